What follows belongs to an exercise in optimizing a design on an open flow for small area; a production flow would make more cautious choices. At most, simulation tests tie the RTL to the original design; equivalence was not proved. Order is by start time. A run may have started before the one above it ended, and the first run may already hold edits. Some runs may be left out. An edit can pass the tests and still lose a function that they never use. Only the layout flow was run in run 8; the RTL was not checked for function there. No driver is modelled on the clock port, so clocking that relies on it looks cheaper here than on a real chip. No activity file was given, so power comes from the tool's default toggle rates.

**flow/config.mk**
```make
export PLATFORM = sky130hd
export DESIGN_NAME = TOP_UPdown
export DESIGN_NICKNAME = TOP_UPdown
export VERILOG_FILES = /design/flow/design.v
export SDC_FILE = /design/flow/constraint.sdc
export NUM_CORES = 4
export LEC_CHECK = 0
export CAP_MARGIN = 20
export CORE_MARGIN = 2
export CORE_UTILIZATION = 40
export SLEW_MARGIN = 20
```
**flow/constraint.sdc**
```tcl
create_clock -name core_clock -period 10.0 [get_ports {i_clk}]
set_input_delay 2.0000 -clock core_clock [delete_from_list [all_inputs] [get_ports {i_clk}]]
set_output_delay 2.0000 -clock core_clock [all_outputs]
set_load 0.01 [all_outputs]
```
**flow/design.v**
```verilog
`timescale 1ns / 1ps
module ButtonController(
    input i_clk,
    input i_reset,
    input i_button,
    output o_button
    );
    parameter   PUSHED = 1'b1,
                RELEASED = 1'b0,
                TRUE = 1'b1,
                FALSE = 1'b0;
    parameter   DEBOUNCE = 500_000;  
    reg r_prevState;
    reg r_button;
    reg [31:0] r_counter;
    assign  o_button = r_button;
    always @(posedge i_clk or posedge i_reset) begin  
        if(i_reset) begin
            r_button <= FALSE;
            r_prevState <= RELEASED;
            r_counter <= 0;
        end
        else begin
            if((i_button == PUSHED) && (r_prevState == RELEASED) && (r_counter < DEBOUNCE)) begin
                r_counter <= r_counter +1;
                r_button <= FALSE;
            end
            else if((i_button == PUSHED) && (r_prevState == RELEASED) && (r_counter == DEBOUNCE)) begin
                r_counter <= 0;
                r_prevState <= PUSHED;
                r_button <= FALSE;
            end
            else if((i_button == RELEASED) && (r_prevState == PUSHED) && (r_counter < DEBOUNCE)) begin
                r_counter <= r_counter +1;
                r_button <= FALSE;
            end
            else if((i_button == RELEASED) && (r_prevState == PUSHED) && (r_counter == DEBOUNCE)) begin
                r_counter <= 0;
                r_prevState <= RELEASED;
                r_button <= TRUE;
            end
            else begin
                r_counter <= 0;
                r_button <= FALSE;
            end
        end
    end
endmodule
`timescale 1ns / 1ps
module clock_divider(
    input i_clk,
    input i_reset,
    output o_clk,
    output o_tick
    );
    reg r_clk;
    reg [6:0] r_counter;
    assign o_clk = r_clk;
    assign o_tick = (r_counter == 50 -1) && !r_clk;
    always @(posedge i_clk or posedge i_reset) begin
        if(i_reset) begin
            r_clk <= 0;
            r_counter <=0;
        end
        else begin
            if(r_counter == 50 -1) begin
                r_counter <=0;
                r_clk <= ~r_clk;
            end
            else begin
                r_counter <= r_counter +1;
            end
        end
    end
endmodule
`timescale 1ns / 1ps
module counter(
    input i_clk,
    input i_en,
    input i_reset,
    output [9:0] o_counter
    );
    reg [9:0] r_counter;
    assign o_counter = r_counter;
    always @(posedge i_clk or posedge i_reset) begin
        if(i_reset) begin
            r_counter <= 0;
        end
        else if(i_en) begin
            if(r_counter == 999) begin
                r_counter <= 0;
            end
            else begin
                r_counter <= r_counter +1;
            end
        end
    end
endmodule
`timescale 1ns / 1ps
module Comparator(
    input [9:0] i_counter,
    output o_light_1, o_light_2, o_light_3, o_light_4
    );
    assign o_light_1 = (i_counter < 300) ? 1'b1 : 1'b0;
    assign o_light_2 = (i_counter < 600) ? 1'b1 : 1'b0;
    assign o_light_3 = (i_counter < 800) ? 1'b1 : 1'b0;
    assign o_light_4 = (i_counter < 999) ? 1'b1 : 1'b0;
endmodule
`timescale 1ns / 1ps
module FSM_LED_UpDown(
    input i_clk,
    input i_reset,
    input  [2:0] i_button,
    output [2:0] o_lightState
    );
    parameter
        S_LS_000 = 3'b000,
        S_LS_001 = 3'b001,
        S_LS_010 = 3'b010,
        S_LS_011 = 3'b011,
        S_LS_100 = 3'b100;
    reg [2:0] curState, nextState;
    reg [2:0] r_lightState ; 
    assign o_lightState = r_lightState;
    always @(posedge i_clk or posedge i_reset) begin
        if(i_reset) curState <= S_LS_000;
        else        curState <= nextState;
    end
    always @(curState or i_button) begin
        case(curState)
            S_LS_000 : begin 
                if      (i_button[0]) nextState <= S_LS_000;
                else if (i_button[1]) nextState <= S_LS_001;
                else if (i_button[2]) nextState <= S_LS_000;
                else nextState <= S_LS_000;
            end
            S_LS_001 : begin
                if      (i_button[0]) nextState <= S_LS_000;
                else if (i_button[1]) nextState <= S_LS_010;
                else if (i_button[2]) nextState <= S_LS_000;
                else nextState <= S_LS_001;
            end
            S_LS_010 : begin
                if      (i_button[0]) nextState <= S_LS_000;
                else if (i_button[1]) nextState <= S_LS_011;
                else if (i_button[2]) nextState <= S_LS_001;
                else nextState <= S_LS_010;
            end
            S_LS_011 : begin
                if      (i_button[0]) nextState <= S_LS_000;
                else if (i_button[1]) nextState <= S_LS_100;
                else if (i_button[2]) nextState <= S_LS_010;
                else nextState <= S_LS_011;
            end
            S_LS_100 : begin
                if      (i_button[0]) nextState <= S_LS_000;
                else if (i_button[1]) nextState <= S_LS_100;
                else if (i_button[2]) nextState <= S_LS_011;
                else nextState <= S_LS_100;
            end
            default : nextState <= S_LS_000;
        endcase
    end
    always @(curState) begin
        case (curState)
            S_LS_000 : r_lightState <= 3'b000;
            S_LS_001 : r_lightState <= 3'b001;
            S_LS_010 : r_lightState <= 3'b010;
            S_LS_011 : r_lightState <= 3'b011;
            S_LS_100 : r_lightState <= 3'b100;
            default  : r_lightState <= 3'b000;
        endcase
    end
endmodule
`timescale 1ns / 1ps
module Mux(
    input [4:0] i_x,
    input [2:0] i_select,
    output o_y 
    );
    reg r_y;
    assign o_y = r_y;
    always @(*) begin
        case (i_select)
            3'b000 : r_y <= 1'b0;
            3'b001 : r_y <= i_x[0];
            3'b010 : r_y <= i_x[1];
            3'b011 : r_y <= i_x[2];
            3'b100 : r_y <= i_x[3];
            default : r_y <= 1'b0;
        endcase
    end
endmodule
`timescale 1ns / 1ps
module TOP_UPdown(
    input i_clk,
    input i_reset,
    input [2:0] i_button,
    output o_LED_UP_down
    );
    wire [2:0] w_button;
    wire w_clk;
    wire w_tick;
    wire [9:0] w_counter;
    wire [4:0] w_light;
    wire [2:0] w_lightState;
    clock_divider clock_divide (
    .i_clk(i_clk),
    .i_reset(i_reset),
    .o_clk(w_clk),
    .o_tick(w_tick)
    );
    counter counter(
    .i_clk(i_clk),
    .i_en(w_tick),
    .i_reset(i_reset),
    .o_counter(w_counter)
    );
    Comparator Compare(
    .i_counter(w_counter),
    .o_light_1(w_light[0]),
    .o_light_2(w_light[1]),
    .o_light_3(w_light[2]),
    .o_light_4(w_light[3])
    );
    assign w_light[4] = 1'b0;
    ButtonController ButtonController0 (
    .i_clk(i_clk),
    .i_reset(i_reset),
    .i_button(i_button[0]),
    .o_button(w_button[0])
    );
    ButtonController ButtonController1 (
    .i_clk(i_clk),
    .i_reset(i_reset),
    .i_button(i_button[1]),
    .o_button(w_button[1])
    );
    ButtonController ButtonController2 (
    .i_clk(i_clk),
    .i_reset(i_reset),
    .i_button(i_button[2]),
    .o_button(w_button[2])
    );
    FSM_LED_UpDown FSM_LED_UpDown0(
    .i_clk(i_clk),
    .i_reset(i_reset),
    .i_button(w_button),
    .o_lightState(w_lightState)
    );
    Mux Mux(
    .i_x(w_light),
    .i_select(w_lightState),
    .o_y(o_LED_UP_down) 
    );
endmodule
```
**flow/run.sh**
```bash
#!/bin/bash
# synth_recipe.tcl (not shown) runs the flow's synth.tcl, then flattens the netlist and writes it again
# the make line also repeats each setting of config.mk as NAME=value (left out here)
make -C /OpenROAD-flow-scripts/flow DESIGN_CONFIG=/design/flow/config.mk WORK_HOME=/design/flow/orfs CLKGATE_MAP_FILE= SYNTH_SCRIPT=/design/flow/synth_recipe.tcl finish
```
==> metrics.md, run 1 <==
| Metric | Value |
|---|---|
| Syn Inst Count | 532 |
| Hold Path Depth | 1 |
| Worst-Margin Slew | 0.801 ns |
| Count leader, synth | dfrtp_1 |
| DRC errors left | 0 |
| Area of the mapped netlist | 5600 sq um |
| Drt via density | 5.28 |
| Row cnt | 43 |
| # IOs | 6 |
| Nets@finish | 590 |
| Worst hold-check path type | register to register |
| Hold buffer count at cts | 0 |
| Worst Skew | 0.00512 ns |
| Vias | 4050 |
| CP max FO | 7 |
| Number of synthesized flops with an enable pin | 0 |
| Syn avg cell area | 10.5 sq um |
| Max-cap violations | 0 |
| Crit path time final | 4.05 ns |
| Critical path endpoint category | primary output |
| Area leader, netlist | dfrtp_1 |
| Largest net degree at the start of global routing | 66 |
| CP Class | register to primary output |
| Initial antenna violation count | 0 |
| Post-route ant nets | 0 |
| Yosys warns | 5 |
| Startpoint types | register |
| Detail Placement HPWL | 6.68 mm |
| Die area | 15000 sq um |
| Core area | 13800 sq um |
| Port Buf Inserts | 5 |
| Largest cells by area after synthesis | dfrtp_1, nor3_1, xnor2_1 |
| DRT Wirelength | 10.2 mm |
| Power after layout | 1.10 mW |
| Sequential share of the synthesized area | 55.0% |
| Clk root buf | clkbuf_16 |
| Post-synth top cells | dfrtp_1, nor3_1, nand2_1 |
| Period Utilization, post-route | 40.5% |
| Clock edge transition at the registers on the reported setup and hold paths | 0.05 ns |
| Yosys top cell area share | 55.0% |
| Post-synth ARST share | 100% |
| Aggregate global routing overflow | 0 |
| P per Cell Area | 169 nW/um^2 |
| Highest clock rate | 247 MHz |
| Deepest clock path buffer count | 2 |
| CTS tree | done |
| Final setup vio count | 0 |
| CTS Sinks | 123 |
| Top_reg_cell synth | dfrtp_1 |
| WP data arrival | 2.05 ns |
| DR pass1 iterations | 4 |
| Worst path required time | 8.00 ns |
| #FFs+latches synth | 123 |
| Vias in the first global route | 3970 |
| Cts bufs inserted | 17 |
| Worst relative slew slack | 46.6% |
| # H-tree levels | 4 |
| Share of layout cells above drive strength 1 | 7.16% |
| Min Hold Slack | 0.468 ns |
| RSZ-0062 raised after global routing | false |
| Layout Area Growth over Synthesis | 16.5% |
| Worst VDD drop | 0.000117 V |
| Die width | 122 microns |
| Chip height | 122 microns |
| Final GP Congestion | 0.773 |
| Hold Violations, Final | 0 |
| Fin Setup TNS | 0 ns |
| Cts repair resizes | 0 |
| Slew Limit Fails | 0 |
| GRT Total Usage | 15.4% |
| FF-to-FF setup slack | 7.78 ns |
| Worst Reg2Reg Path Length in Cells | 5 |
| Static Leak | 2.62 nW |
| WL/cell | 13.4 microns |
| Post-CTS Repair Setup Buffers | 0 |
| DRT iter0 DRCs | 308 |
| First-pass GRT wire length | 18.0 mm |
| Initial Util | 40.7% |
| ANT cells | 0 |
| Clock latency on the worst-skew pair | 0.41 ns |
| Status | timing/DRC/antenna clean |
| Post-synth cell types | 46 |
==> final timing paths <==
path                                                    to                             from
hold reg to reg                FSM_LED_UpDown0.curState[1]       ButtonController0.r_button
hold / removal                 FSM_LED_UpDown0.curState[1]       ButtonController0.r_button
min in group asynchronous        clock_divide.r_counter[0]                          i_reset
setup / recovery                             o_LED_UP_down             counter.r_counter[2]
setup reg to reg            ButtonController0.r_counter[1]  ButtonController0.r_counter[14]
max in group asynchronous  ButtonController1.r_counter[12]                          i_reset
==> registers in the layout, summed over array words and instances (netlist names) <==
signal,flops
ButtonController0.r_counter,32
ButtonController1.r_counter,32
ButtonController2.r_counter,32
counter.r_counter,10
clock_divide.r_counter,7
FSM_LED_UpDown0.curState,3
ButtonController0.r_button,1
ButtonController0.r_prevState,1
ButtonController1.r_button,1
ButtonController1.r_prevState,1
ButtonController2.r_button,1
ButtonController2.r_prevState,1
clock_divide.r_clk,1
==> power by group <==
part           internal, mW  leakage (nW)  switching, mW  total (mW)
logic               0.00315         0.735         0.0127      0.0158
clock network         0.373         0.278          0.205       0.579
registers             0.507          1.61        0.00245       0.509
==> worst max-delay path: stages, from the launching register on <==
cell and delay (ns):
dfrtp_1 0.46, a21o_1 0.21, a211oi_1 0.25, o31ai_1 0.09
nand4_1 0.10, clkdlybuf4s50_1 0.53
==> metrics by stage <==
stage | util, % | instance area [sq um] | std cells | setup slack (ns)
2_1_floorplan | - | 5740 | 570 | 4.73
3_3_place_gp | 43.3 | 5970 | 737 | 6.15
3_5_place_dp | 43.3 | 5970 | 737 | 6.10
4_1_cts | 47.4 | 6530 | 767 | 5.93
5_1_grt | 47.4 | 6530 | 767 | 5.83
6_report | 47.4 | 6530 | 767 | 5.95
==> area by class of cell <==
class,count,area [sq um]
inverter,19,73.8
fill,1303,7250
timing repair buffer,9,80.1
clock inverter,9,97.6
multi-input combinational,406,2510
tap,180,225
clock buffer,21,460
sequential,123,3080
==> logic make-up after synthesis <==
family	Yosys count	share of synthesized area, %
AO/OA/AOI/OAI	65	7.75
XOR/XNOR	48	7.51
adder cells (fa/ha/maj)	9	2.01
buffers and inverters	41	2.77
flip-flops	123	55.0
multiplexers	3	0.603
other	1	0.0670
AND/OR/NAND/NOR	242	24.3
==> per-layer routing <==
| metal | routed length, microns | global-route usage [%] | vias up | share of wire [%] |
|---|---|---|---|---|
| li1 | - | - | 2000 | - |
| met1 | 4870 | 19.2 | 1983 | 47 |
| met2 | 4870 | 24.5 | 47 | 48 |
| met4 | 227 | 7.40 | 0 | 2.2 |
| met5 | 0 | 0 | - | 0 |
| met3 | 281 | 4.37 | 20 | 2.7 |
==> cells in the final DEF, fill, tap and decap left out, drive strengths merged, types with 3 or more instances in the layout <==
cell	netlist	layout
nor4bb	4	4
ha	9	9
xor2	24	24
nor4	13	13
o31ai	10	10
xnor2	24	24
and4	8	8
inv	19	19
and2	3	3
nand4	27	27
or4	12	12
o21ai	13	13
clkbuf	20	21
a211oi	15	15
and3	3	3
clkdlybuf4s50	0	5
nand3	29	29
clkinv	0	6
nand2b	7	7
dfrtp	123	123
nor3b	5	5
a31oi	3	3
conb	1	39
or3	13	13
buf	2	4
nor3	52	52
nand2	31	31
mux2	3	3
a21o	4	4
nor2	23	23
a21oi	11	11
==> run 2: changes to the inputs <==
==> flow/design.v (replaced) <==
`timescale 1ns / 1ps
module ButtonController(
    input  i_clk,
    input  i_reset,
    input  i_button,
    output o_click       
    );
    localparam [18:0] TERM = 19'b1011100111001011110;
    reg        r_level;
    reg [18:0] r_cnt;
    wire w_differ = i_button ^ r_level;
    wire w_term   = (r_cnt == TERM);
    wire w_step   = w_differ & ~w_term;
    wire w_fb     = r_cnt[18] ^ r_cnt[5];
    assign o_click = w_term & r_level & ~i_button;
    always @(posedge i_clk or posedge i_reset) begin
        if (i_reset) begin
            r_level <= 1'b0;
            r_cnt   <= 19'd0;
        end else begin
            if (w_term) r_level <= i_button;
            r_cnt <= w_step ? {~r_cnt[17:0], w_fb} : 19'd0;
        end
    end
endmodule
`timescale 1ns / 1ps
module clock_divider(
    input  i_clk,
    input  i_reset,
    output o_tick
    );
    reg [6:0] r_ph;
    assign o_tick    = ((r_ph & 7'd91) == 7'd10);
    wire   w_wrap    = ((r_ph & 7'd47) == 7'd42);
    wire   w_fb      = r_ph[6] ^ r_ph[0];
    always @(posedge i_clk or posedge i_reset) begin
        if (i_reset) r_ph <= 7'd0;
        else         r_ph <= w_wrap ? 7'd0 : {~r_ph[5:0], w_fb};
    end
endmodule
`timescale 1ns / 1ps
module counter(
    input i_clk,
    input i_en,
    input i_reset,
    output [9:0] o_counter
    );
    reg [9:0] r_counter;
    assign o_counter = r_counter;
    wire w_last = &{r_counter[9:5], r_counter[2:0]};
    always @(posedge i_clk or posedge i_reset) begin
        if (i_reset)
            r_counter <= 10'd0;
        else if (i_en)
            r_counter <= w_last ? 10'd0 : r_counter + 10'd1;
    end
endmodule
`timescale 1ns / 1ps
module Comparator(
    input [9:0] i_counter,
    output o_light_1, o_light_2, o_light_3, o_light_4
    );
    assign o_light_1 = (i_counter < 300);
    assign o_light_2 = (i_counter < 600);
    assign o_light_3 = (i_counter < 800);
    assign o_light_4 = (i_counter < 999);
endmodule
`timescale 1ns / 1ps
module FSM_LED_UpDown(
    input i_clk,
    input i_reset,
    input  [2:0] i_click,        
    output [2:0] o_lightState
    );
    localparam [1:0] A_NONE = 2'd0, A_ZERO = 2'd1, A_UP = 2'd2, A_DOWN = 2'd3;
    reg [1:0] r_act;
    reg [2:0] r_state;
    assign o_lightState = r_state;
    always @(posedge i_clk or posedge i_reset) begin
        if (i_reset) begin
            r_act   <= A_NONE;
            r_state <= 3'd0;
        end else begin
            if      (i_click[0]) r_act <= A_ZERO;
            else if (i_click[1]) r_act <= A_UP;
            else if (i_click[2]) r_act <= A_DOWN;
            else                 r_act <= A_NONE;
            case (r_act)
                A_ZERO: r_state <= 3'd0;
                A_UP:   if (r_state != 3'd4) r_state <= r_state + 3'd1;
                A_DOWN: if (r_state != 3'd0) r_state <= r_state - 3'd1;
                default: ;
            endcase
        end
    end
endmodule
`timescale 1ns / 1ps
module Mux(
    input [4:0] i_x,
    input [2:0] i_select,
    output o_y
    );
    reg r_y;
    assign o_y = r_y;
    always @(*) begin
        case (i_select)
            3'b001 : r_y = i_x[0];
            3'b010 : r_y = i_x[1];
            3'b011 : r_y = i_x[2];
            3'b100 : r_y = i_x[3];
            default : r_y = 1'b0;
        endcase
    end
endmodule
`timescale 1ns / 1ps
module TOP_UPdown(
    input i_clk,
    input i_reset,
    input [2:0] i_button,
    output o_LED_UP_down
    );
    wire [2:0] w_click;
    wire w_tick;
    wire [9:0] w_counter;
    wire [4:0] w_light;
    wire [2:0] w_lightState;
    clock_divider clock_divide (
    .i_clk(i_clk),
    .i_reset(i_reset),
    .o_tick(w_tick)
    );
    counter counter(
    .i_clk(i_clk),
    .i_en(w_tick),
    .i_reset(i_reset),
    .o_counter(w_counter)
    );
    Comparator Compare(
    .i_counter(w_counter),
    .o_light_1(w_light[0]),
    .o_light_2(w_light[1]),
    .o_light_3(w_light[2]),
    .o_light_4(w_light[3])
    );
    assign w_light[4] = 1'b0;
    ButtonController ButtonController0 (
    .i_clk(i_clk),
    .i_reset(i_reset),
    .i_button(i_button[0]),
    .o_click(w_click[0])
    );
    ButtonController ButtonController1 (
    .i_clk(i_clk),
    .i_reset(i_reset),
    .i_button(i_button[1]),
    .o_click(w_click[1])
    );
    ButtonController ButtonController2 (
    .i_clk(i_clk),
    .i_reset(i_reset),
    .i_button(i_button[2]),
    .o_click(w_click[2])
    );
    FSM_LED_UpDown FSM_LED_UpDown0(
    .i_clk(i_clk),
    .i_reset(i_reset),
    .i_click(w_click),
    .o_lightState(w_lightState)
    );
    Mux Mux(
    .i_x(w_light),
    .i_select(w_lightState),
    .o_y(o_LED_UP_down)
    );
endmodule
==> run 2 against run 1 <==
Still clean. Clock power fell by 57%. Power down 41%. Fmax down 2.3%. Critical path type unchanged. Largest cell class unchanged.
==> metrics.md, run 2 <==
| Metric | Value |
|---|---|
| Status | timing/DRC/antenna clean |
| Chip height | 95.9 microns |
| Post-synth top cells | dfrtp_1, nor2_1, o21ai_0 |
| Detail Placement HPWL | 3.92 mm |
| Port Buf Inserts | 5 |
| Multi-input logic area | 1270 sq um |
| Share of layout cells above drive strength 1 | 9.58% |
| Worst relative slew slack | 42.0% |
| Highest clock rate | 241 MHz |
| Clock edge transition at the registers on the reported setup and hold paths | 0.08 ns |
| Aggregate global routing overflow | 0 |
| Number of synthesized flops with an enable pin | 0 |
| Core area | 8220 sq um |
| Registers with the most flip-flops | ButtonController0.r_cnt x19, ButtonController1.r_cnt x19, ButtonController2.r_cnt x19 |
| Sequential share of power | 56.1% |
| Drt via density | 5.22 |
| Power share of the combinational group | 5.8% |
| DRT Wirelength | 5.76 mm |
| Cts repair resizes | 0 |
| Clk root buf | clkbuf_8 |
| Area leader, netlist | dfrtp_1 |
| Setup WS post-layout | 5.85 ns |
| Final GP Congestion | 0.793 |
| Sequential share of the synthesized area | 60.7% |
| Deepest clock path buffer count | 2 |
| Post-synth ARST share | 100% |
| Placed cell areas | 3540 sq um |
| Worst VDD drop | 0.0000656 V |
| Switching pwr | 0.160 mW |
| WL/cell | 13.8 microns |
| Post-Layout Inst Area | 3760 sq um |
| Hold buffer count at cts | 0 |
| Hold Violations, Final | 0 |
| DRC errors left | 0 |
| ANT cells | 0 |
| GRT Total Usage | 14.3% |
| Hold Crit Start | clock_divide.r_ph[5] |
| Clock latency on the worst-skew pair | 0.35 ns |
| Post-route ant nets | 0 |
| Largest cells by area after synthesis | dfrtp_1, nor2_1, ha_1 |
| Yosys top cell area share | 60.7% |
| Startpoint types | register |
| Switching share of power | 24.4% |
| CP max FO | 6 |
| Count leader, synth | dfrtp_1 |
| Most frequent cells in the layout | dfrtp_1, nor2_1, o21ai_0, nand2_1 |
| Initial antenna violation count | 0 |
| Vias in the first global route | 2157 |
| Crit path time final | 4.15 ns |
| CTS tree | done |
| CP Class | register to primary output |
| Layout Area Growth over Synthesis | 11.4% |
| Worst path required time | 8.00 ns |
| Worst-Margin Slew | 0.863 ns |
| Reg2reg start | ButtonController1.r_cnt[5] |
| Largest net degree at the start of global routing | 62 |
| # H-tree levels | 3 |
| Cts bufs inserted | 9 |
| Initial Util | 41.1% |
| Period Utilization, post-route | 41.5% |
| Post-CTS Repair Setup Buffers | 0 |
| Vias | 2181 |
| Max-cap violations | 0 |
| WP data arrival | 2.15 ns |
| Commonest non-fill, non-tap cell in the layout | dfrtp_1 |
| Area taken by flip-flops and latches | 2050 sq um |
| RSZ-0062 raised after global routing | false |
| #FFs+latches synth | 82 |
| Die width | 95.9 microns |
| Syn Inst Count | 297 |
| Design internal power | 0.494 mW |
| CTS Sinks | 82 |
| Final setup vio count | 0 |
| Die area | 9200 sq um |
| Worst hold-check path type | register to register |
| # IOs | 6 |
| Fin Setup TNS | 0 ns |
| Slew Limit Fails | 0 |
| Syn avg cell area | 11.4 sq um |
| Post-synth cell types | 51 |
| Setup WS pre-CTS | 6.17 ns |
| Nets@finish | 320 |
| P per Cell Area | 174 nW/um^2 |
| First-pass GRT wire length | 10.0 mm |
| Row cnt | 33 |
| Static Leak | 1.68 nW |
| Worst Skew | 0.0114 ns |
| DRT iter0 DRCs | 73 |
| DR pass1 iterations | 4 |
| Top_reg_cell synth | dfrtp_1 |
| Critical path endpoint category | primary output |
| Yosys warns | 5 |
| Fill cells | 747 |
| Power share of the clock group | 38.1% |
| Area of the mapped netlist | 3380 sq um |
| Critical path launch point | FSM_LED_UpDown0.r_state[0] |
## run 2: cell families (layout without fill, tap and decap cells)
group | Yosys count | after routing | synth area share (%)
buf+inv | 17 | 33 | 1.93
mux | 5 | 5 | 1.78
simple gates | 134 | 134 | 22.0
compound gates | 43 | 43 | 8.63
xor+xnor | 9 | 9 | 2.33
flops | 82 | 82 | 60.7
fa+ha+maj | 7 | 7 | 2.59
## run 2: area by class of cell
| class | instances | area share (%) |
|---|---|---|
| Clock inverter | 6 | 1.89 |
| Clock buffer | 10 | 3.66 |
| Inverter | 11 | 1.13 |
| Tap cell | 105 | 3.49 |
| Timing Repair Buffer | 6 | 1.53 |
| Multi-Input combinational cell | 198 | 33.8 |
| Sequential cell | 82 | 54.5 |
## run 2: metal layers
layer  track usage, %  routed length [microns]  vias to the layer above
met4             8.10                      137                        0
met5                0                        0                        -
met1             19.4                     2910                     1083
met3             2.82                      124                       13
li1                 -                        -                     1061
met2             21.3                     2600                       24
## run 2: worst max-delay path: stages, from the launching register on
cell	delay, ns
dfrtp_1	0.44
inv_1	0.20
ha_1	0.28
nand2_1	0.10
o21ai_0	0.09
o2bb2ai_1	0.13
clkdlybuf4s50_1	0.55
## run 2: power by group through the flow
stage                     Combinational, mW  Clock (mW)  Sequential [mW]
final                                0.0377       0.249            0.367
after detailed placement             0.0378           0            0.374
after global placement               0.0363           0            0.373
after floorplan                      0.0289           0            0.369
after CTS                            0.0382       0.257            0.367
after global routing                 0.0435       0.272            0.370
## run 2: path summary, 6_finish.rpt
check	slack, ns	endpoint	depth (start not counted)
setup reg to reg	8.18	ButtonController1.r_cnt[0]	4
max in group asynchronous	7.02	clock_divide.r_ph[2]	3
hold / removal	0.40	clock_divide.r_ph[6]	1
setup / recovery	5.85	o_LED_UP_down	6
hold reg to reg	0.40	clock_divide.r_ph[6]	1
min in group asynchronous	1.92	ButtonController1.r_cnt[4]	2
## run 2: through the flow
step	utilization, %	hold WS (ns)	cells	power (mW)
2_1_floorplan	-	0.394	297	0.398
3_3_place_gp	43.1	0.401	402	0.410
3_5_place_dp	43.1	0.404	402	0.411
4_1_cts	45.7	0.403	418	0.663
5_1_grt	45.8	0.425	418	0.685
6_report	45.8	0.402	418	0.654
==> run 3: changes to the inputs <==
==> flow/design.v (replaced) <==
`timescale 1ns / 1ps
module ButtonController(
    input  i_clk,
    input  i_reset,
    input  i_button,
    output o_click       
    );
    localparam [18:0] TERM = 19'b1011100111001011110;
    reg        r_level;
    reg [18:0] r_cnt;
    wire w_differ = i_button ^ r_level;
    wire w_term   = (r_cnt == TERM);
    wire w_step   = w_differ & ~w_term;
    wire w_fb     = r_cnt[18] ^ r_cnt[5];
    assign o_click = w_term & r_level & ~i_button;
    always @(posedge i_clk or posedge i_reset) begin
        if (i_reset) begin
            r_level <= 1'b0;
            r_cnt   <= 19'd0;
        end else begin
            if (w_term) r_level <= i_button;
            r_cnt <= w_step ? {~r_cnt[17:0], w_fb} : 19'd0;
        end
    end
endmodule
`timescale 1ns / 1ps
module clock_divider(
    input  i_clk,
    input  i_reset,
    output [2:0] o_zone
    );
    localparam [14:0] SEG_START = 15'b010100110101010;
    reg [14:0] r_seg;
    reg [2:0]  r_zone;
    assign o_zone = r_zone;
    wire w_end30000 = ((r_seg & 15'b111011111111111) == 15'b101010100111010);
    wire w_end20000 = ((r_seg & 15'b101111111110111) == 15'b101111000100000);
    wire w_end19900 = ((r_seg & 15'b111111101100111) == 15'b110011101000010);
    wire w_end100   = ((r_seg & 15'b010001000000010) == 15'b000001000000000);
    wire w_z01 = ~r_zone[1];                
    wire w_z2  =  r_zone[1] & ~r_zone[2];   
    wire w_z3  =  r_zone[2] &  r_zone[0];   
    wire w_z4  =  r_zone[2] & ~r_zone[0];   
    wire w_end = (w_z01 & w_end30000) | (w_z2 & w_end20000) |
                 (w_z3 & w_end19900) | (w_z4 & w_end100);
    wire w_fb = r_seg[14] ^ r_seg[0];
    always @(posedge i_clk or posedge i_reset) begin
        if (i_reset) begin
            r_seg  <= 15'd0;
            r_zone <= 3'b000;
        end else begin
            r_seg <= w_end ? SEG_START : {~r_seg[13:0], w_fb};
            if (w_end) r_zone <= {r_zone[1] & r_zone[0], r_zone[0], ~r_zone[2]};
        end
    end
endmodule
`timescale 1ns / 1ps
`timescale 1ns / 1ps
module Comparator(
    input [2:0] i_zone,
    output o_light_1, o_light_2, o_light_3, o_light_4
    );
    assign o_light_1 = ~i_zone[1] & ~i_zone[0];    
    assign o_light_2 = ~i_zone[1];                 
    assign o_light_3 = ~i_zone[2];                 
    assign o_light_4 = ~(i_zone[2] & ~i_zone[0]);  
endmodule
`timescale 1ns / 1ps
module FSM_LED_UpDown(
    input i_clk,
    input i_reset,
    input  [2:0] i_click,        
    output [2:0] o_lightState    
    );
    reg       r_act0, r_act1;
    reg [2:0] r_s;
    assign o_lightState = r_s;
    wire w_none = ~r_act1 & ~r_act0;
    wire w_up   = ~r_act1 &  r_act0;
    wire w_down =  r_act1 & ~r_act0;
    always @(posedge i_clk or posedge i_reset) begin
        if (i_reset) begin
            r_act0 <= 1'b0;
            r_act1 <= 1'b0;
            r_s    <= 3'b000;
        end else begin
            r_act0 <= i_click[0] | i_click[1];
            r_act1 <= i_click[0] | (~i_click[1] & i_click[2]);
            r_s[0] <= (w_none & r_s[0]) | (w_up & ~r_s[2])           | (w_down & r_s[1]);
            r_s[1] <= (w_none & r_s[1]) | (w_up & (r_s[1] | r_s[0])) | (w_down & r_s[2]);
            r_s[2] <= (w_none & r_s[2]) | (w_up & r_s[1])            | (w_down & r_s[2] & ~r_s[0]);
        end
    end
endmodule
`timescale 1ns / 1ps
module Mux(
    input [4:0] i_x,
    input [2:0] i_select,
    output o_y
    );
    wire s1 = ~i_select[1] &  i_select[0];    
    wire s2 = ~i_select[2] &  i_select[1];    
    wire s3 =  i_select[2] &  i_select[0];    
    wire s4 =  i_select[2] & ~i_select[0];    
    assign o_y = (s1 & i_x[0]) | (s2 & i_x[1]) | (s3 & i_x[2]) | (s4 & i_x[3]);
endmodule
`timescale 1ns / 1ps
module TOP_UPdown(
    input i_clk,
    input i_reset,
    input [2:0] i_button,
    output o_LED_UP_down
    );
    wire [2:0] w_click;
    wire [2:0] w_zone;
    wire [4:0] w_light;
    wire [2:0] w_lightState;
    clock_divider clock_divide (
    .i_clk(i_clk),
    .i_reset(i_reset),
    .o_zone(w_zone)
    );
    Comparator Compare(
    .i_zone(w_zone),
    .o_light_1(w_light[0]),
    .o_light_2(w_light[1]),
    .o_light_3(w_light[2]),
    .o_light_4(w_light[3])
    );
    assign w_light[4] = 1'b0;
    ButtonController ButtonController0 (
    .i_clk(i_clk),
    .i_reset(i_reset),
    .i_button(i_button[0]),
    .o_click(w_click[0])
    );
    ButtonController ButtonController1 (
    .i_clk(i_clk),
    .i_reset(i_reset),
    .i_button(i_button[1]),
    .o_click(w_click[1])
    );
    ButtonController ButtonController2 (
    .i_clk(i_clk),
    .i_reset(i_reset),
    .i_button(i_button[2]),
    .o_click(w_click[2])
    );
    FSM_LED_UpDown FSM_LED_UpDown0(
    .i_clk(i_clk),
    .i_reset(i_reset),
    .i_click(w_click),
    .o_lightState(w_lightState)
    );
    Mux Mux(
    .i_x(w_light),
    .i_select(w_lightState),
    .o_y(o_LED_UP_down)
    );
endmodule
--- a/flow/config.mk
+++ b/flow/config.mk
@@ -8,4 +8,5 @@
 export CAP_MARGIN = 20
 export CORE_MARGIN = 2
 export CORE_UTILIZATION = 40
+export CTS_BUF_LIST = sky130_fd_sc_hd__clkbuf_4 sky130_fd_sc_hd__clkbuf_8
 export SLEW_MARGIN = 20
==> run 3 against run 2 <==
Still clean on timing, DRC and antenna. Die area decreased by 11%. Utilization is 0.48 points higher. Clock power decreased by 5%. Via count down 22%. Global-route usage decreased by 1.2 points. Clock-buffer cell count up 2. Sequential share of layout area rose by 7.3 points. Worst setup slack better by 0.32 ns. Clock skew is 0.0028 ns lower. Synthesized cell count down 19%. Synthesized area shrank 12%. Register-to-register slack improved by 0.03 ns. Critical path type unchanged.
==> metrics.md, run 3 <==
| Metric | Value |
|---|---|
| RSZ-0062 raised after global routing | false |
| Cts repair resizes | 0 |
| Worst hold-check path type | register to register |
| Cts bufs inserted | 9 |
| Deepest clock path buffer count | 2 |
| Row cnt | 31 |
| Hold Crit Start | ButtonController2.r_cnt[11] |
| Post-route ant nets | 0 |
| Highest clock rate | 261 MHz |
| Registers with the most flip-flops | ButtonController0.r_cnt x19, ButtonController1.r_cnt x19, ButtonController2.r_cnt x19 |
| Static Leak | 1.50 nW |
| Largest net degree at the start of global routing | 84 |
| GRT Total Usage | 13.1% |
| Worst relative slew slack | 53.7% |
| Syn Inst Count | 240 |
| Slew Limit Fails | 0 |
| P per Cell Area | 198 nW/um^2 |
| ANT cells | 0 |
| Worst VDD drop | 0.0000643 V |
| Initial antenna violation count | 0 |
| Chip height | 90.4 microns |
| Commonest non-fill, non-tap cell in the layout | dfrtp_1 |
| Max incr delay on CP | 0.58 ns |
| Nets@finish | 259 |
| Number of synthesized flops with an enable pin | 0 |
| Worst path required time | 8.00 ns |
| Period Utilization, post-route | 38.3% |
| Post-CTS Repair Setup Buffers | 0 |
| Status | timing/DRC/antenna clean |
| Critical path launch point | clock_divide.r_zone[0] |
| Syn avg cell area | 12.4 sq um |
| Post-synth top cells | dfrtp_1, nor2_1, nand2_1 |
| Crit path time final | 3.83 ns |
| Clk root buf | clkbuf_8 |
| Most frequent cells in the layout | dfrtp_1, nor2_1, nand2_1, clkbuf_8, xnor2_1 |
| Yosys top cell area share | 69.5% |
| Top_reg_cell synth | dfrtp_1 |
| Sequential share of the synthesized area | 69.5% |
| Clock edge transition at the registers on the reported setup and hold paths | 0.07 ns |
| Final setup vio count | 0 |
| Max-cap violations | 0 |
| Area of the mapped netlist | 2990 sq um |
| Die width | 90.4 microns |
| Layout Area Growth over Synthesis | 12.4% |
| Yosys warns | 3 |
| Critical path buffer and inverter count | 1 |
| Worst Skew | 0.00864 ns |
| Detail Placement HPWL | 2.98 mm |
| Share of layout cells above drive strength 1 | 11.6% |
| Post-synth ARST share | 100% |
| Critical path's slowest cell | clkdlybuf4s50_1 |
| WP data arrival | 1.83 ns |
| Hold Violations, Final | 0 |
| Initial Util | 41.2% |
| Post-synth cell types | 33 |
| Fill cells | 690 |
| DRT Wirelength | 4.59 mm |
| CTS tree | done |
| CP Class | register to primary output |
| Core area | 7250 sq um |
| Largest cells by area after synthesis | dfrtp_1, nor2_1, xnor2_1 |
| Critical path endpoint category | primary output |
| First-pass GRT wire length | 8.29 mm |
| Crit-path leading delay family | buffers and inverters |
| #FFs+latches synth | 83 |
| # IOs | 6 |
| Final GP Congestion | 0.746 |
| Hold buffer count at cts | 0 |
| DRT iter0 DRCs | 50 |
| Drt via density | 4.74 |
| CP max FO | 6 |
| Reg2reg start | clock_divide.r_seg[6] |
| Worst-Margin Slew | 0.689 ns |
| Fin Setup TNS | 0 ns |
| WL/cell | 12.8 microns |
| Port Buf Inserts | 5 |
| CP Cell Sequence | nor3b_1 -> a21oi_1 -> o21ai_0 -> clkdlybuf4s50_1 |
| CTS Sinks | 83 |
| Aggregate global routing overflow | 0 |
| Die area | 8170 sq um |
| Min Hold Slack | 0.415 ns |
| Area leader, netlist | dfrtp_1 |
| Startpoint types | register |
| DRC errors left | 0 |
| Vias | 1696 |
| Clock latency on the worst-skew pair | 0.35 ns |
| Count leader, synth | dfrtp_1 |
| DR pass1 iterations | 5 |
| Fin util | 46.3% |
| Vias in the first global route | 1779 |
| # H-tree levels | 3 |
==> run 3: changes by cell type after synthesis, sizes merged, moves of 3 or more <==
cell,change
a21o,-3
and4bb,-6
clkbuf,-3
ha,-7
inv,-6
nand2,+4
nand3,-6
nand4bb,+3
nor2,+3
nor3,-6
o21ai,-9
or4,-3
==> run 3: final timing paths <==
check	endpoint	slack, ns	depth (start not counted)
max	o_LED_UP_down	6.17	4
min	ButtonController2.r_cnt[12]	0.42	1
max reg2reg	clock_divide.r_zone[1]	8.21	5
min reg2reg	ButtonController2.r_cnt[12]	0.42	1
max in group asynchronous	ButtonController0.r_cnt[15]	7.36	3
min in group asynchronous	clock_divide.r_zone[2]	2.17	3
==> run 3: through the flow <==
stage	total power [mW]	setup WS (ns)	instance area, sq um	std cells
floorplan	0.420	5.86	2990	240
global placement	0.434	6.27	3160	342
detailed placement	0.435	6.26	3160	342
CTS	0.674	6.16	3350	358
global route	0.701	6.05	3360	358
finish	0.664	6.17	3360	358
==> run 3: layout make-up <==
type / instances / area [sq um] / area share (%)
clock buffer: 12 / 146 / 4.36
clock inverter: 4 / 51.3 / 1.53
inverter: 5 / 20.0 / 0.596
multi-input combinational: 149 / 878 / 26.2
sequential: 83 / 2080 / 61.8
tap: 99 / 124 / 3.69
timing repair buffer: 6 / 61.3 / 1.83
==> run 3: kinds of logic (layout without fill, tap and decap cells) <==
logic type | Yosys count | count (layout) | share of synthesized area, %
and+or+nand+nor | 121 | 121 | 21.4
DFF | 83 | 83 | 69.5
AOI/OAI and AO/OA | 15 | 15 | 3.64
buffers and inverters | 8 | 27 | 1.05
xor gates and xnor gates | 7 | 7 | 2.05
muxes | 6 | 6 | 2.30
==> run 3: layer usage <==
layer / GRT usage [%] / share of wire [%]
met1: 17.5 / 49
met2: 19.0 / 46
met3: 2.84 / 1.8
met4: 9.10 / 3.0
met5: 0 / 0
==> run 3: worst register-to-register path: stages (launching register included) <==
cell and delay [ns]:
dfrtp_1 0.41, nand4bb_4 0.25, nor4_4 0.23, a31oi_2 0.15, o21ai_4 0.31, mux2_4 0.33
==> run 3: report_power, final <==
group | switching (mW) | total [mW] | leakage (nW) | internal [mW]
clock network | 0.113 | 0.237 | 0.101 | 0.124
logic | 0.0228 | 0.0398 | 0.360 | 0.0170
registers | 0.0188 | 0.387 | 1.04 | 0.368
total | 0.155 | 0.664 | 1.50 | 0.509
==> run 4: changes to the inputs <==
--- a/flow/config.mk
+++ b/flow/config.mk
@@ -8,5 +8,7 @@
 export CAP_MARGIN = 20
 export CORE_MARGIN = 2
 export CORE_UTILIZATION = 40
-export CTS_BUF_LIST = sky130_fd_sc_hd__clkbuf_4 sky130_fd_sc_hd__clkbuf_8
+export CTS_BUF_LIST = sky130_fd_sc_hd__clkbuf_8
+export CTS_CLUSTER_DIAMETER = 500
+export CTS_CLUSTER_SIZE = 100
 export SLEW_MARGIN = 20
==> run 4 against run 3 <==
Largest cell class unchanged. Fmax down 0.53%. Critical path type unchanged. Synthesized cell count unchanged. Still clean. Combinational power about the same. Clock skew down 0.0020 ns. Power down 1.8%. Register-to-register slack about the same.
==> metrics.md, run 4 <==
| Metric | Value |
|---|---|
| Placed Instances | 342 |
| # H-tree levels | 3 |
| GR peak layer | met2 |
| Worst hold-check path type | register to register |
| Highest clock rate | 259 MHz |
| Status | timing/DRC/antenna clean |
| CTS Sinks | 83 |
| Clock latency on the worst-skew pair | 0.34 ns |
| Chip height | 90.4 microns |
| Aggregate global routing overflow | 0 |
| Layout Area Growth over Synthesis | 12.1% |
| Power share of the combinational group | 6.1% |
| Port Buf Inserts | 5 |
| Commonest non-fill, non-tap cell in the layout | dfrtp_1 |
| Worst flop-to-flop path endpoint | clock_divide.r_zone[1] |
| Final setup vio count | 0 |
| Max incr delay on CP | 0.59 ns |
| Sequential share of power | 59.4% |
| Post-CTS Repair Setup Buffers | 0 |
| GRT Total Usage | 13.0% |
| Crit path time final | 3.85 ns |
| Fin cells | 358 |
| GR Util met3 | 2.84% |
| Registers with the most flip-flops | ButtonController0.r_cnt x19, ButtonController1.r_cnt x19, ButtonController2.r_cnt x19 |
| Setup WS post-layout | 6.15 ns |
| Fin Setup TNS | 0 ns |
| Deepest clock path buffer count | 2 |
| CP Class | register to primary output |
| Post-synth ARST share | 100% |
| Power share of the clock group | 34.5% |
| Post-Layout Inst Area | 3350 sq um |
| Detail Placement HPWL | 2.98 mm |
| Post-route ant nets | 0 |
| Row cnt | 31 |
| CP max FO | 6 |
| Design internal power | 0.498 mW |
| Yosys top cell area share | 69.5% |
| Slew Limit Fails | 0 |
| First-pass GRT wire length | 8.24 mm |
| Critical path buffer and inverter count | 1 |
| DRT iter0 DRCs | 58 |
| Vias | 1687 |
| Nets@finish | 259 |
| Critical path's slowest cell | clkdlybuf4s50_1 |
| FF-to-FF setup slack | 8.21 ns |
| Vias in the first global route | 1772 |
| WP data arrival | 1.85 ns |
| DRC errors left | 0 |
| Period Utilization, post-route | 38.5% |
| Hold Crit Start | ButtonController2.r_cnt[11] |
| Worst Reg2Reg Path Length in Cells | 5 |
| Critical path endpoint category | primary output |
| Hold Violations, Final | 0 |
| Largest cells by area after synthesis | dfrtp_1, nor2_1, xnor2_1 |
| Area of the mapped netlist | 2990 sq um |
| Worst-Margin Slew | 0.703 ns |
| Syn Inst Count | 240 |
| Clock edge transition at the registers on the reported setup and hold paths | 0.08 ns |
| Initial antenna violation count | 0 |
| Worst path required time | 8.00 ns |
| Die width | 90.4 microns |
| Syn avg cell area | 12.4 sq um |
| CTS tree | done |
| Met1 Use GR | 17.3% |
| Cts repair resizes | 0 |
| Placed cell areas | 3160 sq um |
| Area leader, netlist | dfrtp_1 |
| Worst Skew | 0.00666 ns |
| Final GP Congestion | 0.746 |
| DR pass1 iterations | 4 |
| Hold buffer count at cts | 0 |
| Share of layout cells above drive strength 1 | 10.4% |
| Most frequent cells in the layout | dfrtp_1, nor2_1, nand2_1, clkbuf_8 |
| Sequential share of the synthesized area | 69.5% |
| Startpoint types | register |
| Min Hold Slack | 0.415 ns |
| Top_reg_cell synth | dfrtp_1 |
| Crit-path leading delay family | buffers and inverters |
| # IOs | 6 |
| RSZ-0062 raised after global routing | false |
| WL/cell | 12.8 microns |
| Worst VDD drop | 0.0000643 V |
| Die area | 8170 sq um |
| Yosys warns | 3 |
| Static Leak | 1.50 nW |
| Hold endpoint | ButtonController2.r_cnt[12] |
| Largest net degree at the start of global routing | 84 |
| Worst relative slew slack | 53.1% |
| Post-synth cell types | 33 |
| Max-cap violations | 0 |
| Core area | 7250 sq um |
| Reg2reg start | clock_divide.r_seg[6] |
| ANT cells | 0 |
| Count leader, synth | dfrtp_1 |
| Hold Path Depth | 1 |
| Cts bufs inserted | 9 |
| Setup WS pre-CTS | 6.26 ns |
| Drt via density | 4.71 |
| Clk root buf | clkbuf_8 |
| Switching pwr | 0.154 mW |
| #FFs+latches synth | 83 |
| DRT Wirelength | 4.57 mm |
| GR Util met2 | 19.2% |
| Initial Util | 41.2% |
| Post-synth top cells | dfrtp_1, nor2_1, nand2_1 |
| P per Cell Area | 195 nW/um^2 |
| Switching share of power | 23.6% |
| Number of synthesized flops with an enable pin | 0 |
| CP Cell Sequence | nor3b_1 -> a21oi_1 -> o21ai_0 -> clkdlybuf4s50_1 |
==> run 4: cell counts after synthesis <==
No cell type changed its count.
==> run 4: per-stage QoR <==
step                      util [%]  power [mW]
after global placement        43.5       0.434
after floorplan                  -       0.420
after global routing          46.1       0.688
after detailed placement      43.5       0.435
after CTS                     46.1       0.662
final                         46.1       0.652
==> run 4: cell type report <==
cell class	count	area (sq um)
clock buffers	9	124
clock inverters	7	62.6
fillers	687	3910
inverters	5	20.0
multi-input cells	149	878
flip-flops and latches	83	2080
well taps	99	124
repair buffers	6	61.3
==> run 4: worst register-to-register path, cell delays in order, from the launching register on <==
cell and delay, ns:
dfrtp_1 0.41, nand4bb_4 0.25, nor4_4 0.23, a31oi_2 0.15, o21ai_4 0.31, mux2_4 0.33
==> run 4: logic make-up after synthesis <==
group	Yosys count	share of synthesized area, %
AO/OA/AOI/OAI	15	3.64
AND/OR/NAND/NOR	121	21.4
XOR/XNOR	7	2.05
flip-flops	83	69.5
multiplexers	6	2.30
buffers and inverters	8	1.05
==> run 4: power groups by stage <==
stage	sequential, mW	combinational [mW]	clock (mW)
3_5_place_dp	0.394	0.0414	0
6_report	0.387	0.0397	0.225
2_1_floorplan	0.388	0.0323	0
3_3_place_gp	0.394	0.0397	0
5_1_grt	0.392	0.0468	0.250
4_1_cts	0.388	0.0412	0.233
==> run 4: worst max path at each step <==
| stage | start | end | slack [ns] | cells after the start |
|---|---|---|---|---|
| after floorplan | i_reset | ButtonController0.r_cnt[0] | 5.86 | 1 |
| after CTS | clock_divide.r_zone[0] | o_LED_UP_down | 6.16 | 4 |
| after detailed placement | i_button[2] | ButtonController2.r_cnt[0] | 6.26 | 4 |
| after global routing | FSM_LED_UpDown0.r_s[1] | o_LED_UP_down | 6.05 | 4 |
| final | clock_divide.r_zone[0] | o_LED_UP_down | 6.15 | 4 |
| after global placement | i_button[2] | ButtonController2.r_cnt[18] | 6.27 | 4 |
==> run 4: per-layer routing <==
| metal | vias up | wire length, microns |
|---|---|---|
| li1 | 832 | - |
| met1 | 834 | 2270 |
| met2 | 13 | 2080 |
| met3 | 8 | 78 |
| met4 | 0 | 132 |
| met5 | - | 0 |
==> run 5: changes to the inputs <==
--- a/flow/config.mk
+++ b/flow/config.mk
@@ -8,7 +8,4 @@
 export CAP_MARGIN = 20
 export CORE_MARGIN = 2
 export CORE_UTILIZATION = 40
-export CTS_BUF_LIST = sky130_fd_sc_hd__clkbuf_8
-export CTS_CLUSTER_DIAMETER = 500
-export CTS_CLUSTER_SIZE = 100
 export SLEW_MARGIN = 20
==> run 5 against run 4 <==
Still clean. Synthesized cell count unchanged. Fmax hardly changed. Power rose by 0.44%. Wire length stayed put. Combinational power barely moved. Utilization did not move. Clock skew about the same. Sequential share of layout area did not move. Die area did not move. Cell count unchanged. Non-clock buffer count did not move. Synthesized area unchanged. Largest cell class unchanged.
==> metrics.md, run 5 <==
| Metric | Value |
|---|---|
| GRT Total Usage | 13.0% |
| Drt via density | 4.72 |
| CTS Sinks | 83 |
| Vias | 1691 |
| Vias in the first global route | 1772 |
| CP max FO | 6 |
| Top_reg_cell synth | dfrtp_1 |
| Post-synthesis adder-cell area fraction | 0% |
| Die width | 90.4 microns |
| Nets@finish | 259 |
| Yosys top cell area share | 69.5% |
| Commonest non-fill, non-tap cell in the layout | dfrtp_1 |
| Final GP Congestion | 0.746 |
| Share of layout cells above drive strength 1 | 10.4% |
| WP data arrival | 1.85 ns |
| Row cnt | 31 |
| P per Cell Area | 196 nW/um^2 |
| Slew Limit Fails | 0 |
| Die area | 8170 sq um |
| Highest clock rate | 259 MHz |
| Post-Synth Simple-Gate Area | 21.4% |
| Multi-input logic area | 878 sq um |
| Worst-Margin Slew | 0.703 ns |
| Worst relative slew slack | 53.1% |
| Number of synthesized flops with an enable pin | 0 |
| CTS tree | done |
| Startpoint types | register |
| Yosys warns | 3 |
| Post-synth ARST share | 100% |
| #FFs+latches synth | 83 |
| Static Leak | 1.49 nW |
| Post-synth cell types | 33 |
| CP Class | register to primary output |
| Status | timing/DRC/antenna clean |
| Initial antenna violation count | 0 |
| WL/cell | 12.8 microns |
| Routed wire length on met2 | 2.10 mm |
| Final setup vio count | 0 |
| Compound-Gate Fraction of Synth Area | 3.64% |
| Largest net degree at the start of global routing | 84 |
| Chip height | 90.4 microns |
| Post-CTS Repair Setup Buffers | 0 |
| Clock latency on the worst-skew pair | 0.34 ns |
| Fin Setup TNS | 0 ns |
| Met1 wire length | 2.26 mm |
| Critical path endpoint category | primary output |
| Initial Util | 41.2% |
| RSZ-0062 raised after global routing | false |
| Min Hold Slack | 0.415 ns |
| # IOs | 6 |
| Area leader, netlist | dfrtp_1 |
| Most frequent cells in the layout | dfrtp_1, nor2_1, nand2_1, clkbuf_8, xnor2_1 |
| Worst Skew | 0.00637 ns |
| Post-route ant nets | 0 |
| Core area | 7250 sq um |
| DRT Wirelength | 4.57 mm |
| Hold buffer count at cts | 0 |
| Fill cells | 687 |
| First-pass GRT wire length | 8.24 mm |
| FF-to-FF setup slack | 8.21 ns |
| Post-synth top cells | dfrtp_1, nor2_1, nand2_1 |
| Largest family of logic cells by synthesized area | simple AND/OR/NAND/NOR gates |
| Syn Inst Count | 240 |
| Clk root buf | clkbuf_8 |
| Area taken by flip-flops and latches | 2080 sq um |
| Hold Violations, Final | 0 |
| Count leader, synth | dfrtp_1 |
| Clock edge transition at the registers on the reported setup and hold paths | 0.08 ns |
| Worst VDD drop | 0.0000643 V |
| DRC errors left | 0 |
| Detail Placement HPWL | 2.98 mm |
| # H-tree levels | 3 |
| Max-cap violations | 0 |
| Xor-xnor portion of the synthesized cell area | 2.05% |
| Worst hold-check path type | register to register |
| Period Utilization, post-route | 38.5% |
| Largest cells by area after synthesis | dfrtp_1, nor2_1, xnor2_1 |
| DRT iter0 DRCs | 58 |
| Cts repair resizes | 0 |
| Top Metal Used | met4 |
| Aggregate global routing overflow | 0 |
| Registers with the most flip-flops | ButtonController0.r_cnt x19, ButtonController1.r_cnt x19, ButtonController2.r_cnt x19 |
| Port Buf Inserts | 5 |
| Setup WS pre-CTS | 6.26 ns |
| Syn avg cell area | 12.4 sq um |
| Sequential share of the synthesized area | 69.5% |
| Area of the mapped netlist | 2990 sq um |
| Layout Area Growth over Synthesis | 12.1% |
| DR pass1 iterations | 4 |
| Setup WS post-layout | 6.15 ns |
| Worst path required time | 8.00 ns |
| Cts bufs inserted | 9 |
| Met3 WL post-DR | 78 microns |
| Crit path time final | 3.85 ns |
| Deepest clock path buffer count | 2 |
| Post-synthesis mux area share | 2.30% |
| ANT cells | 0 |
## run 5: routing by layer
layer | vias up | global-route usage, %
li1 | 832 | -
met5 | - | 0
met4 | 0 | 8.72
met3 | 8 | 2.84
met2 | 13 | 19.2
met1 | 838 | 17.3
## run 5: path summary, 6_finish.rpt
kind / startpoint / endpoint / cells past startpoint
worst max-delay path: clock_divide.r_zone[0] / o_LED_UP_down / 4
worst min-delay path: ButtonController2.r_cnt[11] / ButtonController2.r_cnt[12] / 1
worst max register to register: clock_divide.r_seg[6] / clock_divide.r_zone[1] / 5
worst min register to register: ButtonController2.r_cnt[11] / ButtonController2.r_cnt[12] / 1
max in group asynchronous: i_reset / ButtonController0.r_cnt[11] / 3
min in group asynchronous: i_reset / clock_divide.r_zone[2] / 3
## run 5: worst max-delay path, cell delays in order (launching register included)
cell	delay (ns)
dfrtp_1	0.43
nor3b_1	0.21
a21oi_1	0.06
o21ai_0	0.23
clkdlybuf4s50_1	0.59
## run 5: where the power goes
part           internal, mW  switching [mW]
sequential            0.368          0.0189
clock                 0.116           0.112
combinational        0.0170          0.0227
total                 0.501           0.154
## run 5: cell families after synthesis
kind of cell | count (synthesis)
AO/OA/AOI/OAI | 15
XOR/XNOR | 7
buffers and inverters | 8
flip-flops | 83
multiplexers | 6
AND/OR/NAND/NOR | 121
## run 5: stage by stage
| step | utilization, % | std cells | power [mW] | instance area (sq um) |
|---|---|---|---|---|
| final | 46.1 | 358 | 0.655 | 3350 |
| after global routing | 46.1 | 358 | 0.691 | 3350 |
| after CTS | 46.1 | 358 | 0.665 | 3340 |
| after detailed placement | 43.5 | 342 | 0.435 | 3160 |
| after global placement | 43.5 | 342 | 0.434 | 3160 |
| after floorplan | - | 240 | 0.420 | 2990 |
## run 5: cell type report
cell class / count / share of cell area, %
flip-flops and latches: 83 / 62.1
multi-input cells: 149 / 26.2
clock buffers: 12 / 4.04
well taps: 99 / 3.70
repair buffers: 6 / 1.83
clock inverters: 4 / 1.53
inverters: 5 / 0.598
==> run 6: changes to the inputs <==
==> flow/flow/run.sh (new file) <==
#!/bin/bash
set -euo pipefail
W=$(pwd)
export REMOVE_ABC_BUFFERS=1
export POST_FLOORPLAN_TCL="$W/flow/downsize.tcl"
export BUFFER_PORTS_ARGS="-buffer_cell sky130_fd_sc_hd__buf_1"
export CTS_ARGS="-sink_clustering_enable -repair_clock_nets -dont_use_dummy_load -buf_list sky130_fd_sc_hd__clkbuf_4"
export POST_CTS_TCL="$W/flow/clocktree.tcl"
bash standard.sh > "$W/flow_make.log" 2>&1
==> flow/flow/clocktree.tcl (new file) <==
estimate_parasitics -placement
set n 0
foreach inst [[ord::get_db_block] getInsts] {
  if { [[$inst getMaster] getName] ne "sky130_fd_sc_hd__clkbuf_4" } {
    continue
  }
  set worst 0
  foreach it [[[$inst findITerm X] getNet] getITerms] {
    if { [$it isOutputSignal] || [[$it getMTerm] getName] ne "CLK" } {
      continue
    }
    set pin [get_pins [[$it getInst] getName]/[[$it getMTerm] getName]]
    set slew [get_property $pin slew_max]
    if { $slew > $worst } {
      set worst $slew
    }
  }
  if { $worst > 0.115 } {
    puts "clock buffer [$inst getName]: sink slew $worst, using clkbuf_8"
    replace_cell [$inst getName] sky130_fd_sc_hd__clkbuf_8
    incr n
  }
}
puts "upsized $n clock buffers"
if { $n > 0 } {
  detailed_placement
  check_placement -verbose
  estimate_parasitics -placement
}
==> flow/flow/downsize.tcl (new file) <==
# Put every combinational cell back to its smallest drive strength
# (flip-flops, clock cells, ties and physical cells are left as they are).
set db [ord::get_db]
set n 0
foreach inst [[ord::get_db_block] getInsts] {
  set master [[$inst getMaster] getName]
  if { ![regexp {^sky130_fd_sc_hd__([a-z0-9]+)_([0-9]+)$} $master -> base size] } {
    continue
  }
  if { $size <= 1 || [regexp {^(s?e?df|dl|clk|tap|fill|decap|conb|diode|lpflow|probe)} $base] } {
    continue
  }
  foreach s {1 0} {
    set cand "sky130_fd_sc_hd__${base}_$s"
    if { $cand ne $master && [$db findMaster $cand] ne "NULL" } {
      puts "downsize [$inst getName] $master -> $cand"
      replace_cell [$inst getName] $cand
      incr n
      break
    }
  }
}
puts "downsized $n cells"
==> flow/standard.sh (new file) <==
#!/bin/bash
# synth_recipe.tcl (not shown) runs the flow's synth.tcl, then flattens the netlist and writes it again
# the make line also repeats each setting of config.mk as NAME=value (left out here)
make -C /OpenROAD-flow-scripts/flow DESIGN_CONFIG=/design/flow/config.mk WORK_HOME=/design/flow/orfs CLKGATE_MAP_FILE= SYNTH_SCRIPT=/design/flow/synth_recipe.tcl "${@:-finish}"
removed: flow/run.sh
==> run 6 against run 5 <==
Still clean. Critical path depth stayed put. Clock skew is 0.025 ns higher. Sequential power hardly changed. Flip-flop and latch count stayed put. Via count is 0.77% lower. Synthesized area stayed put. Sequential share of layout area is 4.1 points higher. Non-clock buffer count stayed put. Clock-buffer cell count is 3 lower. Largest power group unchanged. Highest routed layer unchanged.
==> metrics.md, run 6 <==
| Metric | Value |
|---|---|
| Status | timing/DRC/antenna clean |
| ANT cells | 0 |
| Placed cell areas | 3050 sq um |
| Critical path buffer and inverter count | 1 |
| Registers with the most flip-flops | ButtonController0.r_cnt x19, ButtonController1.r_cnt x19, ButtonController2.r_cnt x19 |
| Area leader, netlist | dfrtp_1 |
| First-pass GRT wire length | 7.97 mm |
| DRC errors left | 0 |
| Static Leak | 1.40 nW |
| Multi-input logic area | 805 sq um |
| Layout Area Growth over Synthesis | 5.19% |
| Max incr delay on CP | 0.45 ns |
| Worst VDD drop | 0.0000730 V |
| DRT iter0 DRCs | 120 |
| Worst relative slew slack | 49.1% |
| Switching share of power | 24.0% |
| Syn Inst Count | 240 |
| Critical path's slowest cell | dfrtp_1 |
| Final setup vio count | 0 |
| Largest net degree at the start of global routing | 84 |
| Most frequent cells in the layout | dfrtp_1, nor2_1, nand2_1, xnor2_1 |
| Sequential share of the synthesized area | 69.5% |
| Largest cells by area after synthesis | dfrtp_1, nor2_1, xnor2_1 |
| DR pass1 iterations | 4 |
| Clock edge transition at the registers on the reported setup and hold paths | 0.09 ns |
| Number of synthesized flops with an enable pin | 0 |
| Highest clock rate | 284 MHz |
| CTS Sinks | 83 |
| Worst Skew | 0.0316 ns |
| GRT Total Usage | 12.4% |
| Post-synth ARST share | 100% |
| Worst hold-check path type | register to register |
| Die width | 90.4 microns |
| Nets@finish | 259 |
| Sequential share of power | 67.1% |
| Max-cap violations | 0 |
| Detail Placement HPWL | 2.99 mm |
| Final GP Congestion | 0.700 |
| Area taken by flip-flops and latches | 2080 sq um |
| DRT Wirelength | 4.43 mm |
| Worst path required time | 8.00 ns |
| Post-synth top cells | dfrtp_1, nor2_1, nand2_1 |
| Initial antenna violation count | 0 |
| Port Buf Inserts | 5 |
| Fin Setup TNS | 0 ns |
| Period Utilization, post-route | 35.2% |
| Startpoint types | register |
| Core area | 7250 sq um |
| CP Cell Sequence | nor3b_1 -> a21oi_1 -> o21ai_0 -> buf_1 |
| Switching pwr | 0.138 mW |
| #FFs+latches synth | 83 |
| Area of the mapped netlist | 2990 sq um |
| Post-Layout Inst Area | 3140 sq um |
| Min Hold Slack | 0.413 ns |
| Hold Violations, Final | 0 |
| Crit-path leading delay family | flip-flops |
| Die area | 8170 sq um |
| Initial Util | 41.2% |
| RSZ-0062 raised after global routing | false |
| Chip height | 90.4 microns |
| Power share of the clock group | 26.2% |
| Clock latency on the worst-skew pair | 0.41 ns |
| WL/cell | 12.6 microns |
| Yosys warns | 3 |
| Syn avg cell area | 12.4 sq um |
| FF-to-FF setup slack | 7.88 ns |
| Row cnt | 31 |
| Drt via density | 4.78 |
| WP data arrival | 1.52 ns |
| Vias in the first global route | 1703 |
| Critical path endpoint category | primary output |
| Commonest non-fill, non-tap cell in the layout | dfrtp_1 |
| # IOs | 6 |
| Slew Limit Fails | 0 |
| Post-synth cell types | 33 |
| Crit path time final | 3.52 ns |
| Design internal power | 0.439 mW |
| Power share of the combinational group | 6.7% |
| Post-route ant nets | 0 |
| Fill cells | 687 |
| CTS tree | done |
| Count leader, synth | dfrtp_1 |
| Power after layout | 0.577 mW |
| CP Class | register to primary output |
| Top_reg_cell synth | dfrtp_1 |
| P per Cell Area | 184 nW/um^2 |
| Yosys top cell area share | 69.5% |
| CP max FO | 6 |
| Vias | 1678 |
| Worst-Margin Slew | 0.758 ns |
| Aggregate global routing overflow | 0 |
| Share of layout cells above drive strength 1 | 4.37% |
-- run 6: cell counts after synthesis --
No cell type changed its count.
-- run 6: layout make-up --
class                   instances  share of cell area [%]
clock buffers                   9                    2.75
inverters                       5                   0.637
multi-input cells             149                    25.6
flip-flops and latches         83                    66.1
well taps                      99                    3.94
repair buffers                  6                   0.956
-- run 6: final timing paths --
kind,startpoint,endpoint,cells past startpoint
max reg2reg,clock_divide.r_seg[6],clock_divide.r_zone[1],5
min,ButtonController0.r_cnt[1],ButtonController0.r_cnt[2],1
max in group asynchronous,i_reset,ButtonController0.r_cnt[15],3
min in group asynchronous,i_reset,clock_divide.r_seg[11],3
max,clock_divide.r_zone[0],o_LED_UP_down,4
min reg2reg,ButtonController0.r_cnt[1],ButtonController0.r_cnt[2],1
-- run 6: stage by stage --
step | setup slack, ns | util [%] | instances
6_report | 6.48 | 43.3 | 351
5_1_grt | 6.36 | 43.3 | 351
3_5_place_dp | 6.66 | 42.1 | 342
3_3_place_gp | 6.66 | 42.1 | 342
2_1_floorplan | 5.86 | - | 237
-- run 6: layer usage --
layer | up-vias | part of all wire [%] | global-route usage [%]
li1 | 819 | - | -
met1 | 831 | 51 | 17.8
met2 | 18 | 43 | 17.0
met3 | 10 | 2.4 | 2.59
met4 | 0 | 2.9 | 8.46
met5 | - | 0 | 0
-- run 6: kinds of logic after synthesis --
kind of cell              count (synthesis)  share of synthesized area, %
AOI/OAI and AO/OA                        15                          3.64
DFF                                      83                          69.5
xor gates and xnor gates                  7                          2.05
and+or+nand+nor                         121                          21.4
buffers and inverters                     8                          1.05
muxes                                     6                          2.30
-- run 6: power by group through the flow --
stage	clock (mW)	sequential [mW]	combinational (mW)
after floorplan	0	0.388	0.0316
after global placement	0	0.394	0.0386
after detailed placement	0	0.394	0.0401
after global routing	0.169	0.392	0.0458
final	0.151	0.387	0.0388
==> run 7: changes to the inputs <==
--- a/flow/design.v
+++ b/flow/design.v
@@ -2,56 +2,56 @@
 module ButtonController(
     input  i_clk,
     input  i_reset,
+    input  i_run,
     input  i_button,
     output o_click       
     );
     localparam [18:0] TERM = 19'b1011100111001011110;
     reg        r_level;
     reg [18:0] r_cnt;
+    wire [18:0] w_cnt = r_cnt & {19{i_run}};
     wire w_differ = i_button ^ r_level;
-    wire w_term   = (r_cnt == TERM);
+    wire w_term   = (w_cnt == TERM);
     wire w_step   = w_differ & ~w_term;
-    wire w_fb     = r_cnt[18] ^ r_cnt[5];
+    wire w_fb     = w_cnt[18] ^ w_cnt[5];
     assign o_click = w_term & r_level & ~i_button;
     always @(posedge i_clk or posedge i_reset) begin
-        if (i_reset) begin
-            r_level <= 1'b0;
-            r_cnt   <= 19'd0;
-        end else begin
-            if (w_term) r_level <= i_button;
-            r_cnt <= w_step ? {~r_cnt[17:0], w_fb} : 19'd0;
-        end
+        if (i_reset)     r_level <= 1'b0;
+        else if (w_term) r_level <= i_button;
+    end
+    always @(posedge i_clk) begin
+        r_cnt <= w_step ? {~w_cnt[17:0], w_fb} : 19'd0;
     end
 endmodule
 `timescale 1ns / 1ps
 module clock_divider(
     input  i_clk,
     input  i_reset,
+    input  i_run,
     output [2:0] o_zone
     );
     localparam [14:0] SEG_START = 15'b010100110101010;
     reg [14:0] r_seg;
     reg [2:0]  r_zone;
     assign o_zone = r_zone;
-    wire w_end30000 = ((r_seg & 15'b111011111111111) == 15'b101010100111010);
-    wire w_end20000 = ((r_seg & 15'b101111111110111) == 15'b101111000100000);
-    wire w_end19900 = ((r_seg & 15'b111111101100111) == 15'b110011101000010);
-    wire w_end100   = ((r_seg & 15'b010001000000010) == 15'b000001000000000);
+    wire [14:0] w_seg = r_seg & {15{i_run}};
+    wire w_end30000 = ((w_seg & 15'b111011111111111) == 15'b101010100111010);
+    wire w_end20000 = ((w_seg & 15'b101111111110111) == 15'b101111000100000);
+    wire w_end19900 = ((w_seg & 15'b111111101100111) == 15'b110011101000010);
+    wire w_end100   = ((w_seg & 15'b010001000000010) == 15'b000001000000000);
     wire w_z01 = ~r_zone[1];                
     wire w_z2  =  r_zone[1] & ~r_zone[2];   
     wire w_z3  =  r_zone[2] &  r_zone[0];   
     wire w_z4  =  r_zone[2] & ~r_zone[0];   
     wire w_end = (w_z01 & w_end30000) | (w_z2 & w_end20000) |
                  (w_z3 & w_end19900) | (w_z4 & w_end100);
-    wire w_fb = r_seg[14] ^ r_seg[0];
+    wire w_fb = w_seg[14] ^ w_seg[0];
     always @(posedge i_clk or posedge i_reset) begin
-        if (i_reset) begin
-            r_seg  <= 15'd0;
-            r_zone <= 3'b000;
-        end else begin
-            r_seg <= w_end ? SEG_START : {~r_seg[13:0], w_fb};
-            if (w_end) r_zone <= {r_zone[1] & r_zone[0], r_zone[0], ~r_zone[2]};
-        end
+        if (i_reset)    r_zone <= 3'b000;
+        else if (w_end) r_zone <= {r_zone[1] & r_zone[0], r_zone[0], ~r_zone[2]};
+    end
+    always @(posedge i_clk) begin
+        r_seg <= w_end ? SEG_START : {~w_seg[13:0], w_fb};
     end
 endmodule
 `timescale 1ns / 1ps
@@ -115,9 +115,15 @@
     wire [2:0] w_zone;
     wire [4:0] w_light;
     wire [2:0] w_lightState;
+    reg r_run;
+    always @(posedge i_clk or posedge i_reset) begin
+        if (i_reset) r_run <= 1'b0;
+        else         r_run <= 1'b1;
+    end
     clock_divider clock_divide (
     .i_clk(i_clk),
     .i_reset(i_reset),
+    .i_run(r_run),
     .o_zone(w_zone)
     );
     Comparator Compare(
@@ -131,18 +137,21 @@
     ButtonController ButtonController0 (
     .i_clk(i_clk),
     .i_reset(i_reset),
+    .i_run(r_run),
     .i_button(i_button[0]),
     .o_click(w_click[0])
     );
     ButtonController ButtonController1 (
     .i_clk(i_clk),
     .i_reset(i_reset),
+    .i_run(r_run),
     .i_button(i_button[1]),
     .o_click(w_click[1])
     );
     ButtonController ButtonController2 (
     .i_clk(i_clk),
     .i_reset(i_reset),
+    .i_run(r_run),
     .i_button(i_button[2]),
     .o_click(w_click[2])
     );
==> run 7 against run 6 <==
Wire length grew 1.4%. Fmax grew 2.8%. First-iteration DRC count down 3.3%. Combinational power is 15% lower. Cell area fell by 8.2%. Clock-buffer cell count did not move. Non-clock buffer count did not move. Synthesized area is 7.8% lower. Sequential share of layout area down 5.6 points. Critical path type unchanged. Critical endpoint unchanged.
==> metrics.md, run 7 <==
| Metric | Value |
|---|---|
| Yosys warns | 4 |
| Power after layout | 0.567 mW |
| Aggregate global routing overflow | 0 |
| Detail Placement HPWL | 2.93 mm |
| FF-to-FF setup slack | 7.28 ns |
| DRC errors left | 0 |
| Hold Crit Start | clock_divide.r_seg[2] |
| Clock edge transition at the registers on the reported setup and hold paths | 0.09 ns |
| Commonest non-fill, non-tap cell in the layout | dfxtp_1 |
| Switching pwr | 0.132 mW |
| Worst hold-check path type | register to register |
| Reg2reg start | r_run |
| Clock latency on the worst-skew pair | 0.40 ns |
| CTS tree | done |
| First-pass GRT wire length | 7.77 mm |
| Hold endpoint | clock_divide.r_seg[3] |
| Final setup vio count | 0 |
| #FFs+latches synth | 84 |
| Syn avg cell area | 10.6 sq um |
| Power share of the clock group | 26.3% |
| WP data arrival | 1.42 ns |
| DRT iter0 DRCs | 116 |
| Worst path required time | 8.00 ns |
| Share of layout cells above drive strength 1 | 4.21% |
| # IOs | 6 |
| Worst Skew | 0.0280 ns |
| Post-synth ARST share | 14.3% |
| Critical path endpoint category | primary output |
| CP Class | register to primary output |
| Slew Limit Fails | 0 |
| Design internal power | 0.435 mW |
| Post-synth cell types | 41 |
| Initial antenna violation count | 0 |
| Max-cap violations | 0 |
| Number of synthesized flops with an enable pin | 0 |
| Status | timing/DRC/antenna clean |
| Fill cells | 653 |
| Worst relative slew slack | 55.5% |
| Largest cells by area after synthesis | dfxtp_1, a21oi_1, dfrtp_1 |
| Top_reg_cell synth | dfxtp_1 |
| Vias | 1835 |
| GRT Total Usage | 13.3% |
| Switching share of power | 23.3% |
| Sequential share of power | 67.9% |
| Crit path time final | 3.42 ns |
| Drt via density | 5.38 |
| Period Utilization, post-route | 34.2% |
| Largest net degree at the start of global routing | 41 |
| Static Leak | 1.14 nW |
| Worst VDD drop | 0.000111 V |
| CTS Sinks | 84 |
| Chip height | 87.0 microns |
| Core area | 6720 sq um |
| Worst Reg2Reg Path Length in Cells | 5 |
| Count leader, synth | dfxtp_1 |
| Vias in the first global route | 1656 |
| Sequential share of the synthesized area | 63.2% |
| RSZ-0062 raised after global routing | false |
| Post-route ant nets | 0 |
| Registers with the most flip-flops | ButtonController0.r_cnt x19, ButtonController1.r_cnt x19, ButtonController2.r_cnt x19 |
| CP max FO | 6 |
| DR pass1 iterations | 4 |
| Post-synth top cells | dfxtp_1, a21oi_1, nand2_1 |
| WL/cell | 13.2 microns |
| Initial Util | 41.0% |
| Worst-Margin Slew | 0.668 ns |
| Hold Violations, Final | 0 |
| Area leader, netlist | dfxtp_1 |
| Startpoint types | register |
| Hold Path Depth | 1 |
| Die width | 87.0 microns |
| Area of the mapped netlist | 2760 sq um |
| Nets@finish | 268 |
| Row cnt | 30 |
| Layout Area Growth over Synthesis | 4.63% |
| Worst flop-to-flop path endpoint | ButtonController0.r_cnt[0] |
| P per Cell Area | 197 nW/um^2 |
| Highest clock rate | 292 MHz |
| Most frequent cells in the layout | dfxtp_1, a21oi_1, nand2_1, dfrtp_1, nand3_1 |
| Port Buf Inserts | 5 |
| Final GP Congestion | 0.830 |
| Power share of the combinational group | 5.8% |
| Die area | 7570 sq um |
| Fin Setup TNS | 0 ns |
| DRT Wirelength | 4.49 mm |
| ANT cells | 0 |
| Yosys top cell area share | 52.3% |
| Syn Inst Count | 259 |
==> run 7: cell types whose count changed in the layout (fill, tap and decap cells not counted), sizes merged, moves of 7 or more <==
cell / change
a21oi: +59
dfxtp: +72
nand3: +10
xnor2: -7
dfrtp: -71
nor2: -69
xor2: +7
==> run 7: power by group through the flow <==
stage | Sequential, mW | Combinational, mW | Clock [mW]
3_3_place_gp | 0.392 | 0.0323 | 0
3_5_place_dp | 0.392 | 0.0334 | 0
6_report | 0.385 | 0.0330 | 0.149
2_1_floorplan | 0.388 | 0.0259 | 0
5_1_grt | 0.389 | 0.0385 | 0.169
==> run 7: kinds of logic after synthesis <==
| family | Yosys count | synth area share [%] |
|---|---|---|
| other cells | 1 | 0.136 |
| xor+xnor | 7 | 2.23 |
| compound gates | 78 | 15.0 |
| buf+inv | 18 | 2.82 |
| simple gates | 68 | 15.3 |
| mux | 3 | 1.23 |
| flops | 84 | 63.2 |
==> run 7: layer usage <==
| metal | GRT usage [%] | vias to the layer above | wire (microns) |
|---|---|---|---|
| met5 | 0 | - | 0 |
| met1 | 18.4 | 850 | 2260 |
| li1 | - | 937 | - |
| met3 | 4.27 | 10 | 190 |
| met2 | 18.2 | 38 | 1930 |
| met4 | 7.67 | 0 | 110 |
==> run 7: how the worst max path moves through the flow <==
stage / start / endpoint / slack, ns / cells after the start
2_1_floorplan: clock_divide.r_zone[0] / o_LED_UP_down / 7.08 / 3
3_3_place_gp: i_button[2] / ButtonController2.r_cnt[16] / 7.02 / 4
3_5_place_dp: i_button[1] / ButtonController1.r_cnt[1] / 6.97 / 4
5_1_grt: clock_divide.r_zone[0] / o_LED_UP_down / 6.42 / 4
6_report: clock_divide.r_zone[0] / o_LED_UP_down / 6.58 / 4
==> run 7: area by class of cell <==
cell class / count / area, sq um / share of cell area, %
inverter: 5 / 18.8 / 0.651
clock buffer: 9 / 86.3 / 2.99
timing repair buffer: 6 / 26.3 / 0.911
sequential: 84 / 1740 / 60.5
tap: 80 / 100 / 3.47
multi-input combinational: 157 / 908 / 31.5
==> run 7: through the flow <==
step                      setup WS, ns  cells  hold WS, ns  utilization [%]  area [sq um]
after global routing              6.42    341        0.422             42.9          2880
final                             6.58    341        0.401             42.9          2880
after global placement            7.02    332        0.398             41.6          2800
after floorplan                   7.08    246        0.378                -          2700
after detailed placement          6.97    332        0.400             41.6          2800
==> run 7: critical path: stages (launching register included) <==
cell and delay [ns]:
dfrtp_1 0.44, nor3b_1 0.21, a21oi_1 0.06, o21ai_0 0.15, buf_1 0.17
==> run 8: changes to the inputs <==
--- a/flow/design.v
+++ b/flow/design.v
@@ -6,10 +6,11 @@
     input  i_button,
     output o_click       
     );
-    localparam [18:0] TERM = 19'b1011100111001011110;
+    localparam [18:0] START = 19'b0101010101010101010;
+    localparam [18:0] TERM  = 19'b0011000001111011011;
     reg        r_level;
     reg [18:0] r_cnt;
-    wire [18:0] w_cnt = r_cnt & {19{i_run}};
+    wire [18:0] w_cnt = i_run ? r_cnt : START;
     wire w_differ = i_button ^ r_level;
     wire w_term   = (w_cnt == TERM);
     wire w_step   = w_differ & ~w_term;
@@ -20,7 +21,7 @@
         else if (w_term) r_level <= i_button;
     end
     always @(posedge i_clk) begin
-        r_cnt <= w_step ? {~w_cnt[17:0], w_fb} : 19'd0;
+        r_cnt <= w_step ? {~w_cnt[17:0], w_fb} : START;
     end
 endmodule
 `timescale 1ns / 1ps
--- a/flow/flow/run.sh
+++ b/flow/flow/run.sh
@@ -1,6 +1,21 @@
 #!/bin/bash
+# Own layout flow: the standard flow (standard.sh), with these changes to
+# how the layout is built:
+#  - after the standard synthesis, resynth.sh maps the combinational logic
+#    again with ABC for area (flip-flops kept as they are, by name and cell);
+#  - after floorplan, combinational cells left above their smallest drive
+#    strength are put back to it (downsize.tcl); the placement step's
+#    repair_design then buffers or resizes whatever misses a slew or
+#    capacitance limit, as usual;
+#  - the port buffers are the smallest buffer, buf_1;
 set -euo pipefail
 W=$(pwd)
+R=$W/orfs/results/$FLOW_PLATFORM/TOP_UPdown/base
+bash standard.sh synth > "$W/flow_synth.log" 2>&1
+cp "$R/1_2_yosys.v" "$W/standard_synth.v"
+bash flow/resynth.sh "$W/standard_synth.v" "$W/resynth.v" > "$W/flow_resynth.log" 2>&1
+cp "$W/resynth.v" "$R/1_2_yosys.v"
+rm -f "$R/1_synth.odb" "$R/1_synth.sdc"
 export REMOVE_ABC_BUFFERS=1
 export POST_FLOORPLAN_TCL="$W/flow/downsize.tcl"
 export BUFFER_PORTS_ARGS="-buffer_cell sky130_fd_sc_hd__buf_1"
==> flow/flow/resynth.sh (new file) <==
#!/bin/bash
# Re-map the combinational logic of the standard synthesis netlist for area.
# The flip-flops (and tie cells) are kept as they are, as black boxes, so
# every register keeps its instance name and cell; only the gates between
# them are mapped again by ABC. Several ABC scripts are tried and the
# smallest result is kept. usage: resynth.sh NETLIST_IN NETLIST_OUT
set -euo pipefail
IN=$1; OUT=$2
W=$(pwd)/resynth; mkdir -p "$W"
YOSYS=${YOSYS_EXE:-$FLOW_HOME/../tools/install/yosys/bin/yosys}
LIB=$FLOW_HOME/platforms/sky130hd/lib/sky130_fd_sc_hd__tt_025C_1v80.lib
DONT_USE=$(sed -n '/^export DONT_USE_CELLS/,/^$/p' "$FLOW_HOME/platforms/sky130hd/config.mk" | tr -d '\\' | tr ' \t' '\n\n' | grep '^sky130' | sed 's/^/-dont_use /' | tr '\n' ' ')
scripts=(
  "strash; dc2; dch -f; map -a; topo; dnsize"
  "strash; dch -f; map -a; topo; dnsize"
  "strash; ifraig; dc2; dch -f; map -a -B 0; topo; dnsize"
  "strash; dch; map -a; topo; dnsize"
)
best=""; best_area=""
for i in "${!scripts[@]}"; do
  echo "${scripts[$i]}" > "$W/s$i.abc"
  cat > "$W/r$i.ys" <<EOS
read_liberty -ignore_miss_func $LIB
blackbox sky130_fd_sc_hd__df* sky130_fd_sc_hd__conb_1
read_verilog $IN
hierarchy -top $FLOW_TOP
flatten
rename -hide w:_*_.*
opt_clean
abc -liberty $LIB $DONT_USE -script $W/s$i.abc
opt_clean -purge
setattr -mod -unset blackbox
stat -liberty $LIB
write_verilog -noattr -nohex -nodec $W/out$i.v
EOS
  if "$YOSYS" -q -s "$W/r$i.ys" -l "$W/r$i.log" > /dev/null 2>&1; then
    area=$(grep -E "Chip area for module" "$W/r$i.log" | tail -1 | awk '{print $NF}')
    echo "resynth script $i: area $area"
    if [[ -n "$area" ]] && { [[ -z "$best_area" ]] || awk "BEGIN{exit !($area < $best_area)}"; }; then
      best=$i; best_area=$area
    fi
  else
    echo "resynth script $i failed"
  fi
done
[[ -n "$best" ]]
echo "resynth: using script $best, area $best_area"
cp "$W/out$best.v" "$OUT"
==> run 8 against run 7 <==
Die area fell by 4.4%. Synthesized area decreased by 4.6%. Fmax up 0.94%. Register-to-register slack gained 0.44 ns. Global-route usage grew 0.41 points. Cell count increased by 11%. Wire length fell by 4.7%. Critical path depth is the same. Via count fell by 1.3%.
==> metrics.md, run 8 <==
| Metric | Value |
|---|---|
| Worst relative slew slack | 58.1% |
| Clock latency on the worst-skew pair | 0.41 ns |
| DRT Wirelength | 4.28 mm |
| Most frequent cells in the layout | dfxtp_1, nand2_1, nor2_1, clkinv_1 |
| CP Cell Sequence | nor3_1 -> o21ai_0 -> o21ai_0 -> buf_1 |
| Worst path most repeated cell | o21ai_0 |
| CTS Sinks | 84 |
| GRT Total Usage | 13.7% |
| Worst hold-check path type | register to register |
| Yosys warns | 4 |
| Syn Inst Count | 287 |
| Vias in the first global route | 1718 |
| Min Hold Slack | 0.366 ns |
| Clock edge transition at the registers on the reported setup and hold paths | 0.11 ns |
| Crit path time final | 3.39 ns |
| Area of the mapped netlist | 2630 sq um |
| Aggregate global routing overflow | 0 |
| CP Class | register to primary output |
| Critical path endpoint category | primary output |
| Drt via density | 4.79 |
| Static Leak | 1.09 nW |
| Final setup vio count | 0 |
| First-pass GRT wire length | 7.63 mm |
| Registers with the most flip-flops | ButtonController0.r_cnt x19, ButtonController1.r_cnt x19, ButtonController2.r_cnt x19 |
| Max-cap violations | 0 |
| WP data arrival | 1.39 ns |
| DRC errors left | 0 |
| Critical path's slowest cell | dfrtp_1 |
| Core area | 6350 sq um |
| Startpoint types | register |
| Period Utilization, post-route | 33.9% |
| DR pass1 iterations | 5 |
| Share of layout cells above drive strength 1 | 2.99% |
| Slew Limit Fails | 0 |
| Die area | 7230 sq um |
| ANT cells | 0 |
| Largest net degree at the start of global routing | 16 |
| RSZ-0062 raised after global routing | false |
| Worst Skew | 0.0321 ns |
| # IOs | 6 |
| Port Buf Inserts | 5 |
| Post-route ant nets | 0 |
| Commonest non-fill, non-tap cell in the layout | dfxtp_1 |
| Syn avg cell area | 9.16 sq um |
| Final GP Congestion | 0.753 |
| Fin Setup TNS | 0 ns |
| Setup WS post-layout | 6.61 ns |
| Vias | 1811 |
| Initial antenna violation count | 0 |
| Row cnt | 29 |
| Crit-path leading delay family | flip-flops |
| WL/cell | 11.3 microns |
| Status | timing/DRC/antenna clean |
| Chip height | 85.1 microns |
| Initial Util | 41.4% |
| Worst path required time | 8.00 ns |
| Nets@finish | 308 |
| Critical path buffer and inverter count | 1 |
| Max incr delay on CP | 0.44 ns |
| Highest clock rate | 295 MHz |
| Layout Area Growth over Synthesis | 7.43% |
| Setup WS pre-CTS | 6.45 ns |
| DRT iter0 DRCs | 67 |
| CTS tree | done |
| Die width | 85.1 microns |
| Worst-Margin Slew | 0.627 ns |
| Hold Violations, Final | 0 |
| P per Cell Area | 179 nW/um^2 |
| CP max FO | 5 |
| Detail Placement HPWL | 3.15 mm |
| Worst VDD drop | 0.0000776 V |
run 8: cell type report:
class / count / area, sq um
timing repair buffer: 5 / 18.8
fill: 611 / 3530
multi-input combinational: 177 / 788
clock buffer: 9 / 80.1
tap: 77 / 96.3
sequential: 84 / 1740
inverter: 26 / 97.6
run 8: per-stage QoR:
step                instances  area (sq um)  power, mW  utilization, %
global route              378          2820      0.532            44.5
finish                    378          2820      0.505            44.5
global placement          369          2740      0.371            43.2
floorplan                 287          2630      0.366               -
detailed placement        369          2740      0.371            43.2
run 8: path summary, 6_finish.rpt:
check                                            from                          to  slack, ns  depth (start not counted)
setup / recovery               FSM_LED_UpDown0.r_s[1]               o_LED_UP_down       6.61                          4
hold / removal             ButtonController0.r_cnt[6]  ButtonController0.r_cnt[7]       0.37                          1
setup reg to reg                                r_run  ButtonController1.r_cnt[8]       7.72                          9
hold reg to reg            ButtonController0.r_cnt[6]  ButtonController0.r_cnt[7]       0.37                          1
max in group asynchronous                     i_reset   ButtonController0.r_level       8.24                          2
min in group asynchronous                     i_reset      FSM_LED_UpDown0.r_s[1]       1.49                          2
run 8: per-layer routing:
metal / up-vias / track usage [%] / wire length, microns
met1: 832 / 17.9 / 2140
met4: 0 / 9.09 / 123
met3: 11 / 3.79 / 120
met5: - / 0 / 0
met2: 16 / 19.9 / 1900
li1: 952 / - / -
run 8: worst register-to-register path, delay by kind of cell, from the launching register on:
family	cells	cell delay [ns]
AND/OR/NAND/NOR	6	0.96
buffers and inverters	3	0.76
flip-flops	1	0.50
run 8: where the power goes:
group	switching [mW]	internal, mW	total, mW
sequential	0.00529	0.342	0.348
clock	0.0913	0.0504	0.142
combinational	0.0112	0.00468	0.0159
==> run 9: changes to the inputs <==
--- a/flow/design.v
+++ b/flow/design.v
@@ -31,22 +31,23 @@
     input  i_run,
     output [2:0] o_zone
     );
-    localparam [14:0] SEG_START = 15'b010100110101010;
+    localparam [14:0] SEG_START = 15'b001010010100000;
+    localparam [14:0] SEG_RESET = 15'b111010110101111;
     reg [14:0] r_seg;
     reg [2:0]  r_zone;
     assign o_zone = r_zone;
-    wire [14:0] w_seg = r_seg & {15{i_run}};
-    wire w_end30000 = ((w_seg & 15'b111011111111111) == 15'b101010100111010);
-    wire w_end20000 = ((w_seg & 15'b101111111110111) == 15'b101111000100000);
-    wire w_end19900 = ((w_seg & 15'b111111101100111) == 15'b110011101000010);
-    wire w_end100   = ((w_seg & 15'b010001000000010) == 15'b000001000000000);
+    wire [14:0] w_seg = i_run ? r_seg : SEG_RESET;
+    wire w_end30000 = ((w_seg & 15'b111111110111111) == 15'b000001100001000);
+    wire w_end20000 = ((w_seg & 15'b111000111111111) == 15'b000000011100001);
+    wire w_end19900 = ((w_seg & 15'b001111111111111) == 15'b000000011001000);
+    wire w_end100   = ((w_seg & 15'b010011000010000) == 15'b010000000000000);
     wire w_z01 = ~r_zone[1];                
     wire w_z2  =  r_zone[1] & ~r_zone[2];   
     wire w_z3  =  r_zone[2] &  r_zone[0];   
     wire w_z4  =  r_zone[2] & ~r_zone[0];   
     wire w_end = (w_z01 & w_end30000) | (w_z2 & w_end20000) |
                  (w_z3 & w_end19900) | (w_z4 & w_end100);
-    wire w_fb = w_seg[14] ^ w_seg[0];
+    wire w_fb = ~(w_seg[14] ^ w_seg[7]);
     always @(posedge i_clk or posedge i_reset) begin
         if (i_reset)    r_zone <= 3'b000;
         else if (w_end) r_zone <= {r_zone[1] & r_zone[0], r_zone[0], ~r_zone[2]};
--- a/flow/flow/clocktree.tcl
+++ b/flow/flow/clocktree.tcl
@@ -15,7 +15,7 @@
       set worst $slew
     }
   }
-  if { $worst > 0.115 } {
+  if { $worst > 0.120 } {
     puts "clock buffer [$inst getName]: sink slew $worst, using clkbuf_8"
     replace_cell [$inst getName] sky130_fd_sc_hd__clkbuf_8
     incr n
==> run 9 against run 8 <==
Worst hold slack better by 0.015 ns. Clock-buffer cell count unchanged. Sequential share of layout area up 0.39 points. Synthesized cell count down 3.5%. Highest routed layer unchanged. Still clean on timing, DRC and antenna. Sequential power down 1%. Via count down 2.7%. Fmax down 0.30%. Worst setup slack worse by 0.010 ns. Power down 1.4%. Flip-flop and latch count unchanged.
==> metrics.md, run 9 <==
| Metric | Value |
|---|---|
| Clock edge transition at the registers on the reported setup and hold paths | 0.11 ns |
| Post-route ant nets | 0 |
| Power after layout | 0.498 mW |
| GR peak layer | met2 |
| Chip height | 84.8 microns |
| Worst path required time | 8.00 ns |
| Largest net degree at the start of global routing | 13 |
| Highest clock rate | 294 MHz |
| DR pass1 iterations | 4 |
| Commonest non-fill, non-tap cell in the layout | dfxtp_1 |
| First-pass GRT wire length | 7.51 mm |
| ANT cells | 0 |
| Static Leak | 1.04 nW |
| Drt via density | 4.79 |
| GRT Total Usage | 13.3% |
| Worst Skew | 0.0328 ns |
| DRT iter0 DRCs | 96 |
| Worst-Margin Slew | 0.778 ns |
| GR Util met3 | 2.75% |
| DRC errors left | 0 |
| WP data arrival | 1.40 ns |
| Vias | 1762 |
| Max-cap violations | 0 |
| Worst relative slew slack | 47.3% |
| Status | timing/DRC/antenna clean |
| Slew Limit Fails | 0 |
| CTS tree | done |
| Die width | 84.8 microns |
| Row cnt | 29 |
| Die area | 7190 sq um |
| P per Cell Area | 178 nW/um^2 |
| WL/cell | 11.4 microns |
| Multi-input logic area | 782 sq um |
| Clock latency on the worst-skew pair | 0.41 ns |
| Period Utilization, post-route | 34.0% |
| Area taken by flip-flops and latches | 1740 sq um |
| Fin Setup TNS | 0 ns |
| DRT Wirelength | 4.21 mm |
| # IOs | 6 |
| CP Class | register to primary output |
| Detail Placement HPWL | 3.02 mm |
| Fill cells | 613 |
| Final setup vio count | 0 |
| Core area | 6310 sq um |
| Final GP Congestion | 0.835 |
| Startpoint types | register |
| RSZ-0062 raised after global routing | false |
| Syn avg cell area | 9.42 sq um |
| Area of the mapped netlist | 2610 sq um |
| Nets@finish | 298 |
| Syn Inst Count | 277 |
| Most frequent cells in the layout | dfxtp_1, nand2_1, nor2_1, clkinv_1, dfrtp_1 |
| Met1 Use GR | 16.8% |
| Worst VDD drop | 0.0000759 V |
| Initial Util | 41.3% |
| Critical path endpoint category | primary output |
| Aggregate global routing overflow | 0 |
| Initial antenna violation count | 0 |
| CTS Sinks | 84 |
| Layout Area Growth over Synthesis | 7.48% |
| Vias in the first global route | 1758 |
| CP max FO | 6 |
| Crit path time final | 3.40 ns |
| Share of layout cells above drive strength 1 | 3.09% |
| Yosys warns | 4 |
| Hold Violations, Final | 0 |
| GR Util met2 | 20.6% |
| Port Buf Inserts | 5 |
| Worst hold-check path type | register to register |
| Registers with the most flip-flops | ButtonController0.r_cnt x19, ButtonController1.r_cnt x19, ButtonController2.r_cnt x19 |
[run 9: critical path, cell delays in order (launching register included)]
cell and delay (ns):
dfrtp_1 0.46, nor3_1 0.19, a21oi_1 0.06, o22ai_1 0.11, buf_1 0.17
[run 9: power breakdown]
part	leakage, nW	switching, mW	internal, mW
Combinational	0.260	0.00901	0.00313
Sequential	0.736	0.00340	0.339
Clock	0.0466	0.0928	0.0504
Total	1.04	0.105	0.393
[run 9: area by class of cell]
cell class                      count  share of cell area, %
Sequential cell                    84                   62.1
Multi-Input combinational cell    170                   27.9
Tap cell                           77                   3.43
Inverter                           23                   3.08
Clock buffer                        9                   2.85
Timing Repair Buffer                5                  0.669
[run 9: stage by stage]
step | utilization (%) | hold WS (ns) | setup slack [ns] | area (sq um) | instances
floorplan | - | 0.361 | 6.90 | 2610 | 277
global placement | 43.2 | 0.371 | 6.38 | 2730 | 359
detailed placement | 43.2 | 0.371 | 6.41 | 2730 | 359
global route | 44.4 | 0.395 | 6.50 | 2810 | 368
finish | 44.4 | 0.381 | 6.60 | 2810 | 368
[run 9: metal layers]
metal	vias to the layer above	share of wire [%]
met5	-	0
met4	0	2.3
met3	8	2.9
met2	31	44
met1	796	50
li1	927	-
[run 9: worst paths after layout]
check / start / to / slack (ns) / depth (start not counted)
setup / recovery: clock_divide.r_zone[0] / o_LED_UP_down / 6.60 / 4
hold reg to reg: ButtonController1.r_cnt[12] / ButtonController1.r_cnt[13] / 0.38 / 1
setup reg to reg: r_run / clock_divide.r_seg[2] / 7.09 / 10
max in group asynchronous: i_reset / FSM_LED_UpDown0.r_s[1] / 8.21 / 2
min in group asynchronous: i_reset / clock_divide.r_zone[0] / 1.50 / 2
hold / removal: ButtonController1.r_cnt[12] / ButtonController1.r_cnt[13] / 0.38 / 1
==> run 10: changes to the inputs <==
==> flow/flow/resynth.sh (replaced) <==
#!/bin/bash
# Re-map the combinational logic of the standard synthesis netlist for area.
# The flip-flops (and tie cells) are kept as they are, as black boxes, so
# every register keeps its instance name, cell and output net; only the gates
# between them are mapped again by ABC. Each round tries several ABC scripts
# on the best netlist so far and keeps the smallest result (or the netlist it
# started from, if none is smaller); the rounds stop after one that finds
# nothing smaller, or after six. usage: resynth.sh NETLIST_IN NETLIST_OUT
set -euo pipefail
IN=$1; OUT=$2
W=$(pwd)/resynth; mkdir -p "$W"
YOSYS=${YOSYS_EXE:-$FLOW_HOME/../tools/install/yosys/bin/yosys}
LIB=$FLOW_HOME/platforms/sky130hd/lib/sky130_fd_sc_hd__tt_025C_1v80.lib
DONT_USE=$(sed -n '/^export DONT_USE_CELLS/,/^$/p' "$FLOW_HOME/platforms/sky130hd/config.mk" | tr -d '\\' | tr ' \t' '\n\n' | grep '^sky130' | sed 's/^/-dont_use /' | tr '\n' ' ')
scripts=(
  "strash; dc2; dch -f; map -a; topo; dnsize"
  "strash; dch -f; map -a; topo; dnsize"
  "strash; ifraig; dc2; dch -f; map -a -B 0; topo; dnsize"
  "strash; dch; map -a; topo; dnsize"
  "strash; dch -f; map -a; strash; dch -f; map -a; topo; dnsize"
  "strash; dch -f; map -a; strash; dch -f; map -a; strash; dch -f; map -a; topo; dnsize"
  "strash; dc2; dch -f; map -a; strash; dc2; dch -f; map -a; topo; dnsize"
  "strash; dch; map -a; strash; dch; map -a; topo; dnsize"
)
area_of() {  # area of a netlist, as Yosys counts it with the liberty
  cat > "$W/area.ys" <<EOS
read_liberty -lib $LIB
read_verilog $1
hierarchy -top $FLOW_TOP
stat -liberty $LIB
EOS
  "$YOSYS" -q -s "$W/area.ys" -l "$W/area.log" > /dev/null 2>&1
  grep -E "Chip area for module" "$W/area.log" | tail -1 | awk '{print $NF}'
}
cp "$IN" "$W/best.v"
best_area=$(area_of "$W/best.v")
echo "input: area $best_area"
for round in 1 2 3 4 5 6; do
  start_area=$best_area
  cur="$W/round$round.in.v"
  cp "$W/best.v" "$cur"
  for i in "${!scripts[@]}"; do
    tag="r${round}s$i"
    echo "${scripts[$i]}" > "$W/$tag.abc"
    cat > "$W/$tag.ys" <<EOS
read_liberty -ignore_miss_func $LIB
blackbox sky130_fd_sc_hd__df* sky130_fd_sc_hd__conb_1
read_verilog $cur
hierarchy -top $FLOW_TOP
flatten
rename -hide w:_*_.*
opt_clean
abc -liberty $LIB $DONT_USE -script $W/$tag.abc
opt_clean -purge
setattr -mod -unset blackbox
write_verilog -noattr -nohex -nodec $W/$tag.v
EOS
    if "$YOSYS" -q -s "$W/$tag.ys" -l "$W/$tag.log" > /dev/null 2>&1; then
      area=$(area_of "$W/$tag.v")
      echo "round $round script $i: area $area"
      if [[ -n "$area" ]] && awk "BEGIN{exit !($area < $best_area)}"; then
        cp "$W/$tag.v" "$W/best.v"; best_area=$area
      fi
    else
      echo "round $round script $i: failed"
    fi
  done
  if ! awk "BEGIN{exit !($best_area < $start_area)}"; then
    break
  fi
done
echo "resynth: area $best_area"
cp "$W/best.v" "$OUT"
==> run 10 against run 9 <==
Still clean. Worst setup slack better by 0.012 ns. Sequential share of layout area up 0.70 points. Synthesized cell count down 2.5%. Clock-buffer cell count unchanged. Sequential power about the same. Wire length down 1.1%. Global-route usage down 0.37 points. Clock skew down 0.00076 ns. Clock power down 3%. First-iteration DRC count down 70%. Highest routed layer unchanged.
==> metrics.md, run 10 <==
| Metric | Value |
|---|---|
| Largest net degree at the start of global routing | 18 |
| Area taken by flip-flops and latches | 1740 sq um |
| Worst Reg2Reg Path Length in Cells | 9 |
| Critical path endpoint category | primary output |
| Critical path's slowest cell | dfrtp_1 |
| P per Cell Area | 179 nW/um^2 |
| Worst VDD drop | 0.0000705 V |
| Fin cells | 361 |
| Fin Setup TNS | 0 ns |
| Vias | 1726 |
| Highest clock rate | 295 MHz |
| Layout Area Growth over Synthesis | 7.31% |
| Worst Setup EP | o_LED_UP_down |
| Nets@finish | 291 |
| Post-route ant nets | 0 |
| Worst relative slew slack | 29.0% |
| Area of the mapped netlist | 2580 sq um |
| Row cnt | 29 |
| Clock latency on the worst-skew pair | 0.40 ns |
| Syn avg cell area | 9.57 sq um |
| ANT cells | 0 |
| DRC errors left | 0 |
| Vias in the first global route | 1598 |
| CP Class | register to primary output |
| Chip height | 84.4 microns |
| Most frequent cells in the layout | dfxtp_1, nor2_1, nand2_1, clkinv_1, dfrtp_1 |
| Aggregate global routing overflow | 0 |
| Core area | 6310 sq um |
| FF-to-FF setup slack | 7.12 ns |
| # IOs | 6 |
| CTS tree | done |
| Status | timing/DRC/antenna clean |
| Fill cells | 637 |
| DRT Wirelength | 4.16 mm |
| CTS Sinks | 84 |
| Die area | 7120 sq um |
| Final GP Congestion | 0.785 |
| Crit path time final | 3.39 ns |
| Static Leak | 1.04 nW |
| Slew Limit Fails | 0 |
| Critical path launch point | clock_divide.r_zone[0] |
| CP max FO | 6 |
| Port Buf Inserts | 5 |
| Die width | 84.4 microns |
| Multi-input logic area | 776 sq um |
| Hold Violations, Final | 0 |
| Max incr delay on CP | 0.46 ns |
| Period Utilization, post-route | 33.9% |
| Registers with the most flip-flops | ButtonController0.r_cnt x19, ButtonController1.r_cnt x19, ButtonController2.r_cnt x19 |
| WP data arrival | 1.39 ns |
| Initial Util | 40.9% |
| Crit-path leading delay family | flip-flops |
| CP Cell Sequence | nor3_1 -> a21oi_1 -> o22ai_1 -> buf_1 |
| Max-cap violations | 0 |
| First-pass GRT wire length | 7.10 mm |
| Share of layout cells above drive strength 1 | 3.17% |
| Worst flop-to-flop path endpoint | clock_divide.r_seg[8] |
| Drt via density | 4.78 |
| Worst-Margin Slew | 1.05 ns |
| Startpoint types | register |
| Worst hold-check path type | register to register |
| Detail Placement HPWL | 3.01 mm |
| Worst Skew | 0.0321 ns |
| Worst path required time | 8.00 ns |
| RSZ-0062 raised after global routing | false |
| Commonest non-fill, non-tap cell in the layout | dfxtp_1 |
| Final setup vio count | 0 |
| WL/cell | 11.5 microns |
| Clock edge transition at the registers on the reported setup and hold paths | 0.12 ns |
| Placed Instances | 352 |
| GRT Total Usage | 12.9% |
| DRT iter0 DRCs | 29 |
| DR pass1 iterations | 4 |
| Syn Inst Count | 270 |
| Critical path buffer and inverter count | 1 |
| Hold Path Depth | 1 |
| Yosys warns | 4 |
| Reg2reg start | r_run |
| Critical Path Stages | 4 |
| Initial antenna violation count | 0 |
-- run 10: worst reg2reg max path, delay by kind of cell, from the launching register on --
kind / cells / cell delay, ns
flops: 1 / 0.51
buf+inv: 2 / 0.56
compound gates: 2 / 0.94
simple gates: 5 / 0.78
-- run 10: routing by layer --
metal	track usage [%]	vias up	part of all wire [%]
met5	0	-	0
met4	8.23	0	1.9
met3	3.24	7	2.8
met2	19.3	14	44
met1	16.7	794	51
li1	-	911	-
-- run 10: worst min-delay path by stage --
stage	slack [ns]	start	end
floorplan	0.36	clock_divide.r_seg[6]	clock_divide.r_seg[7]
global placement	0.37	clock_divide.r_seg[6]	clock_divide.r_seg[7]
detailed placement	0.37	ButtonController1.r_cnt[16]	ButtonController1.r_cnt[17]
global route	0.39	clock_divide.r_seg[10]	clock_divide.r_seg[11]
finish	0.38	clock_divide.r_seg[10]	clock_divide.r_seg[11]
-- run 10: per-stage QoR --
step | util (%) | hold slack, ns | setup WS (ns) | total power, mW | cell area, sq um
after floorplan | - | 0.361 | 6.90 | 0.362 | 2580
after global placement | 42.8 | 0.369 | 6.27 | 0.367 | 2700
after detailed placement | 42.8 | 0.371 | 6.29 | 0.367 | 2700
after global routing | 43.9 | 0.394 | 6.46 | 0.523 | 2770
final | 43.9 | 0.382 | 6.61 | 0.497 | 2770
-- run 10: power breakdown --
group          switching (mW)  internal, mW
Sequential            0.00408         0.341
Combinational          0.0103       0.00387
Clock                  0.0918        0.0463
Total                   0.106         0.391
-- run 10: final cells by class --
class                      count  area share (%)
multi-input combinational    168            28.0
inverter                      18            2.44
tap                           77            3.47
timing repair buffer           5           0.677
sequential                    84            62.8
clock buffer                   9            2.66
==> run 11: changes to the inputs <==
==> flow/flow/resynth.sh (replaced) <==
#!/bin/bash
set -euo pipefail
IN=$1; OUT=$2
BEAM=3; ROUNDS=5
W=$(pwd)/resynth; mkdir -p "$W"
YOSYS=${YOSYS_EXE:-$FLOW_HOME/../tools/install/yosys/bin/yosys}
LIB=$FLOW_HOME/platforms/sky130hd/lib/sky130_fd_sc_hd__tt_025C_1v80.lib
DONT_USE=$(sed -n '/^export DONT_USE_CELLS/,/^$/p' "$FLOW_HOME/platforms/sky130hd/config.mk" | tr -d '\\' | tr ' \t' '\n\n' | grep '^sky130' | sed 's/^/-dont_use /' | tr '\n' ' ')
scripts=(
  "strash; dc2; dch -f; map -a; topo; dnsize"
  "strash; dch -f; map -a; topo; dnsize"
  "strash; ifraig; dc2; dch -f; map -a -B 0; topo; dnsize"
  "strash; dch; map -a; topo; dnsize"
  "strash; dch -f; map -a; strash; dch -f; map -a; topo; dnsize"
  "strash; dch -f; map -a; strash; dch -f; map -a; strash; dch -f; map -a; topo; dnsize"
  "strash; dc2; dch -f; map -a; strash; dc2; dch -f; map -a; topo; dnsize"
  "strash; dch; map -a; strash; dch; map -a; topo; dnsize"
  "strash; rewrite; rewrite -z; balance; dch -f; map -a; topo; dnsize"
  "strash; &get -n; &dc2; &put; dch; map -a; topo; dnsize"
  "strash; resub; dch; map -a; topo; dnsize"
  "strash; &get -n; &b; &put; dch -f; map -a; topo; dnsize"
)
area_of() {  # area of a netlist, as Yosys counts it with the liberty
  cat > "$W/area.ys" <<EOS
read_liberty -lib $LIB
read_verilog $1
hierarchy -top $FLOW_TOP
stat -liberty $LIB
EOS
  "$YOSYS" -q -s "$W/area.ys" -l "$W/area.log" > /dev/null 2>&1
  grep -E "Chip area for module" "$W/area.log" | tail -1 | awk '{print $NF}'
}
for i in "${!scripts[@]}"; do
  echo "${scripts[$i]}" > "$W/s$i.abc"
done
cp "$IN" "$W/in.v"
best_area=$(area_of "$W/in.v")
best="$W/in.v"
echo "input: area $best_area"
beam=("$W/in.v")
for round in $(seq 1 $ROUNDS); do
  start_area=$best_area
  : > "$W/round$round.list"
  for b in "${!beam[@]}"; do
    for i in "${!scripts[@]}"; do
      tag="r${round}b${b}s$i"
      cat > "$W/$tag.ys" <<EOS
read_liberty -ignore_miss_func $LIB
blackbox sky130_fd_sc_hd__df* sky130_fd_sc_hd__conb_1
read_verilog ${beam[$b]}
hierarchy -top $FLOW_TOP
flatten
rename -hide w:_*_.*
opt_clean
abc -liberty $LIB $DONT_USE -script $W/s$i.abc
opt_clean -purge
setattr -mod -unset blackbox
write_verilog -noattr -nohex -nodec $W/$tag.v
EOS
      if "$YOSYS" -q -s "$W/$tag.ys" -l "$W/$tag.log" > /dev/null 2>&1; then
        area=$(area_of "$W/$tag.v")
        echo "round $round beam $b script $i: area $area"
        [[ -n "$area" ]] && echo "$area $W/$tag.v" >> "$W/round$round.list"
      else
        echo "round $round beam $b script $i: failed"
      fi
    done
  done
  # next beam: the BEAM smallest results of this round, one per area value
  mapfile -t beam < <(sort -n -k1,1 "$W/round$round.list" | awk '!seen[$1]++' | head -n $BEAM | awk '{print $2}')
  [[ ${#beam[@]} -gt 0 ]] || break
  top=$(sort -n -k1,1 "$W/round$round.list" | head -1)
  top_area=${top%% *}
  if awk "BEGIN{exit !($top_area < $best_area)}"; then
    best_area=$top_area; best=${top#* }
  fi
  if ! awk "BEGIN{exit !($best_area < $start_area)}"; then
    break
  fi
done
echo "resynth: area $best_area ($best)"
cp "$best" "$OUT"
==> run 11 against run 10 <==
Still clean. Critical path depth unchanged. Non-clock buffer count unchanged. First-iteration DRC count increased by 76%. Highest routed layer unchanged. Register-to-register slack improved by 0.46 ns. Cell count decreased by 0.83%. Fmax decreased by 0.98%. Power increased by 1.3%. Die area decreased by 1.2%. Sequential share of layout area increased by 0.57 points. Utilization decreased by 0.14 points. Synthesized area decreased by 1.2%. Worst hold slack got worse by 0.0086 ns.
==> metrics.md, run 11 <==
| Metric | Value |
|---|---|
| Worst VDD drop | 0.0000930 V |
| CP max FO | 4 |
| Largest net degree at the start of global routing | 15 |
| Most frequent cells in the layout | dfxtp_1, nand2_1, nor2_1, clkinv_1, nor3_1 |
| Static Leak | 1.04 nW |
| DRT iter0 DRCs | 51 |
| RSZ-0062 raised after global routing | false |
| Final setup vio count | 0 |
| Status | timing/DRC/antenna clean |
| Fill cells | 636 |
| Commonest non-fill, non-tap cell in the layout | dfxtp_1 |
| Vias | 1718 |
| Area of the mapped netlist | 2550 sq um |
| Highest clock rate | 292 MHz |
| Chip height | 83.9 microns |
| Vias in the first global route | 1655 |
| Multi-input logic area | 741 sq um |
| Area taken by flip-flops and latches | 1740 sq um |
| WL/cell | 11.7 microns |
| Worst Skew | 0.0319 ns |
| Switching pwr | 0.109 mW |
| Aggregate global routing overflow | 0 |
| Power share of the combinational group | 2.8% |
| GRT Total Usage | 13.5% |
| CTS Sinks | 84 |
| DRT Wirelength | 4.18 mm |
| Fin Setup TNS | 0 ns |
| Die area | 7040 sq um |
| DRC errors left | 0 |
| Drt via density | 4.80 |
| # IOs | 6 |
| Share of layout cells above drive strength 1 | 3.20% |
| CTS tree | done |
| CP Class | register to primary output |
| DR pass1 iterations | 4 |
| Setup WS post-layout | 6.58 ns |
| Startpoint types | register |
| Switching share of power | 21.6% |
| Core area | 6280 sq um |
| P per Cell Area | 183 nW/um^2 |
| Port Buf Inserts | 5 |
| Row cnt | 29 |
| First-pass GRT wire length | 7.52 mm |
| Die width | 83.9 microns |
| Worst hold-check path type | register to register |
| Sequential share of power | 68.5% |
| Power share of the clock group | 28.8% |
| Placed Instances | 349 |
| Clock latency on the worst-skew pair | 0.41 ns |
| Nets@finish | 288 |
| Worst-Margin Slew | 0.639 ns |
| Final GP Congestion | 0.793 |
| Design internal power | 0.395 mW |
| Period Utilization, post-route | 34.2% |
| Clock edge transition at the registers on the reported setup and hold paths | 0.11 ns |
| Slew Limit Fails | 0 |
| Max-cap violations | 0 |
| Detail Placement HPWL | 2.94 mm |
| Hold Violations, Final | 0 |
| Post-route ant nets | 0 |
| WP data arrival | 1.42 ns |
| Registers with the most flip-flops | ButtonController0.r_cnt x19, ButtonController1.r_cnt x19, ButtonController2.r_cnt x19 |
| Initial Util | 40.7% |
| Initial antenna violation count | 0 |
| Syn avg cell area | 9.56 sq um |
| ANT cells | 0 |
| Min Hold Slack | 0.373 ns |
| Syn Inst Count | 267 |
| Crit path time final | 3.42 ns |
| Setup WS pre-CTS | 6.47 ns |
| Critical path endpoint category | primary output |
| Fin cells | 358 |
| Layout Area Growth over Synthesis | 7.64% |
| Yosys warns | 4 |
| Power after layout | 0.504 mW |
| Worst path required time | 8.00 ns |
| Worst relative slew slack | 57.3% |
-- run 11: final timing paths --
check	startpoint	end	slack [ns]	depth (start not counted)
max in group asynchronous	i_reset	ButtonController2.r_level	8.23	2
worst max-delay path	clock_divide.r_zone[0]	o_LED_UP_down	6.58	4
worst min register to register	ButtonController2.r_cnt[14]	ButtonController2.r_cnt[15]	0.37	1
min in group asynchronous	i_reset	ButtonController0.r_level	1.49	2
worst max register to register	r_run	ButtonController2.r_cnt[3]	7.58	7
worst min-delay path	ButtonController2.r_cnt[14]	ButtonController2.r_cnt[15]	0.37	1
-- run 11: power groups by stage --
stage | Sequential [mW] | Clock, mW | Combinational [mW]
floorplan | 0.351 | 0 | 0.0102
global placement | 0.353 | 0 | 0.0139
detailed placement | 0.352 | 0 | 0.0141
global route | 0.346 | 0.167 | 0.0163
finish | 0.345 | 0.145 | 0.0140
-- run 11: worst max-delay path, stage by stage, from the launching register on --
cell      delay (ns)
dfrtp_1         0.41
clkinv_1        0.12
o21ai_0         0.16
a32o_1          0.16
buf_1           0.17
-- run 11: through the flow --
| stage | util, % | area [sq um] |
|---|---|---|
| global placement | 42.5 | 2670 |
| global route | 43.8 | 2750 |
| detailed placement | 42.5 | 2670 |
| finish | 43.8 | 2750 |
| floorplan | - | 2550 |
-- run 11: cell type report --
type,count,area share (%)
well taps,77,3.50
inverters,19,2.59
flip-flops and latches,84,63.4
clock buffers,9,2.91
repair buffers,5,0.683
multi-input cells,164,26.9
-- run 11: routing by layer --
layer  vias up  GRT usage [%]  share of wire, %
met5         -              0                 0
met4         0           4.84              0.86
met3         2           5.93               4.4
met2        25           18.9                43
met1       793           18.6                52
li1        898              -                 -
==> run 12: changes to the inputs <==
--- a/flow/design.v
+++ b/flow/design.v
@@ -11,17 +11,15 @@
     reg        r_level;
     reg [18:0] r_cnt;
     wire [18:0] w_cnt = i_run ? r_cnt : START;
-    wire w_differ = i_button ^ r_level;
+    wire w_level = i_run & r_level;
+    wire w_differ = i_button ^ w_level;
     wire w_term   = (w_cnt == TERM);
     wire w_step   = w_differ & ~w_term;
     wire w_fb     = w_cnt[18] ^ w_cnt[5];
-    assign o_click = w_term & r_level & ~i_button;
-    always @(posedge i_clk or posedge i_reset) begin
-        if (i_reset)     r_level <= 1'b0;
-        else if (w_term) r_level <= i_button;
-    end
+    assign o_click = w_term & w_level & ~i_button;
     always @(posedge i_clk) begin
-        r_cnt <= w_step ? {~w_cnt[17:0], w_fb} : START;
+        r_level <= w_term ? i_button : w_level;
+        r_cnt   <= w_step ? {~w_cnt[17:0], w_fb} : START;
     end
 endmodule
 `timescale 1ns / 1ps
@@ -35,25 +33,23 @@
     localparam [14:0] SEG_RESET = 15'b111010110101111;
     reg [14:0] r_seg;
     reg [2:0]  r_zone;
-    assign o_zone = r_zone;
+    wire [2:0] w_zone = i_run ? r_zone : 3'b000;
+    assign o_zone = w_zone;
     wire [14:0] w_seg = i_run ? r_seg : SEG_RESET;
     wire w_end30000 = ((w_seg & 15'b111111110111111) == 15'b000001100001000);
     wire w_end20000 = ((w_seg & 15'b111000111111111) == 15'b000000011100001);
     wire w_end19900 = ((w_seg & 15'b001111111111111) == 15'b000000011001000);
     wire w_end100   = ((w_seg & 15'b010011000010000) == 15'b010000000000000);
-    wire w_z01 = ~r_zone[1];                
-    wire w_z2  =  r_zone[1] & ~r_zone[2];   
-    wire w_z3  =  r_zone[2] &  r_zone[0];   
-    wire w_z4  =  r_zone[2] & ~r_zone[0];   
+    wire w_z01 = ~w_zone[1];                
+    wire w_z2  =  w_zone[1] & ~w_zone[2];   
+    wire w_z3  =  w_zone[2] &  w_zone[0];   
+    wire w_z4  =  w_zone[2] & ~w_zone[0];   
     wire w_end = (w_z01 & w_end30000) | (w_z2 & w_end20000) |
                  (w_z3 & w_end19900) | (w_z4 & w_end100);
     wire w_fb = ~(w_seg[14] ^ w_seg[7]);
-    always @(posedge i_clk or posedge i_reset) begin
-        if (i_reset)    r_zone <= 3'b000;
-        else if (w_end) r_zone <= {r_zone[1] & r_zone[0], r_zone[0], ~r_zone[2]};
-    end
     always @(posedge i_clk) begin
-        r_seg <= w_end ? SEG_START : {~w_seg[13:0], w_fb};
+        r_zone <= w_end ? {w_zone[1] & w_zone[0], w_zone[0], ~w_zone[2]} : w_zone;
+        r_seg  <= w_end ? SEG_START : {~w_seg[13:0], w_fb};
     end
 endmodule
 `timescale 1ns / 1ps
@@ -71,27 +67,27 @@
 module FSM_LED_UpDown(
     input i_clk,
     input i_reset,
+    input i_run,
     input  [2:0] i_click,        
     output [2:0] o_lightState    
     );
     reg       r_act0, r_act1;
     reg [2:0] r_s;
-    assign o_lightState = r_s;
-    wire w_none = ~r_act1 & ~r_act0;
-    wire w_up   = ~r_act1 &  r_act0;
-    wire w_down =  r_act1 & ~r_act0;
-    always @(posedge i_clk or posedge i_reset) begin
-        if (i_reset) begin
-            r_act0 <= 1'b0;
-            r_act1 <= 1'b0;
-            r_s    <= 3'b000;
-        end else begin
-            r_act0 <= i_click[0] | i_click[1];
-            r_act1 <= i_click[0] | (~i_click[1] & i_click[2]);
-            r_s[0] <= (w_none & r_s[0]) | (w_up & ~r_s[2])           | (w_down & r_s[1]);
-            r_s[1] <= (w_none & r_s[1]) | (w_up & (r_s[1] | r_s[0])) | (w_down & r_s[2]);
-            r_s[2] <= (w_none & r_s[2]) | (w_up & r_s[1])            | (w_down & r_s[2] & ~r_s[0]);
-        end
+    wire [2:0] w_s = i_run ? r_s : 3'b000;
+    assign o_lightState = w_s;
+    wire w_act0 = i_run & r_act0;
+    wire w_act1 = i_run & r_act1;
+    wire w_none = ~w_act1 & ~w_act0;
+    wire w_up   = ~w_act1 &  w_act0;
+    wire w_down =  w_act1 & ~w_act0;
+    always @(posedge i_clk) begin
+        r_act0 <= i_click[0] | i_click[1];
+        r_act1 <= i_click[0] | (~i_click[1] & i_click[2]);
+    end
+    always @(posedge i_clk) begin
+        r_s[0] <= (w_none & w_s[0]) | (w_up & ~w_s[2])           | (w_down & w_s[1]);
+        r_s[1] <= (w_none & w_s[1]) | (w_up & (w_s[1] | w_s[0])) | (w_down & w_s[2]);
+        r_s[2] <= (w_none & w_s[2]) | (w_up & w_s[1])            | (w_down & w_s[2] & ~w_s[0]);
     end
 endmodule
 `timescale 1ns / 1ps
@@ -160,6 +156,7 @@
     FSM_LED_UpDown FSM_LED_UpDown0(
     .i_clk(i_clk),
     .i_reset(i_reset),
+    .i_run(r_run),
     .i_click(w_click),
     .o_lightState(w_lightState)
     );
--- a/flow/config.mk
+++ b/flow/config.mk
@@ -7,5 +7,6 @@
 export LEC_CHECK = 0
 export CAP_MARGIN = 20
 export CORE_MARGIN = 2
-export CORE_UTILIZATION = 40
+export CORE_UTILIZATION = 65
+export PLACE_DENSITY = 0.75
 export SLEW_MARGIN = 20
==> run 12 against run 11 <==
Utilization grew 29 points. Flip-flop and latch count is the same. Critical path depth shrank 1. Clock power shrank 8%. Fmax shrank 10%. Sequential share of layout area shrank 0.72 points.
==> metrics.md, run 12 <==
| Metric | Value |
|---|---|
| Drt via density | 5.37 |
| Detail Placement HPWL | 2.95 mm |
| Worst hold-check path type | register to register |
| WP data arrival | 1.82 ns |
| P per Cell Area | 181 nW/um^2 |
| Critical path endpoint category | primary output |
| Clock edge transition at the registers on the reported setup and hold paths | 0.12 ns |
| Worst relative slew slack | 59.5% |
| Power after layout | 0.486 mW |
| Commonest non-fill, non-tap cell in the layout | dfxtp_1 |
| CP Cell Sequence | clkinv_1 -> nor2_1 -> buf_1 |
| CP Class | register to primary output |
| Slew Limit Fails | 0 |
| Placed Instances | 329 |
| Static Leak | 0.997 nW |
| Worst VDD drop | 0.000134 V |
| GRT Total Usage | 22.3% |
| Chip height | 66.6 microns |
| DR pass1 iterations | 4 |
| Vias | 1816 |
| Aggregate global routing overflow | 0 |
| Yosys warns | 4 |
| Layout Area Growth over Synthesis | 5.75% |
| # IOs | 6 |
| Worst-Margin Slew | 0.606 ns |
| Startpoint types | register |
| Initial antenna violation count | 0 |
| Clock latency on the worst-skew pair | 0.41 ns |
| Final GP Congestion | 0.819 |
| Post-route ant nets | 0 |
| Reg2reg start | r_run |
| Hold Violations, Final | 0 |
| WL/cell | 12.3 microns |
| ANT cells | 0 |
| CP max FO | 13 |
| FF-to-FF setup slack | 7.30 ns |
| DRC errors left | 0 |
| Registers with the most flip-flops | ButtonController0.r_cnt x19, ButtonController1.r_cnt x19, ButtonController2.r_cnt x19 |
| Largest net degree at the start of global routing | 14 |
| Port Buf Inserts | 5 |
| First-pass GRT wire length | 7.14 mm |
| DRT iter0 DRCs | 196 |
| Nets@finish | 297 |
| Status | timing/DRC/antenna clean |
| RSZ-0062 raised after global routing | false |
| Crit path time final | 3.82 ns |
| Fin cells | 338 |
| Hold Crit Start | ButtonController0.r_cnt[16] |
| Area of the mapped netlist | 2550 sq um |
| Max-cap violations | 0 |
| Die width | 66.6 microns |
| Vias in the first global route | 1615 |
| CTS tree | done |
| Syn avg cell area | 9.23 sq um |
| Fin Setup TNS | 0 ns |
| Syn Inst Count | 276 |
| Highest clock rate | 262 MHz |
| Core area | 3720 sq um |
| Row cnt | 22 |
| Critical path launch point | r_run |
| Die area | 4430 sq um |
| Max incr delay on CP | 0.62 ns |
| Share of layout cells above drive strength 1 | 3.10% |
| CTS Sinks | 84 |
| Most frequent cells in the layout | dfxtp_1, nor2_1, nand2_1, clkinv_1, nor3_1 |
| DRT Wirelength | 4.14 mm |
| Initial Util | 68.5% |
| Worst path required time | 8.00 ns |
| Period Utilization, post-route | 38.2% |
| Worst Skew | 0.0263 ns |
| Critical path's slowest cell | dfrtp_1 |
| Final setup vio count | 0 |
## run 12: changes by cell type in the layout (fill, tap and decap cells not counted), moves of 2 or more
| cell | previous run | this run |
|---|---|---|
| a21oi_1 | 5 | 10 |
| clkbuf_4 | 7 | 9 |
| clkbuf_8 | 2 | 0 |
| clkinv_1 | 19 | 17 |
| dfrtp_1 | 12 | 1 |
| dfxtp_1 | 72 | 83 |
| nand4_1 | 9 | 6 |
| nor2_1 | 53 | 56 |
| nor3b_1 | 1 | 3 |
| nor4_1 | 1 | 4 |
| xor2_1 | 3 | 1 |
## run 12: per-layer routing
| metal | share of wire (%) | GRT usage [%] | vias up |
|---|---|---|---|
| met5 | 0 | 0 | - |
| met4 | 1.4 | 10.5 | 0 |
| met3 | 5.0 | 9.63 | 8 |
| met2 | 44 | 30.4 | 43 |
| met1 | 50 | 30.4 | 828 |
| li1 | - | - | 937 |
## run 12: path summary, 6_finish.rpt
check / to / cells past startpoint
setup / recovery: o_LED_UP_down / 3
min in group asynchronous: r_run / 2
hold / removal: ButtonController0.r_cnt[17] / 1
hold reg to reg: ButtonController0.r_cnt[17] / 1
setup reg to reg: clock_divide.r_zone[1] / 8
max in group asynchronous: r_run / 2
## run 12: worst max-delay path: cells and delay by family, from the launching register on
kind,cells,cell delay (ns)
buffers and inverters,2,0.59
DFF,1,0.62
and+or+nand+nor,1,0.19
## run 12: power by group
group / internal [mW] / total [mW] / leakage (nW) / switching, mW
clock: 0.0419 / 0.133 / 0.0414 / 0.0908
sequential: 0.339 / 0.343 / 0.686 / 0.00358
combinational: 0.00308 / 0.0110 / 0.269 / 0.00788
total: 0.384 / 0.486 / 0.997 / 0.102
## run 12: area by class of cell
type	instances	area [sq um]
Clock buffer	9	67.6
Multi-Input combinational cell	175	796
Fill cell	276	1020
Sequential cell	84	1690
Tap cell	48	60.1
Timing Repair Buffer	5	18.8
Inverter	17	63.8
## run 12: stage by stage
stage | setup WS [ns] | hold slack [ns] | cell area (sq um) | utilization (%)
2_1_floorplan | 6.77 | 0.362 | 2550 | -
5_1_grt | 6.01 | 0.390 | 2690 | 72.5
3_5_place_dp | 6.28 | 0.375 | 2630 | 70.6
3_3_place_gp | 6.33 | 0.373 | 2630 | 70.6
6_report | 6.18 | 0.391 | 2690 | 72.5

==> afterwards: timing with drivers on the ports <==
The flow's constraints put no driver on any port. The routed layouts listed below were extracted and timed again, unchanged, in two steps. Step 1 assumes that a clkbuf_16 drives the clock port and a buf_2 every other input. Step 2 moves the port delays by t, midway between the first and last clock arrival at a register: inputs arrive t later, outputs are due t later. That takes back most of the time a late clock gives input paths. a / b / c = no drivers / after step 1 / after step 2; a / b = the first two.
| run | t, ns | slack for setup (ns) | worst setup path at the end | clock arrival spread, ns |
|---|---|---|---|---|
| run 1 | 0.449 | 5.947 / 5.908 / 6.241 | input, reset recovery | 0.006 / 0.005 |
| run 2 | 0.377 | 5.851 / 5.823 / 6.166 | input to register | 0.015 / 0.015 |
| run 3 | 0.370 | 6.166 / 6.137 / 6.269 | input to register | 0.013 / 0.012 |
| run 4 | 0.371 | 6.146 / 6.116 / 6.270 | input to register | 0.010 / 0.010 |
| run 5 | 0.371 | 6.146 / 6.116 / 6.269 | input to register | 0.010 / 0.010 |
| run 6 | 0.426 | 6.482 / 6.455 / 6.664 | input to register | 0.032 / 0.032 |
| run 7 | 0.415 | 6.580 / 6.555 / 6.938 | input to register | 0.028 / 0.028 |
| run 8 | 0.421 | 6.612 / 6.583 / 6.478 | input to register | 0.032 / 0.033 |
| run 9 | 0.418 | 6.601 / 6.576 / 6.372 | input to register | 0.034 / 0.034 |
| run 10 | 0.415 | 6.613 / 6.586 / 6.332 | input to register | 0.033 / 0.033 |
| run 11 | 0.423 | 6.580 / 6.553 / 6.465 | input to register | 0.032 / 0.032 |
| run 12 | 0.424 | 6.183 / 6.159 / 6.252 | input to register | 0.026 / 0.026 |
After both steps every run listed still meets setup and hold. The setup slack of run 10, which loses most, moves by -0.027 ns with the drivers and by -0.281 ns with both steps. The worst setup slack also covers recovery checks on asynchronous resets.
